Context: an optimization exercise on an open-source flow, tuned for a short achievable clock period and few clock cycles. The choices shown serve that exercise and are no tape-out recipe.
RTL that was checked went through simulation tests only; none was proved equivalent to the original.
The runs stand in the order in which they began. Some may have run side by side, so a run need not build on the results above it, and the first need not be the original design.
Some runs may be left out. An edit can pass the tests and still lose a function that they never use.
For runs 9, 10, 13, 14 and 17, only the layout was checked, not whether the RTL still works.
The clock cells of runs 8 to 18 come from the design's own scripts or RTL, not from TritonCTS.
The flow treats the clock pin as an ideal source. Dropping or thinning the clock tree relies on that and would not hold on a real chip.

File: flow/run.sh
#!/bin/bash
# synth_recipe.tcl (not shown) runs the flow's synth.tcl, then flattens the netlist and writes it again
# the make line also repeats each setting of config.mk as NAME=value (left out here)
make -C /OpenROAD-flow-scripts/flow DESIGN_CONFIG=/design/flow/config.mk WORK_HOME=/design/flow/orfs CLKGATE_MAP_FILE= SYNTH_SCRIPT=/design/flow/synth_recipe.tcl finish
File: flow/config.mk
export PLATFORM = sky130hd
export DESIGN_NAME = ShortestPath
export DESIGN_NICKNAME = ShortestPath
export VERILOG_FILES = /design/flow/design.v
export SDC_FILE = /design/flow/constraint.sdc
export NUM_CORES = 4
export LEC_CHECK = 0
export CAP_MARGIN = 20
export CORE_MARGIN = 2
export CORE_UTILIZATION = 40
export SLEW_MARGIN = 20
File: flow/constraint.sdc
create_clock -name core_clock -period 7.0 [get_ports {Clk}]
set_input_delay 1.4000 -clock core_clock [delete_from_list [all_inputs] [get_ports {Clk}]]
set_output_delay 1.4000 -clock core_clock [all_outputs]
set_load 0.01 [all_outputs]
File: flow/design.v
`timescale 1 ns/1 ns
module ShortestPath(Go, Clk, Rst, L_In, M_In, L_Out, P_Out, M_Addr, L_Addr, P_Addr,
				M_En, M_Rw, L_En, L_Rw, P_En, P_Rw, Done);
	input Go;
	input Clk, Rst;
	input [7:0] L_In, M_In;
	output [7:0] L_Out;
	output [7:0] P_Out;
	output [12:0] M_Addr, L_Addr, P_Addr;
	output M_En, M_Rw, L_En, L_Rw, P_En, P_Rw, Done;
	localparam [12:0] LAST = 13'd8191;
	reg        iss;
	reg [12:0] cnt;
	reg        m_en_r;
	reg [12:0] m_addr_r;
	reg        fi0_m, fj0_m;
	reg        vd;
	reg        fi0_d, fj0_d;
	reg        v1;
	reg [7:0]  m1;
	reg        fi0_1, fj0_1;
	reg        v2;
	reg [7:0]  m2, mn2;
	reg [1:0]  dir2;
	reg        v3;
	reg [7:0]  l3;
	reg [1:0]  dir3;
	reg [12:0] idx3;
	reg [7:0]  h1, h2, h3, h4, h5, h6;
	reg        w_en_r;
	reg [7:0]  l_out_r;
	reg [1:0]  p_out_r;
	reg [12:0] w_addr_r;
	reg        last_o;
	reg        done_r;
	assign M_En   = m_en_r;
	assign M_Rw   = 1'b0;
	assign M_Addr = m_addr_r;
	assign L_En   = w_en_r;
	assign L_Rw   = 1'b1;
	assign L_Addr = w_addr_r;
	assign L_Out  = l_out_r;
	assign P_En   = w_en_r;
	assign P_Rw   = 1'b1;
	assign P_Addr = w_addr_r;
	assign P_Out  = {6'b000010, p_out_r};
	assign Done   = done_r;
	wire [7:0] left = l3;
	wire [7:0] up   = h6;
	wire       up_lt = up < left;
	always @(posedge Clk) begin
		if (Rst) begin
			iss    <= 1'b0;
			m_en_r <= 1'b0;
			vd     <= 1'b0;
			v1     <= 1'b0;
			v2     <= 1'b0;
			v3     <= 1'b0;
			w_en_r <= 1'b0;
			last_o <= 1'b0;
			done_r <= 1'b0;
		end else begin
			if (Go)
				iss <= 1'b1;
			else if (iss && cnt == LAST)
				iss <= 1'b0;
			m_en_r <= iss;
			vd     <= m_en_r;
			v1     <= vd;
			v2     <= v1;
			v3     <= v2;
			w_en_r <= v3;
			last_o <= v3 && idx3 == LAST;
			done_r <= last_o;
		end
		cnt      <= iss ? cnt + 13'd1 : 13'd0;
		m_addr_r <= {cnt[12:5], cnt[0], cnt[4:1]};
		fi0_m    <= cnt[4:3] == 2'd0;
		fj0_m    <= cnt[2:1] == 2'd0;
		fi0_d <= fi0_m;
		fj0_d <= fj0_m;
		m1    <= M_In;
		fi0_1 <= fi0_d;
		fj0_1 <= fj0_d;
		m2 <= m1;
		if (fi0_1 && fj0_1) begin
			mn2  <= 8'd0;
			dir2 <= 2'b00;        
		end else if (fi0_1) begin
			mn2  <= left;
			dir2 <= 2'b01;        
		end else if (fj0_1) begin
			mn2  <= up;
			dir2 <= 2'b10;        
		end else if (up_lt) begin
			mn2  <= up;
			dir2 <= 2'b10;        
		end else begin
			mn2  <= left;
			dir2 <= 2'b01;        
		end
		l3   <= m2 + mn2;
		dir3 <= dir2;
		idx3 <= v2 ? (v3 ? idx3 + 13'd1 : 13'd0) : 13'd0;
		h1 <= l3;
		h2 <= h1;
		h3 <= h2;
		h4 <= h3;
		h5 <= h4;
		h6 <= h5;
		l_out_r  <= l3;
		p_out_r  <= dir3;
		w_addr_r <= {idx3[12:5], idx3[0], idx3[4:1]};
	end
endmodule
==> flow_metrics.py, run 1 <==
metrics = {
    "finish": {
        "n_fill_cell": 941,
        "multiInputGateArea_mm2": 0.00122,
        "areaGrowthSynthToFinish_pct": 28.0,
        "register_area_mm2": 0.00306,
        "final_nets": 453,
        "layout-drive-gt1-share": 0.0837,
        "final_cell_mix": "dfxtp_1 (153), clkdlybuf4s50_1 (63), nor2_1 (18)",
        "layout_commonest_cell": "dfxtp_1",
        "postLayoutCellArea_mm2": 0.00575,
        "n_antenna_cell": 0,
    },
    "critical_path": {
        "worstPathArrival_ns": 1.45,
        "worstPathMaxFanout": 2,
        "r2r-end": "mn2[2]",
        "r2r_cells": 6,
        "r2r_slack_ns": 5.09,
        "endpoint_kind": "output pin",
        "critical_path_class": "reg -> out",
        "worstPathCellList": "clkdlybuf4s50_1",
        "crit_slowest_cell": "clkdlybuf4s50_1",
        "required_ns": 5.60,
        "crit_family": "buffers and inverters",
        "cp-start-kind": "register",
        "crit_path_max_incr_delay_ns": 0.57,
        "cp_num_buf_inv": 1,
        "reg2reg_from": "l3[7]",
    },
    "sta": {
        "slew_violations": 0,
        "min_period_over_period": 0.407,
        "skew_ns": 0.00390,
        "finalSetupTns_ns": 0,
        "grt_setup_unrepaired": "no",
        "fmax_mhz": 351,
        "setup_viol": 0,
        "layout_min_cycle_time_ns": 2.85,
        "hold_violations": 0,
        "max_slew_margin": 0.546,
        "max_slew.worst_pin.slew_ns": 0.681,
    },
    "cts": {
        "htree_levels": 4,
        "cts_hold_buf": 0,
        "cts_tree": "done",
        "cts_max_path_buffers": 2,
        "post-cts-setup-buffer-count": 0,
        "clock-sinks": 153,
        "root_buffer": "clkbuf_8",
        "cts_resized": 0,
        "cts_inserted_buffers": 17,
        "insertion_delay_ns": 0.52,
        "clk_pin_slew_ns": 0.06,
    },
    "synthesis": {
        "synth.distinct_cells": 40,
        "synthFlopType": "dfxtp_1",
        "synth_enable_flop_cells": 0,
        "ys_warn_count": 1,
        "synth_seq_cells": 153,
        "synth_area_per_cell_um2": 12.7,
        "syn_inst": 355,
        "synth_seq_area_share": 0.682,
        "syn_area_mm2": 0.00449,
        "async_reset_ff_frac": 0,
    },
    "floorplanning": {
        "die_x_um": 110,
        "die-area_mm2": 0.0121,
        "start_util": 0.413,
        "die_h_um": 110,
        "num_rows": 38,
        "io_pins": 81,
        "core_area_mm2": 0.0109,
    },
    "routing": {
        "ant_nets": 0,
        "met3WireLength_um": 309,
        "wire_per_inst_um": 12.2,
        "drt-total-wl_mm": 6.96,
        "first_pass_iters": 4,
        "via_count": 2503,
        "drt-vias-per-instance": 4.39,
        "wl_met2_mm": 3.28,
        "highest_layer": "met4",
        "wl_met1_mm": 3.20,
        "drtIter0Drc": 119,
        "drc_errors": 0,
    },
    "hold_path": {
        "worstHoldStart": "h3[1]",
        "hold_end": "h4[1]",
        "min_path_type": "reg -> reg",
        "min_path_cells": 0,
    },
    "placed_design": {
        "post_dp_cell_area_mm2": 0.00513,
        "portBuffers": 63,
        "place.gp.congestion": 0.749,
        "hpwl_mm": 4.51,
    },
    "global_route": {
        "antenna_found_initial": 0,
        "grt_max_degree": 18,
        "grt_pass1_vias": 2417,
        "grt_pass1_wl_mm": 11.2,
        "track_usage": 0.127,
        "grt_overflow": 0,
    },
    "flow_run": {
        "cap_violations": 0,
    },
    "run_status": {
        "status": "finished clean",
    },
}
final cells by class:
class / instances / area share
clock buffers: 20 / 0.0775
clock inverters: 12 / 0.0298
inverters: 12 / 0.00783
multi-input cells: 170 / 0.212
flip-flops and latches: 153 / 0.533
well taps: 140 / 0.0305
repair buffers: 63 / 0.110
registers in the layout, indices dropped and copies added, names as in the netlist, 8 cells and up:
signal	flops
idx3	13
h6	8
l3	8
cnt	13
w_addr_r	13
m_addr_r	13
m1	8
h4	8
h2	8
l_out_r	8
mn2	8
h3	8
h5	8
m2	8
kinds of logic after synthesis:
family	synth area share
fa+ha+maj	0.0490
compound gates	0.0557
xor+xnor	0.0468
flops	0.682
other cells	0.00167
mux	0.00446
buf+inv	0.0526
simple gates	0.108
synth_stat cells (4+ instances only):
master | n | area (um2)
xor2_1 | 12 | 105
nor2_1 | 18 | 67.6
nor2b_1 | 10 | 62.6
nand4_1 | 6 | 37.5
a22o_1 | 9 | 78.8
dfxtp_1 | 153 | 3060
nand3_1 | 9 | 45.0
ha_1 | 16 | 200
xnor2_1 | 12 | 105
buf_4 | 24 | 180
and3_1 | 6 | 37.5
inv_1 | 12 | 45.0
nand2_1 | 11 | 41.3
and2_1 | 10 | 62.6
a21oi_1 | 4 | 20.0
o21ai_0 | 4 | 20.0
stage by stage:
step	util	std cells	hold WS, ns	setup slack (ns)
2_1_floorplan	-	362	0.310	5.11
3_3_place_gp	0.472	538	0.310	4.56
3_5_place_dp	0.472	538	0.312	4.56
4_1_cts	0.528	570	0.327	4.10
5_1_grt	0.528	570	0.329	4.08
6_report	0.528	570	0.325	4.15
per-layer routing:
layer,vias to the layer above,global-route usage
met3,16,0.0606
met2,42,0.186
li1,1275,-
met5,-,0
met1,1170,0.151
met4,0,0.0759
worst max path at each step:
stage / start / to / slack [ns] / cells after the start
final: l_out_r[7] / L_Out[7] / 4.15 / 1
after global routing: l_out_r[7] / L_Out[7] / 4.08 / 1
after CTS: l_out_r[7] / L_Out[7] / 4.10 / 1
after detailed placement: Rst / last_o / 4.56 / 3
after global placement: Rst / last_o / 4.56 / 3
after floorplan: w_addr_r[0] / P_Addr[0] / 5.11 / 1
Testbench counts, summed over its fixed seeds: cycles 65,596.
Power of run 1 is not shown: the default activity estimate is doubtful for this run.
==> run 2: changes to the inputs <==
--- a/flow/config.mk
+++ b/flow/config.mk
@@ -8,4 +8,6 @@
 export CAP_MARGIN = 20
 export CORE_MARGIN = 2
 export CORE_UTILIZATION = 40
+export SETUP_SLACK_MARGIN = 4.9
 export SLEW_MARGIN = 20
+export TNS_END_PERCENT = 100
==> run 2 against run 1 <==
Still clean. Critical path type unchanged. Synthesized area is the same. Sequential share of layout area grew 0.51 points. Register-to-register slack about the same. Largest cell class unchanged. Clock skew up 0.0018 ns. Cell count rose by 0.18%. Die area stayed put. Worst setup slack improved by 0.48 ns. Routed wire length rose by 0.14%. Synthesized cell count is the same. Sequential cell count did not move.
==> flow_metrics.py, run 2 <==
metrics = {
    "run_status": {
        "status": "finished clean",
    },
    "critical_path": {
        "cp-start-kind": "register",
        "worstPathMaxFanout": 2,
        "cp_num_buf_inv": 1,
        "required_ns": 5.60,
        "crit_path_max_incr_delay_ns": 0.35,
        "endpoint_kind": "output pin",
        "crit_slowest_cell": "dfxtp_2",
        "crit_family": "flip-flops",
        "worstPathArrival_ns": 0.97,
        "worstPathCellList": "buf_6",
        "critical_path_class": "reg -> out",
    },
    "routing": {
        "via_count": 2503,
        "drt-vias-per-instance": 4.38,
        "drt-total-wl_mm": 6.97,
        "drc_errors": 0,
        "wl_met2_mm": 3.29,
        "met3WireLength_um": 313,
        "ant_nets": 0,
        "first_pass_iters": 4,
        "drtIter0Drc": 111,
        "highest_layer": "met4",
        "wl_met1_mm": 3.19,
        "wire_per_inst_um": 12.2,
    },
    "global_route": {
        "antenna_found_initial": 0,
        "grt_pass1_wl_mm": 11.3,
        "grt_pass1_vias": 2427,
        "grt_max_degree": 18,
        "track_usage": 0.128,
        "grt_overflow": 0,
    },
    "sta": {
        "max_slew_margin": 0.547,
        "slew_violations": 0,
        "max_slew.worst_pin.slew_ns": 0.679,
        "setup_viol": 0,
        "skew_ns": 0.00567,
        "layout_min_cycle_time_ns": 2.37,
        "grt_setup_unrepaired": "yes",
        "min_period_over_period": 0.339,
        "fmax_mhz": 421,
        "finalSetupTns_ns": 0,
        "whs_ns": 0.325,
        "hold_violations": 0,
    },
    "finish": {
        "layout_commonest_cell": "dfxtp_1",
        "areaGrowthSynthToFinish_pct": 28.4,
        "layout-drive-gt1-share": 0.283,
        "final_cell_mix": "dfxtp_1 (121), buf_6 (38), dfxtp_2 (32)",
        "n_antenna_cell": 0,
        "final_nets": 454,
    },
    "synthesis": {
        "syn_area_mm2": 0.00449,
        "ys_warn_count": 1,
        "synth.largest_area_cell": "dfxtp_1",
        "synth_commonest_cells": "dfxtp_1 (153), buf_4 (24), nor2_1 (18)",
        "syn_inst": 355,
        "synth_area_per_cell_um2": 12.7,
        "synth_seq_cells": 153,
        "synth_enable_flop_cells": 0,
        "async_reset_ff_frac": 0,
        "synth_seq_area_share": 0.682,
        "yosysMostFrequentCell": "dfxtp_1",
        "synthFlopType": "dfxtp_1",
        "synth_top_area_frac": 0.682,
        "synth.distinct_cells": 40,
        "yosys-top-cells-area": "dfxtp_1 (68%), ha_1 (4.5%), buf_4 (4.0%), xnor2_1 (2.3%), xor2_1 (2.3%)",
    },
    "floorplanning": {
        "die_x_um": 110,
        "num_rows": 38,
        "die_h_um": 110,
        "start_util": 0.413,
        "die-area_mm2": 0.0121,
        "io_pins": 81,
        "core_area_mm2": 0.0109,
    },
    "cts": {
        "root_buffer": "clkbuf_8",
        "htree_levels": 4,
        "cts_tree": "done",
        "insertion_delay_ns": 0.52,
        "cts_inserted_buffers": 17,
        "clock-sinks": 153,
        "clk_pin_slew_ns": 0.06,
        "cts_max_path_buffers": 2,
    },
    "hold_path": {
        "min_path_type": "reg -> reg",
    },
    "placed_design": {
        "place.gp.congestion": 0.749,
        "portBuffers": 63,
        "hpwl_mm": 4.51,
    },
    "flow_run": {
        "cap_violations": 0,
    },
}
run 2: changes by cell type in the layout (fill, tap and decap cells not counted):
cell	change
buf_2	+15
buf_6	+38
buf_4	+1
clkdlybuf4s50_1	-53
dfxtp_2	+32
dfxtp_1	-32
run 2: per-layer routing:
layer	up-vias	GRT usage
li1	1277	-
met1	1170	0.153
met2	40	0.188
met3	16	0.0606
met4	0	0.0759
met5	-	0
run 2: stage by stage:
step,util,instances,cell area [um2],setup WS (ns)
4_1_cts,0.519,571,5650,4.60
3_3_place_gp,0.472,538,5130,4.56
3_5_place_dp,0.472,538,5130,4.56
2_1_floorplan,-,362,4520,5.11
5_1_grt,0.530,571,5770,4.57
6_report,0.530,571,5770,4.63
run 2: what timing repair did:
item / 4_1_cts / 5_1_grt
hold buffers: 0 / 0
setup buffers: 1 / 0
setup endpoints to repair: 53 / 53
gates resized for setup: 258 / 24
run 2: final cells by class:
cell class / count / area [um2]
fill: 932 / 5120
sequential: 153 / 3100
multi-input combinational: 170 / 1220
timing repair buffer: 64 / 611
clock buffer: 20 / 445
tap: 140 / 175
clock inverter: 12 / 171
inverter: 12 / 45.0
run 2: cell families after synthesis:
group | share of synthesized area
flops | 0.682
simple gates | 0.108
buf+inv | 0.0526
compound gates | 0.0557
xor+xnor | 0.0468
fa+ha+maj | 0.0490
other cells | 0.00167
mux | 0.00446
run 2: path summary, 6_finish.rpt:
kind / cells after the start / slack (ns) / end / from
setup / recovery: 1 / 4.63 / P_Addr[5] / w_addr_r[5]
hold / removal: 0 / 0.32 / h6[6] / h5[6]
setup reg to reg: 6 / 5.09 / mn2[2] / l3[7]
hold reg to reg: 0 / 0.32 / h6[6] / h5[6]
Power of run 2 is not shown: the default activity estimate is doubtful for this run.
==> run 3: changes to the inputs <==
--- a/flow/config.mk
+++ b/flow/config.mk
@@ -5,9 +5,11 @@
 export SDC_FILE = /design/flow/constraint.sdc
 export NUM_CORES = 4
 export LEC_CHECK = 0
+export ABC_CLOCK_PERIOD_IN_PS = 2000
 export CAP_MARGIN = 20
 export CORE_MARGIN = 2
-export CORE_UTILIZATION = 40
+export CORE_UTILIZATION = 60
+export PLACE_DENSITY = 0.7
 export SETUP_SLACK_MARGIN = 4.9
 export SLEW_MARGIN = 20
 export TNS_END_PERCENT = 100
==> run 3 against run 2 <==
Cell area decreased by 0.17%. Clock skew increased by 0.00099 ns. Cell count decreased by 7.0%. Largest cell class unchanged. Maximum frequency decreased by 0.40%. Hold slack got worse by 0.0013 ns. Global-route usage increased by 6.9 points. Die area decreased by 32%. Critical path depth unchanged. Routed wire length increased by 5.9%. Clock-buffer cell count decreased by 2.
==> flow_metrics.py, run 3 <==
metrics = {
    "sta": {
        "layout_min_cycle_time_ns": 2.38,
        "setup_viol": 0,
        "finalSetupTns_ns": 0,
        "grt_setup_unrepaired": "yes",
        "slew_violations": 0,
        "fmax_mhz": 420,
        "hold_violations": 0,
        "min_period_over_period": 0.340,
        "skew_ns": 0.00665,
    },
    "cts": {
        "clk_pin_slew_ns": 0.06,
        "insertion_delay_ns": 0.52,
        "cts_inserted_buffers": 17,
        "cts_max_path_buffers": 2,
        "clock-sinks": 153,
        "root_buffer": "clkbuf_8",
        "htree_levels": 4,
        "cts_tree": "done",
    },
    "synthesis": {
        "synth-compound-area-share": 0.0557,
        "syn_inst": 355,
        "synth_seq_area_share": 0.682,
        "muxShareOfSynthArea": 0.00446,
        "yosysMostFrequentCell": "dfxtp_1",
        "synth_commonest_cells": "dfxtp_1 (153), buf_4 (24), nor2_1 (18)",
        "synth_top_family_by_area": "simple AND/OR/NAND/NOR gates",
        "synth_xor_area_frac": 0.0468,
        "yosys.area_share.simple": 0.108,
        "yosys-top-cells-area": "dfxtp_1 (68%), ha_1 (4.5%), buf_4 (4.0%), xnor2_1 (2.3%), xor2_1 (2.3%)",
        "async_reset_ff_frac": 0,
        "synth.distinct_cells": 40,
        "synth_seq_cells": 153,
        "synth.largest_area_cell": "dfxtp_1",
        "syn_area_mm2": 0.00449,
        "synthAdderAreaFrac": 0.0490,
        "synth_top_area_frac": 0.682,
        "synthFlopType": "dfxtp_1",
        "synth_area_per_cell_um2": 12.7,
        "synth_enable_flop_cells": 0,
        "ys_warn_count": 1,
    },
    "floorplanning": {
        "die_h_um": 90.5,
        "core_area_mm2": 0.00725,
        "num_rows": 31,
        "die-area_mm2": 0.00820,
        "start_util": 0.619,
        "io_pins": 81,
        "die_x_um": 90.5,
    },
    "finish": {
        "layout-drive-gt1-share": 0.285,
        "areaGrowthSynthToFinish_pct": 28.2,
        "n_fill_cell": 450,
        "n_antenna_cell": 0,
        "final_cell_mix": "dfxtp_1 (121), buf_6 (42), dfxtp_2 (32)",
        "layout_commonest_cell": "dfxtp_1",
        "final_nets": 455,
    },
    "critical_path": {
        "required_ns": 5.60,
        "endpoint_kind": "output pin",
        "critical_path_class": "reg -> out",
        "crit_path_max_incr_delay_ns": 0.36,
        "crit_family": "flip-flops",
        "crit_slowest_cell": "dfxtp_2",
        "worstPathCellList": "buf_6",
        "cp-start-kind": "register",
        "worstPathArrival_ns": 0.98,
        "cp_num_buf_inv": 1,
        "worstPathMaxFanout": 2,
    },
    "routing": {
        "drtIter0Drc": 121,
        "wire_per_inst_um": 13.9,
        "drt-vias-per-instance": 4.87,
        "drc_errors": 0,
        "first_pass_iters": 4,
        "ant_nets": 0,
        "drt-total-wl_mm": 7.38,
        "via_count": 2588,
    },
    "placed_design": {
        "place.gp.congestion": 0.779,
        "portBuffers": 63,
        "hpwl_mm": 4.44,
    },
    "hold_path": {
        "min_path_type": "reg -> reg",
    },
    "global_route": {
        "grt_pass1_wl_mm": 12.5,
        "grt_overflow": 0,
        "antenna_found_initial": 0,
        "track_usage": 0.197,
        "grt_max_degree": 18,
        "grt_pass1_vias": 2610,
    },
    "flow_run": {
        "cap_violations": 0,
    },
    "run_status": {
        "status": "finished clean",
    },
}
[run 3: cell counts after synthesis]
No cell type changed its count.
[run 3: what timing repair did]
item	CTS	global route
setup endpoints to repair	53	60
cloned	0	0
resized for setup	270	17
setup buffers	1	1
hold buffers	0	0
[run 3: final timing paths]
path                     from         to  slack (ns)  depth (start not counted)
setup reg to reg        l3[7]     mn2[7]        5.13                          6
hold / removal          fj0_d      fj0_1        0.32                          0
hold reg to reg         fj0_d      fj0_1        0.32                          0
setup / recovery  w_addr_r[4]  L_Addr[4]        4.62                          1
[run 3: cells by family after synthesis]
group	Yosys count
multiplexers	2
buffers and inverters	39
flip-flops	153
AO/OA/AOI/OAI	30
adder cells (fa/ha/maj)	17
AND/OR/NAND/NOR	88
XOR/XNOR	24
other	2
[run 3: metal layers]
layer  routed length [um]  part of all wire  track usage  up-vias
met5                    0                 0            0        -
met4                  113             0.015       0.0756        0
met3                  357             0.048       0.0785        9
met2                 3670              0.50        0.322       64
met1                 3230              0.44        0.235     1237
li1                     -                 -            -     1278
[run 3: area by class of cell]
| cell class | instances | area [um2] | area share |
|---|---|---|---|
| clock buffers | 18 | 418 | 0.0725 |
| inverters | 12 | 45.0 | 0.00782 |
| flip-flops and latches | 153 | 3100 | 0.539 |
| clock inverters | 14 | 196 | 0.0341 |
| multi-input cells | 170 | 1230 | 0.214 |
| well taps | 99 | 124 | 0.0215 |
| repair buffers | 65 | 643 | 0.112 |
[run 3: through the flow]
step / utilization / hold WS (ns) / std cells / area [um2] / worst slack [ns]
3_3_place_gp: 0.701 / 0.311 / 497 / 5080 / 4.57
2_1_floorplan: - / 0.310 / 362 / 4520 / 5.11
6_report: 0.794 / 0.324 / 531 / 5760 / 4.62
5_1_grt: 0.794 / 0.332 / 531 / 5760 / 4.58
3_5_place_dp: 0.701 / 0.312 / 497 / 5080 / 4.56
4_1_cts: 0.783 / 0.326 / 530 / 5680 / 4.60
Power of run 3 is not shown: the default activity estimate is doubtful for this run.
==> run 4: changes to the inputs <==
==> flow/config.mk (replaced) <==
export PLATFORM = sky130hd
export DESIGN_NAME = ShortestPath
export DESIGN_NICKNAME = ShortestPath
export VERILOG_FILES = /design/flow/design.v
export SDC_FILE = /design/flow/constraint.sdc
export NUM_CORES = 4
export LEC_CHECK = 0
export CAP_MARGIN = 20
export CORE_MARGIN = 2
export CORE_UTILIZATION = 40
export CTS_BUF_LIST = sky130_fd_sc_hd__clkbuf_16
export CTS_CLUSTER_DIAMETER = 200
export CTS_CLUSTER_SIZE = 50
export SETUP_SLACK_MARGIN = 4.9
export SLEW_MARGIN = 20
export TNS_END_PERCENT = 100
==> run 4 against run 3 <==
First-iteration DRC count fell by 17%. Highest routed layer unchanged. Register-to-register slack got worse by 0.03 ns. Maximum frequency grew 5.5%. Die area increased by 48%. Utilization down 27 points. Critical path type unchanged. Non-clock buffer count decreased by 1. Cell area about the same. Sequential share of layout area barely moved. Via count down 3.2%.
==> flow_metrics.py, run 4 <==
metrics = {
    "run_status": {
        "status": "finished clean",
    },
    "global_route": {
        "grt_overflow": 0,
        "antenna_found_initial": 0,
        "grt_pass1_vias": 2426,
        "track_usage": 0.128,
        "grt_max_degree": 18,
        "grt_pass1_wl_mm": 11.4,
    },
    "routing": {
        "wire_per_inst_um": 12.3,
        "drtIter0Drc": 100,
        "first_pass_iters": 5,
        "drc_errors": 0,
        "highest_layer": "met4",
        "via_count": 2504,
        "ant_nets": 0,
        "met3WireLength_um": 334,
        "wl_met2_mm": 3.32,
        "drt-total-wl_mm": 7.00,
        "drt-vias-per-instance": 4.39,
        "wl_met1_mm": 3.22,
    },
    "sta": {
        "hold_violations": 0,
        "slew_violations": 0,
        "max_slew.worst_pin.slew_ns": 0.673,
        "max_slew_margin": 0.551,
        "finalSetupTns_ns": 0,
        "setup_viol": 0,
        "min_period_over_period": 0.323,
        "skew_ns": 0.00692,
        "fmax_mhz": 443,
        "layout_min_cycle_time_ns": 2.26,
        "grt_setup_unrepaired": "yes",
    },
    "critical_path": {
        "crit_slowest_cell": "dfxtp_2",
        "reg2reg_from": "l3[7]",
        "worstPathArrival_ns": 0.86,
        "critical_path_class": "reg -> out",
        "endpoint_kind": "output pin",
        "r2r_cells": 6,
        "cp_num_buf_inv": 1,
        "crit_path_max_incr_delay_ns": 0.35,
        "worstPathCellList": "buf_6",
        "crit_cells": 1,
        "cp-start-kind": "register",
        "cp-endpoint": "P_Addr[5]",
        "r2r_slack_ns": 5.10,
        "worstPathMaxFanout": 2,
        "r2r-end": "mn2[2]",
        "crit_family": "flip-flops",
        "required_ns": 5.60,
        "startpoint": "w_addr_r[5]",
    },
    "cts": {
        "clk_pin_slew_ns": 0.06,
        "cts_inserted_buffers": 17,
        "clock-sinks": 153,
        "htree_levels": 4,
        "insertion_delay_ns": 0.41,
        "root_buffer": "clkbuf_16",
        "cts_tree": "done",
        "cts_max_path_buffers": 2,
    },
    "placed_design": {
        "place.gp.congestion": 0.749,
        "portBuffers": 63,
        "hpwl_mm": 4.51,
    },
    "finish": {
        "areaGrowthSynthToFinish_pct": 28.2,
        "n_antenna_cell": 0,
        "layout-drive-gt1-share": 0.278,
        "final_nets": 454,
        "n_fill_cell": 934,
        "layout_commonest_cell": "dfxtp_1",
        "final_cell_mix": "dfxtp_1 (121), buf_6 (38), dfxtp_2 (32)",
    },
    "floorplanning": {
        "die_h_um": 110,
        "die-area_mm2": 0.0121,
        "start_util": 0.413,
        "core_area_mm2": 0.0109,
        "die_x_um": 110,
        "num_rows": 38,
        "io_pins": 81,
    },
    "synthesis": {
        "async_reset_ff_frac": 0,
        "yosys-top-cells-area": "dfxtp_1 (68%), ha_1 (4.5%), buf_4 (4.0%), xnor2_1 (2.3%), xor2_1 (2.3%)",
        "synth_area_per_cell_um2": 12.7,
        "ys_warn_count": 1,
        "syn_inst": 355,
        "yosysMostFrequentCell": "dfxtp_1",
        "synth_enable_flop_cells": 0,
        "synth_commonest_cells": "dfxtp_1 (153), buf_4 (24), nor2_1 (18)",
        "synth_seq_cells": 153,
        "synth.largest_area_cell": "dfxtp_1",
        "synth_seq_area_share": 0.682,
        "synthFlopType": "dfxtp_1",
        "synth_top_area_frac": 0.682,
        "syn_area_mm2": 0.00449,
        "synth.distinct_cells": 40,
    },
    "flow_run": {
        "cap_violations": 0,
    },
    "hold_path": {
        "min_path_type": "reg -> reg",
        "min_path_cells": 0,
    },
}
## run 4: changes by cell type in the layout (fill, tap and decap cells not counted), sizes merged
cell and delta:
buf -1, clkbuf -1, inv -1, clkinv +2
## run 4: what timing repair did
action | in CTS | in global routing
endpoints found under the hold margin | 0 | 0
endpoints found under the setup margin | 53 | 53
hold buffers | 0 | 0
gates resized for setup | 258 | 24
pin swaps | 0 | 0
buffers inserted | 1 | 0
## run 4: routing by layer
layer | up-vias | track usage
met3 | 12 | 0.0606
met2 | 40 | 0.188
met5 | - | 0
met1 | 1176 | 0.153
met4 | 0 | 0.0759
li1 | 1276 | -
## run 4: cells by family (layout without fill, tap and decap cells)
logic type,after synthesis,in the layout,synth area share
flops,153,153,0.682
simple gates,88,88,0.108
other cells,2,9,0.00167
fa+ha+maj,17,17,0.0490
mux,2,2,0.00446
buf+inv,39,108,0.0526
xor+xnor,24,24,0.0468
compound gates,30,30,0.0557
## run 4: how the worst min path moves through the flow
stage	startpoint	to	slack, ns
after floorplan	dir2[0]	dir3[0]	0.31
after global placement	h5[4]	h6[4]	0.31
after detailed placement	m1[6]	m2[6]	0.31
after CTS	dir3[0]	p_out_r[0]	0.33
after global routing	h2[4]	h3[4]	0.33
final	h5[6]	h6[6]	0.32
## run 4: stage by stage
step / setup WS (ns) / utilization / instances / cell area (um2) / hold slack, ns
6_report: 4.74 / 0.529 / 571 / 5760 / 0.323
4_1_cts: 4.72 / 0.518 / 571 / 5640 / 0.326
5_1_grt: 4.69 / 0.529 / 571 / 5760 / 0.328
2_1_floorplan: 5.11 / - / 362 / 4520 / 0.310
3_5_place_dp: 4.56 / 0.472 / 538 / 5130 / 0.312
3_3_place_gp: 4.56 / 0.472 / 538 / 5130 / 0.310
## run 4: final cells by class
cell class | instances | area, um2 | share of cell area
Clock buffer | 17 | 425 | 0.0738
Sequential cell | 153 | 3100 | 0.539
Multi-Input combinational cell | 170 | 1220 | 0.212
Timing Repair Buffer | 64 | 611 | 0.106
Clock inverter | 15 | 183 | 0.0317
Inverter | 12 | 45.0 | 0.00782
Tap cell | 140 | 175 | 0.0304
## run 4: worst reg2reg max path, delay by kind of cell, from the launching register on
kind | cells | cell delay, ns
compound gates | 2 | 0.82
simple gates | 2 | 0.34
fa+ha+maj | 1 | 0.28
flops | 1 | 0.35
buf+inv | 1 | 0.05
Power of run 4 is not shown: the default activity estimate is doubtful for this run.
==> run 5: changes to the inputs <==
--- a/flow/config.mk
+++ b/flow/config.mk
@@ -8,9 +8,9 @@
 export CAP_MARGIN = 20
 export CORE_MARGIN = 2
 export CORE_UTILIZATION = 40
-export CTS_BUF_LIST = sky130_fd_sc_hd__clkbuf_16
+export CTS_BUF_LIST = sky130_fd_sc_hd__clkbuf_16 sky130_fd_sc_hd__clkbuf_8
 export CTS_CLUSTER_DIAMETER = 200
-export CTS_CLUSTER_SIZE = 50
+export CTS_CLUSTER_SIZE = 30
 export SETUP_SLACK_MARGIN = 4.9
 export SLEW_MARGIN = 20
 export TNS_END_PERCENT = 100
==> run 5 against run 4 <==
Critical endpoint unchanged. Routed wire length decreased by 0.34%. Synthesized area unchanged. Die area unchanged. Highest routed layer unchanged. Hold slack about the same. Critical path type unchanged. Synthesized cell count unchanged. Cell count unchanged. Sequential share of layout area decreased by 0.082 points. Sequential cell count unchanged. First-iteration DRC count increased by 11%. Non-clock buffer count unchanged.
==> flow_metrics.py, run 5 <==
metrics = {
    "run_status": {
        "status": "finished clean",
    },
    "critical_path": {
        "crit_path_max_incr_delay_ns": 0.35,
        "cp-start-kind": "register",
        "startpoint": "w_addr_r[5]",
        "worstPathCellList": "buf_6",
        "crit_family": "flip-flops",
        "worstPathMaxFanout": 2,
        "crit_slowest_cell": "dfxtp_2",
        "cp_num_buf_inv": 1,
        "r2r_slack_ns": 5.09,
        "reg2reg_from": "l3[7]",
        "critical_path_class": "reg -> out",
        "r2r-end": "mn2[2]",
        "endpoint_kind": "output pin",
        "required_ns": 5.60,
        "cp-endpoint": "P_Addr[5]",
        "r2r_cells": 6,
        "worstPathArrival_ns": 0.97,
        "crit_cells": 1,
    },
    "finish": {
        "register_area_mm2": 0.00310,
        "multiInputGateArea_mm2": 0.00122,
        "final_nets": 454,
        "layout-drive-gt1-share": 0.283,
        "final_cell_mix": "dfxtp_1 (121), buf_6 (38), dfxtp_2 (32)",
        "n_fill_cell": 932,
        "layout_commonest_cell": "dfxtp_1",
        "areaGrowthSynthToFinish_pct": 28.4,
        "n_antenna_cell": 0,
    },
    "sta": {
        "finalSetupTns_ns": 0,
        "max_slew_margin": 0.547,
        "grt_setup_unrepaired": "yes",
        "fmax_mhz": 421,
        "hold_violations": 0,
        "slew_violations": 0,
        "setup_viol": 0,
        "layout_min_cycle_time_ns": 2.37,
        "skew_ns": 0.00544,
        "max_slew.worst_pin.slew_ns": 0.679,
        "min_period_over_period": 0.339,
    },
    "routing": {
        "drc_errors": 0,
        "drt-vias-per-instance": 4.38,
        "drtIter0Drc": 111,
        "wire_per_inst_um": 12.2,
        "via_count": 2499,
        "ant_nets": 0,
        "first_pass_iters": 4,
        "drt-total-wl_mm": 6.97,
    },
    "cts": {
        "htree_levels": 4,
        "clock-sinks": 153,
        "cts_inserted_buffers": 17,
        "cts_tree": "done",
        "cts_max_path_buffers": 2,
        "root_buffer": "clkbuf_8",
        "clk_pin_slew_ns": 0.06,
        "insertion_delay_ns": 0.52,
        "cts_hold_buf": 0,
    },
    "synthesis": {
        "syn_inst": 355,
        "yosysMostFrequentCell": "dfxtp_1",
        "synth_top_area_frac": 0.682,
        "yosys-top-cells-area": "dfxtp_1 (68%), ha_1 (4.5%), buf_4 (4.0%), xnor2_1 (2.3%), xor2_1 (2.3%)",
        "synth.largest_area_cell": "dfxtp_1",
        "synth_seq_area_share": 0.682,
        "synth_area_per_cell_um2": 12.7,
        "synth.distinct_cells": 40,
        "syn_area_mm2": 0.00449,
        "ys_warn_count": 1,
        "synth_seq_cells": 153,
        "synthFlopType": "dfxtp_1",
        "async_reset_ff_frac": 0,
        "synth_commonest_cells": "dfxtp_1 (153), buf_4 (24), nor2_1 (18)",
        "synth_enable_flop_cells": 0,
    },
    "global_route": {
        "grt_max_degree": 18,
        "track_usage": 0.128,
        "antenna_found_initial": 0,
        "grt_pass1_wl_mm": 11.3,
        "grt_overflow": 0,
        "grt_pass1_vias": 2427,
    },
    "floorplanning": {
        "die_h_um": 110,
        "core_area_mm2": 0.0109,
        "die_x_um": 110,
        "num_rows": 38,
        "io_pins": 81,
        "die-area_mm2": 0.0121,
        "start_util": 0.413,
    },
    "placed_design": {
        "portBuffers": 63,
        "place.gp.congestion": 0.749,
        "hpwl_mm": 4.51,
    },
    "hold_path": {
        "min_path_type": "reg -> reg",
    },
    "flow_run": {
        "cap_violations": 0,
    },
}
## run 5: cell counts after synthesis
Identical to the previous run, type by type.
## run 5: logic make-up (layout without fill, tap and decap cells)
kind of cell,Yosys count,in the layout,share of synthesized area
other cells,2,9,0.00167
buf+inv,39,108,0.0526
mux,2,2,0.00446
fa+ha+maj,17,17,0.0490
xor+xnor,24,24,0.0468
simple gates,88,88,0.108
compound gates,30,30,0.0557
flops,153,153,0.682
## run 5: worst min-delay path by stage
stage,cells past startpoint,from,end
2_1_floorplan,0,dir2[0],dir3[0]
3_3_place_gp,0,h5[4],h6[4]
3_5_place_dp,0,m1[6],m2[6]
4_1_cts,0,dir3[0],p_out_r[0]
5_1_grt,0,h2[4],h3[4]
6_report,0,h5[6],h6[6]
## run 5: metal layers
metal / GRT usage / wire, um
met5: 0 / 0
met4: 0.0759 / 169
met3: 0.0606 / 313
met2: 0.188 / 3290
met1: 0.153 / 3210
## run 5: layout make-up
cell class / instances / area share
Sequential cell: 153 / 0.538
Tap cell: 140 / 0.0304
Multi-Input combinational cell: 170 / 0.211
Clock buffer: 19 / 0.0765
Timing Repair Buffer: 64 / 0.106
Clock inverter: 13 / 0.0304
Inverter: 12 / 0.00781
## run 5: repair_timing
item | 4_1_cts | 5_1_grt
pin swaps | 0 | 0
resized for setup | 258 | 24
cloned | 0 | 0
endpoints found under the setup margin | 53 | 53
setup buffers | 1 | 0
## run 5: worst register-to-register path: stages (launching register included)
cell and delay (ns):
dfxtp_1 0.35, inv_1 0.05, ha_1 0.28, nand4_1 0.11, or2_0 0.23, o32ai_2 0.58, a22o_1 0.25
## run 5: per-stage QoR
stage / setup WS, ns / util / cell area [um2] / hold slack, ns / instances
floorplan: 5.11 / - / 4520 / 0.310 / 362
global placement: 4.56 / 0.472 / 5130 / 0.310 / 538
detailed placement: 4.56 / 0.472 / 5130 / 0.312 / 538
CTS: 4.60 / 0.519 / 5650 / 0.327 / 571
global route: 4.57 / 0.530 / 5770 / 0.329 / 571
finish: 4.63 / 0.530 / 5770 / 0.324 / 571
Power of run 5 is not shown: the default activity estimate is doubtful for this run.
==> run 6: changes to the inputs <==
--- a/flow/config.mk
+++ b/flow/config.mk
@@ -8,9 +8,9 @@
 export CAP_MARGIN = 20
 export CORE_MARGIN = 2
 export CORE_UTILIZATION = 40
-export CTS_BUF_LIST = sky130_fd_sc_hd__clkbuf_16 sky130_fd_sc_hd__clkbuf_8
-export CTS_CLUSTER_DIAMETER = 200
-export CTS_CLUSTER_SIZE = 30
+export CTS_BUF_LIST = sky130_fd_sc_hd__clkbuf_16
+export CTS_CLUSTER_DIAMETER = 500
+export CTS_CLUSTER_SIZE = 100
 export SETUP_SLACK_MARGIN = 4.9
 export SLEW_MARGIN = 20
 export TNS_END_PERCENT = 100
==> run 6 against run 5 <==
Cell count did not move. Sequential share of layout area rose by 0.082 points. Maximum frequency rose by 5.0%. Critical path depth did not move. Worst setup slack improved by 0.11 ns. Hold slack barely moved. Non-clock buffer count did not move. Critical path type unchanged. Largest cell class unchanged. Highest routed layer unchanged.
==> flow_metrics.py, run 6 <==
metrics = {
    "floorplanning": {
        "die_x_um": 110,
        "start_util": 0.413,
        "io_pins": 81,
        "num_rows": 38,
        "die-area_mm2": 0.0121,
        "core_area_mm2": 0.0109,
        "die_h_um": 110,
    },
    "routing": {
        "first_pass_iters": 5,
        "wire_per_inst_um": 12.3,
        "drtIter0Drc": 100,
        "drt-total-wl_mm": 7.00,
        "drt-vias-per-instance": 4.39,
        "drc_errors": 0,
        "via_count": 2504,
        "ant_nets": 0,
    },
    "global_route": {
        "grt_pass1_vias": 2426,
        "grt_max_degree": 18,
        "track_usage": 0.128,
        "antenna_found_initial": 0,
        "grt_overflow": 0,
        "grt_pass1_wl_mm": 11.4,
    },
    "critical_path": {
        "cp-start-kind": "register",
        "crit_slowest_cell": "dfxtp_2",
        "r2r_slack_ns": 5.10,
        "critical_path_class": "reg -> out",
        "required_ns": 5.60,
        "crit_family": "flip-flops",
        "worstPathArrival_ns": 0.86,
        "cp_num_buf_inv": 1,
        "r2r_cells": 6,
        "worstPathMaxFanout": 2,
        "crit_cells": 1,
        "crit_path_max_incr_delay_ns": 0.35,
        "endpoint_kind": "output pin",
        "worstPathCellList": "buf_6",
    },
    "sta": {
        "slew_violations": 0,
        "layout_min_cycle_time_ns": 2.26,
        "min_period_over_period": 0.323,
        "hold_violations": 0,
        "max_slew_margin": 0.551,
        "max_slew.worst_pin.slew_ns": 0.673,
        "setup_viol": 0,
        "grt_setup_unrepaired": "yes",
        "finalSetupTns_ns": 0,
        "fmax_mhz": 443,
        "skew_ns": 0.00692,
    },
    "synthesis": {
        "synth_top_area_frac": 0.682,
        "async_reset_ff_frac": 0,
        "synth.distinct_cells": 40,
        "yosys-top-cells-area": "dfxtp_1 (68%), ha_1 (4.5%), buf_4 (4.0%), xnor2_1 (2.3%), xor2_1 (2.3%)",
        "synth_enable_flop_cells": 0,
        "synth_area_per_cell_um2": 12.7,
        "syn_inst": 355,
        "synth_seq_cells": 153,
        "ys_warn_count": 1,
        "synth_seq_area_share": 0.682,
        "synthFlopType": "dfxtp_1",
        "synth.largest_area_cell": "dfxtp_1",
        "yosysMostFrequentCell": "dfxtp_1",
        "synth_commonest_cells": "dfxtp_1 (153), buf_4 (24), nor2_1 (18)",
        "syn_area_mm2": 0.00449,
    },
    "finish": {
        "areaGrowthSynthToFinish_pct": 28.2,
        "layout_commonest_cell": "dfxtp_1",
        "layout-drive-gt1-share": 0.278,
        "n_antenna_cell": 0,
        "final_nets": 454,
        "finalNonFillerCells": 571,
        "final_cell_mix": "dfxtp_1 (121), buf_6 (38), dfxtp_2 (32)",
    },
    "cts": {
        "root_buffer": "clkbuf_16",
        "htree_levels": 4,
        "cts_max_path_buffers": 2,
        "cts_hold_buf": 0,
        "cts_inserted_buffers": 17,
        "cts_tree": "done",
        "clock-sinks": 153,
        "clk_pin_slew_ns": 0.06,
        "insertion_delay_ns": 0.41,
    },
    "hold_path": {
        "min_path_cells": 0,
        "min_path_type": "reg -> reg",
    },
    "placed_design": {
        "place.gp.congestion": 0.749,
        "placed_cells": 538,
        "portBuffers": 63,
        "hpwl_mm": 4.51,
    },
    "run_status": {
        "status": "finished clean",
    },
    "flow_run": {
        "cap_violations": 0,
    },
}
[run 6: cell counts after synthesis]
Identical to the previous run, type by type.
[run 6: area by class of cell]
| class | instances | area (um2) |
|---|---|---|
| multi-input cells | 170 | 1220 |
| clock buffers | 17 | 425 |
| clock inverters | 15 | 183 |
| repair buffers | 64 | 611 |
| well taps | 140 | 175 |
| fillers | 934 | 5130 |
| inverters | 12 | 45.0 |
| flip-flops and latches | 153 | 3100 |
[run 6: final timing paths]
kind / startpoint / endpoint
worst max-delay path: w_addr_r[5] / P_Addr[5]
worst min-delay path: h5[6] / h6[6]
worst max register to register: l3[7] / mn2[2]
worst min register to register: h5[6] / h6[6]
[run 6: through the flow]
step	setup slack [ns]	hold WS [ns]	utilization	area, um2
2_1_floorplan	5.11	0.310	-	4520
6_report	4.74	0.323	0.529	5760
4_1_cts	4.72	0.326	0.518	5640
3_5_place_dp	4.56	0.312	0.472	5130
5_1_grt	4.69	0.328	0.529	5760
3_3_place_gp	4.56	0.310	0.472	5130
[run 6: what timing repair did]
action                                  4_1_cts  5_1_grt
endpoints found under the setup margin       53       53
resized for setup                           258       24
pin swaps                                     0        0
buffers inserted                              1        0
[run 6: routing by layer]
metal | vias to the layer above | GRT usage | wire length [um]
met5 | - | 0 | 0
met4 | 0 | 0.0759 | 125
met3 | 12 | 0.0606 | 334
met2 | 40 | 0.188 | 3320
met1 | 1176 | 0.153 | 3220
li1 | 1276 | - | -
[run 6: kinds of logic (layout without fill, tap and decap cells)]
logic type,after synthesis,count (layout),synth area share
buffers and inverters,39,108,0.0526
flip-flops,153,153,0.682
AO/OA/AOI/OAI,30,30,0.0557
AND/OR/NAND/NOR,88,88,0.108
adder cells (fa/ha/maj),17,17,0.0490
multiplexers,2,2,0.00446
other,2,9,0.00167
XOR/XNOR,24,24,0.0468
Power of run 6 is not shown: the default activity estimate is doubtful for this run.
==> run 7: changes to the inputs <==
==> flow/flow/run.sh (new file) <==
#!/bin/bash
# Standard ORFS layout, except that after CTS the clock tree is replaced by one level
# of clock buffers fed straight from the clock port (see flow/clock_tree.tcl).
set -euo pipefail
here=$(pwd)
bash standard.sh POST_CTS_TCL="$here/flow/clock_tree.tcl" finish > standard.log 2>&1
==> flow/flow/clock_tree.tcl (new file) <==
# Replace the CTS tree with a single level of NBUF clock buffers driven directly by the
# clock port. The registers are split into NBUF balanced groups by position (median
# split on x, then on y) and each group gets a buffer at its centroid.
set nbuf 4
set buf_cell sky130_fd_sc_hd__clkbuf_16

set db [ord::get_db]
set block [ord::get_db_block]
set clk_net [$block findNet Clk]
set buf_master [$db findMaster $buf_cell]

# Walk the clock tree from the port: registers are sinks, everything else is tree.
set sinks {}
set tree_insts {}
set tree_nets {}
set queue [list $clk_net]
while {[llength $queue] > 0} {
  set net [lindex $queue 0]
  set queue [lrange $queue 1 end]
  foreach it [$net getITerms] {
    if {[$it getIoType] ne "INPUT"} { continue }
    set inst [$it getInst]
    set master [$inst getMaster]
    if {[$master isSequential]} {
      lappend sinks $it
      continue
    }
    set mname [$master getName]
    if {![string match "*clkbuf*" $mname] && ![string match "*buf*" $mname]} {
      error "clock_tree.tcl: unexpected cell $mname ([$inst getName]) on the clock tree"
    }
    lappend tree_insts $inst
    foreach ot [$inst getITerms] {
      if {[$ot getIoType] eq "OUTPUT" && [$ot getNet] ne "NULL"} {
        lappend queue [$ot getNet]
        lappend tree_nets [$ot getNet]
      }
    }
  }
}
puts "clock_tree.tcl: [llength $sinks] sinks, removing [llength $tree_insts] tree cells"

foreach inst $tree_insts {
  foreach it [$inst getITerms] { $it disconnect }
  odb::dbInst_destroy $inst
}
foreach net $tree_nets {
  if {[llength [$net getITerms]] == 0} { odb::dbNet_destroy $net }
}

# sink positions (pin centres)
set pts {}
foreach it $sinks {
  set box [[$it getInst] getBBox]
  set x [expr {([$box xMin] + [$box xMax]) / 2}]
  set y [expr {([$box yMin] + [$box yMax]) / 2}]
  lappend pts [list $x $y $it]
}

proc split_half {pts idx} {
  set s [lsort -integer -index $idx $pts]
  set h [expr {[llength $s] / 2}]
  return [list [lrange $s 0 [expr {$h - 1}]] [lrange $s $h end]]
}

set groups {}
foreach half [split_half $pts 0] {
  foreach q [split_half $half 1] { lappend groups $q }
}

set k 0
foreach g $groups {
  set net [odb::dbNet_create $block "clknet_m$k"]
  $net setSigType CLOCK
  set inst [odb::dbInst_create $block $buf_master "clkbuf_m$k"]
  set sx 0; set sy 0
  foreach p $g {
    set it [lindex $p 2]
    $it disconnect
    $it connect $net
    incr sx [lindex $p 0]
    incr sy [lindex $p 1]
  }
  set n [llength $g]
  set cx [expr {$sx / $n}]
  set cy [expr {$sy / $n}]
  foreach it [$inst getITerms] {
    set mt [[$it getMTerm] getName]
    if {$mt eq "A"} { $it connect $clk_net }
    if {$mt eq "X"} { $it connect $net }
  }
  set w [[$inst getMaster] getWidth]
  set hgt [[$inst getMaster] getHeight]
  $inst setLocation [expr {$cx - $w / 2}] [expr {$cy - $hgt / 2}]
  $inst setPlacementStatus PLACED
  puts "clock_tree.tcl: clkbuf_m$k drives $n sinks at ($cx, $cy)"
  incr k
}

detailed_placement
check_placement -verbose
estimate_parasitics -placement
repair_timing_helper
detailed_placement
check_placement -verbose
report_clock_skew
report_checks -path_delay max -format full_clock_expanded
==> flow/standard.sh (new file) <==
#!/bin/bash
# synth_recipe.tcl (not shown) runs the flow's synth.tcl, then flattens the netlist and writes it again
# the make line also repeats each setting of config.mk as NAME=value (left out here)
make -C /OpenROAD-flow-scripts/flow DESIGN_CONFIG=/design/flow/config.mk WORK_HOME=/design/flow/orfs CLKGATE_MAP_FILE= SYNTH_SCRIPT=/design/flow/synth_recipe.tcl "${@:-finish}"
--- a/flow/config.mk
+++ b/flow/config.mk
@@ -9,8 +9,8 @@
 export CORE_MARGIN = 2
 export CORE_UTILIZATION = 40
 export CTS_BUF_LIST = sky130_fd_sc_hd__clkbuf_16
-export CTS_CLUSTER_DIAMETER = 500
-export CTS_CLUSTER_SIZE = 100
+export CTS_CLUSTER_DIAMETER = 200
+export CTS_CLUSTER_SIZE = 50
 export SETUP_SLACK_MARGIN = 4.9
 export SLEW_MARGIN = 20
 export TNS_END_PERCENT = 100
removed: flow/run.sh
==> run 7 against run 6 <==
The run now fails in clock tree synthesis. Synthesized cell count stayed put. Synthesized area did not move.
==> flow_metrics.py, run 7 <==
metrics = {
    "synthesis": {
        "synthFlopType": "dfxtp_1",
        "syn_inst": 355,
        "synth_seq_area_share": 0.682,
        "yosysMostFrequentCell": "dfxtp_1",
        "synth_area_per_cell_um2": 12.7,
        "synth_commonest_cells": "dfxtp_1 (153), buf_4 (24), nor2_1 (18)",
        "synth.distinct_cells": 40,
        "syn_area_mm2": 0.00449,
        "async_reset_ff_frac": 0,
        "synth.largest_area_cell": "dfxtp_1",
        "synth_enable_flop_cells": 0,
        "synth_seq_cells": 153,
        "ys_warn_count": 1,
        "yosys-top-cells-area": "dfxtp_1 (68%), ha_1 (4.5%), buf_4 (4.0%), xnor2_1 (2.3%), xor2_1 (2.3%)",
        "synth_top_area_frac": 0.682,
    },
    "floorplanning": {
        "die_h_um": 110,
        "io_pins": 81,
        "die_x_um": 110,
        "start_util": 0.413,
        "num_rows": 38,
    },
    "run_status": {
        "status": "did not finish",
        "haltStage": "clock tree synthesis",
        "stop_error": "Error: cts.tcl, 90 clock_tree.tcl: unexpected cell sky130_fd_sc_hd__inv_1 (clkload12) on the clock tree",
    },
    "placed_design": {
        "place.gp.congestion": 0.749,
        "hpwl_mm": 4.51,
        "portBuffers": 63,
    },
    "cts": {
        "clock-sinks": 153,
    },
}
-- run 7: cell counts after synthesis --
Identical to the previous run, type by type.
-- run 7: cell families after synthesis --
| kind of cell | after synthesis | synth area share |
|---|---|---|
| other | 2 | 0.00167 |
| multiplexers | 2 | 0.00446 |
| buffers and inverters | 39 | 0.0526 |
| flip-flops | 153 | 0.682 |
| adder cells (fa/ha/maj) | 17 | 0.0490 |
| AND/OR/NAND/NOR | 88 | 0.108 |
| AO/OA/AOI/OAI | 30 | 0.0557 |
| XOR/XNOR | 24 | 0.0468 |
-- run 7: worst max path at each step --
stage / startpoint / endpoint / slack [ns] / depth (start not counted)
floorplan: w_addr_r[0] / P_Addr[0] / 5.11 / 1
global placement: Rst / last_o / 4.56 / 3
detailed placement: Rst / last_o / 4.56 / 3
-- run 7: metrics by stage --
stage / instances / area, um2 / setup WS (ns) / hold slack [ns]
floorplan: 362 / 4520 / 5.11 / 0.310
global placement: 538 / 5130 / 4.56 / 0.310
detailed placement: 538 / 5130 / 4.56 / 0.312
==> run 8: changes to the inputs <==
--- a/flow/flow/clock_tree.tcl
+++ b/flow/flow/clock_tree.tcl
@@ -26,12 +26,13 @@
       continue
     }
     set mname [$master getName]
-    if {![string match "*clkbuf*" $mname] && ![string match "*buf*" $mname]} {
-      error "clock_tree.tcl: unexpected cell $mname ([$inst getName]) on the clock tree"
-    }
+    set is_buf [string match "*buf*" $mname]
     lappend tree_insts $inst
     foreach ot [$inst getITerms] {
       if {[$ot getIoType] eq "OUTPUT" && [$ot getNet] ne "NULL"} {
+        if {!$is_buf} {
+          error "clock_tree.tcl: $mname ([$inst getName]) drives a net on the clock tree"
+        }
         lappend queue [$ot getNet]
         lappend tree_nets [$ot getNet]
       }
==> run 8 against run 7 <==
Now clean on timing, DRC and antenna. Synthesized cell count is the same. Synthesized area is the same.
==> flow_metrics.py, run 8 <==
metrics = {
    "critical_path": {
        "critical_path_class": "in -> reg",
        "crit_path_max_incr_delay_ns": 0.49,
        "worstPathCellList": "clkdlybuf4s50_1 > nor2_1 > a311oi_1",
        "r2r-end": "mn2[2]",
        "reg2reg_from": "l3[5]",
        "r2r_cells": 6,
        "r2r_slack_ns": 5.07,
        "cp-start-kind": "primary input",
        "worstPathMaxFanout": 2,
        "crit_slowest_cell": "clkdlybuf4s50_1",
        "required_ns": 7.11,
        "worstPathArrival_ns": 2.17,
        "endpoint_kind": "register",
    },
    "floorplanning": {
        "core_area_mm2": 0.0109,
        "die_h_um": 110,
        "start_util": 0.413,
        "die-area_mm2": 0.0121,
        "die_x_um": 110,
        "num_rows": 38,
        "io_pins": 81,
    },
    "sta": {
        "finalSetupTns_ns": 0,
        "min_period_over_period": 0.295,
        "layout_min_cycle_time_ns": 2.07,
        "max_slew_margin": 0.547,
        "whs_ns": 0.339,
        "setup_viol": 0,
        "fin_ws_ns": 4.93,
        "max_slew.worst_pin.slew_ns": 0.679,
        "skew_ns": 0.0112,
        "hold_violations": 0,
        "grt_setup_unrepaired": "no",
        "fmax_mhz": 484,
        "slew_violations": 0,
    },
    "placed_design": {
        "place.gp.congestion": 0.749,
        "hpwl_mm": 4.51,
        "portBuffers": 63,
        "preCtsSetupSlack_ns": 4.56,
    },
    "synthesis": {
        "synth_commonest_cells": "dfxtp_1 (153), buf_4 (24), nor2_1 (18)",
        "synth_top_area_frac": 0.682,
        "synth_area_per_cell_um2": 12.7,
        "synth_seq_area_share": 0.682,
        "syn_inst": 355,
        "synth.distinct_cells": 40,
        "synth.largest_area_cell": "dfxtp_1",
        "async_reset_ff_frac": 0,
        "syn_area_mm2": 0.00449,
        "ys_warn_count": 1,
        "synth_enable_flop_cells": 0,
        "synth_seq_cells": 153,
        "yosysMostFrequentCell": "dfxtp_1",
        "yosys-top-cells-area": "dfxtp_1 (68%), ha_1 (4.5%), buf_4 (4.0%), xnor2_1 (2.3%), xor2_1 (2.3%)",
        "synthFlopType": "dfxtp_1",
    },
    "routing": {
        "first_pass_iters": 4,
        "via_count": 2418,
        "drt-vias-per-instance": 4.45,
        "ant_nets": 0,
        "drc_errors": 0,
        "drt-total-wl_mm": 6.68,
        "wire_per_inst_um": 12.3,
        "drtIter0Drc": 103,
    },
    "hold_path": {
        "min_path_cells": 0,
        "min_path_type": "reg -> reg",
        "hold_end": "h6[3]",
        "worstHoldStart": "h5[3]",
    },
    "global_route": {
        "grtUsageMet1": 0.151,
        "antenna_found_initial": 0,
        "met2_usage": 0.186,
        "grt_max_degree": 40,
        "grt_pass1_wl_mm": 10.9,
        "track_usage": 0.114,
        "grt.busiest_layer": "met2",
        "grt_pass1_vias": 2312,
        "use_met3": 0.0323,
        "grt_overflow": 0,
    },
    "finish": {
        "layout-drive-gt1-share": 0.221,
        "final_cell_mix": "dfxtp_1 (127), buf_2 (33), dfxtp_2 (26)",
        "final_nets": 457,
        "layout_commonest_cell": "dfxtp_1",
        "n_antenna_cell": 0,
        "multiInputGateArea_mm2": 0.00122,
        "register_area_mm2": 0.00310,
        "n_fill_cell": 985,
        "areaGrowthSynthToFinish_pct": 14.2,
    },
    "cts": {
        "clk_pin_slew_ns": 0.13,
        "insertion_delay_ns": 0.19,
        "clock-sinks": 153,
    },
    "run_status": {
        "status": "finished clean",
    },
    "flow_run": {
        "cap_violations": 0,
    },
}
-- run 8: cell counts after synthesis --
Identical to the previous run, type by type.
-- run 8: worst max-delay path by stage --
| stage | end | from | slack, ns | cells past startpoint |
|---|---|---|---|---|
| 6_report | iss | Go | 4.93 | 3 |
| 5_1_grt | L_Addr[5] | w_addr_r[5] | 4.90 | 1 |
| 3_5_place_dp | last_o | Rst | 4.56 | 3 |
| 3_3_place_gp | last_o | Rst | 4.56 | 3 |
| 2_1_floorplan | P_Addr[0] | w_addr_r[0] | 5.11 | 1 |
-- run 8: area by class of cell --
cell class,count,area share
Timing Repair Buffer,64,0.0968
Multi-Input combinational cell,170,0.238
Sequential cell,153,0.603
Tap cell,140,0.0341
Buffer,4,0.0195
Inverter,12,0.00878
-- run 8: kinds of logic after synthesis --
family / synth area share
AOI/OAI and AO/OA: 0.0557
buffers and inverters: 0.0526
adders and majority gates: 0.0490
muxes: 0.00446
other: 0.00167
xor gates and xnor gates: 0.0468
and+or+nand+nor: 0.108
DFF: 0.682
-- run 8: stage by stage --
| stage | area (um2) | util | std cells |
|---|---|---|---|
| global route | 5130 | 0.471 | 543 |
| finish | 5130 | 0.471 | 543 |
| detailed placement | 5130 | 0.472 | 538 |
| global placement | 5130 | 0.472 | 538 |
| floorplan | 4520 | - | 362 |
-- run 8: worst max-delay path, delay by kind of cell --
| kind | cells | cell delay [ns] |
|---|---|---|
| AOI/OAI and AO/OA | 1 | 0.23 |
| and+or+nand+nor | 1 | 0.05 |
| buffers and inverters | 1 | 0.49 |
-- run 8: layer usage --
metal	share of wire	vias to the layer above	wire (um)
met5	0	-	0
met4	0.0097	0	65
met3	0.035	3	235
met2	0.49	28	3260
met1	0.47	1148	3110
li1	-	1239	-
Power of run 8 is not shown: the default activity estimate is doubtful for this run.
==> run 9: changes to the inputs <==
==> flow/design.v (replaced) <==
`timescale 1 ns/1 ns
module ShortestPath(Go, Clk, Rst, L_In, M_In, L_Out, P_Out, M_Addr, L_Addr, P_Addr,
				M_En, M_Rw, L_En, L_Rw, P_En, P_Rw, Done);
	input Go;
	input Clk, Rst;
	input [7:0] L_In, M_In;
	output [7:0] L_Out;
	output [7:0] P_Out;
	output [12:0] M_Addr, L_Addr, P_Addr;
	output M_En, M_Rw, L_En, L_Rw, P_En, P_Rw, Done;
	localparam [12:0] LAST = 13'd8191;
	reg        iss;
	reg [12:0] cnt;
	reg        m_en_r;
	reg [12:0] m_addr_r;
	reg        fi0_m, fj0_m;
	reg        vd;
	reg        fi0_d, fj0_d;
	reg        v1;
	reg [7:0]  m1;
	reg        fi0_1, fj0_1;
	reg        v2;
	reg [7:0]  l, h1, h2, h3;
	reg [1:0]  dir2;
	reg [12:0] idx2;
	reg        w_en_r;
	reg [7:0]  l_out_r;
	reg [1:0]  p_out_r;
	reg [12:0] w_addr_r;
	reg        last_o;
	reg        done_r;
	assign M_En   = m_en_r;
	assign M_Rw   = 1'b0;
	assign M_Addr = m_addr_r;
	assign L_En   = w_en_r;
	assign L_Rw   = 1'b1;
	assign L_Addr = w_addr_r;
	assign L_Out  = l_out_r;
	assign P_En   = w_en_r;
	assign P_Rw   = 1'b1;
	assign P_Addr = w_addr_r;
	assign P_Out  = {6'b000010, p_out_r};
	assign Done   = done_r;
	wire [7:0] left = l;
	wire [7:0] up   = h3;
	wire [7:0] sum_left = m1 + left;
	wire [7:0] sum_up   = m1 + up;
	wire       up_lt    = up < left;
	always @(posedge Clk) begin
		if (Rst) begin
			iss    <= 1'b0;
			m_en_r <= 1'b0;
			vd     <= 1'b0;
			v1     <= 1'b0;
			v2     <= 1'b0;
			w_en_r <= 1'b0;
			last_o <= 1'b0;
			done_r <= 1'b0;
		end else begin
			if (Go)
				iss <= 1'b1;
			else if (iss && cnt == LAST)
				iss <= 1'b0;
			m_en_r <= iss;
			vd     <= m_en_r;
			v1     <= vd;
			v2     <= v1;
			w_en_r <= v2;
			last_o <= v2 && idx2 == LAST;
			done_r <= last_o;
		end
		cnt      <= iss ? cnt + 13'd1 : 13'd0;
		m_addr_r <= cnt;
		fi0_m    <= cnt[3:2] == 2'd0;
		fj0_m    <= cnt[1:0] == 2'd0;
		fi0_d <= fi0_m;
		fj0_d <= fj0_m;
		m1    <= M_In;
		fi0_1 <= fi0_d;
		fj0_1 <= fj0_d;
		if (fi0_1 && fj0_1) begin
			l    <= m1;
			dir2 <= 2'b00;        
		end else if (fi0_1) begin
			l    <= sum_left;
			dir2 <= 2'b01;        
		end else if (fj0_1) begin
			l    <= sum_up;
			dir2 <= 2'b10;        
		end else if (up_lt) begin
			l    <= sum_up;
			dir2 <= 2'b10;        
		end else begin
			l    <= sum_left;
			dir2 <= 2'b01;        
		end
		h1   <= l;
		h2   <= h1;
		h3   <= h2;
		idx2 <= v1 ? (v2 ? idx2 + 13'd1 : 13'd0) : 13'd0;
		l_out_r  <= l;
		p_out_r  <= dir2;
		w_addr_r <= idx2;
	end
endmodule
==> flow/flow/run.sh (replaced) <==
#!/bin/bash
# Standard ORFS layout, except that after CTS the clock tree is replaced by one level
# of clock buffers fed straight from the clock port (see flow/clock_tree.tcl), and
# timing repair aims for a slack of 5.0 ns.
set -euo pipefail
here=$(pwd)
bash standard.sh SETUP_SLACK_MARGIN=5.0 POST_CTS_TCL="$here/flow/clock_tree.tcl" finish > standard.log 2>&1
--- a/flow/config.mk
+++ b/flow/config.mk
@@ -8,9 +8,5 @@
 export CAP_MARGIN = 20
 export CORE_MARGIN = 2
 export CORE_UTILIZATION = 40
-export CTS_BUF_LIST = sky130_fd_sc_hd__clkbuf_16
-export CTS_CLUSTER_DIAMETER = 200
-export CTS_CLUSTER_SIZE = 50
-export SETUP_SLACK_MARGIN = 4.9
 export SLEW_MARGIN = 20
 export TNS_END_PERCENT = 100
==> run 9 against run 8 <==
Hold slack lost 0.0070 ns. Cell area shrank 6.0%. First-iteration DRC count shrank 67%. Routed wire length shrank 1.0%. Register-to-register slack lost 0.06 ns. Synthesized area shrank 12%. Die area shrank 12%. Sequential share of layout area shrank 14 points. Largest cell class unchanged.
==> flow_metrics.py, run 9 <==
metrics = {
    "critical_path": {
        "cp-start-kind": "register",
        "critical_path_class": "reg -> out",
        "cp_num_buf_inv": 1,
        "endpoint_kind": "output pin",
        "required_ns": 5.60,
        "worstPathArrival_ns": 0.64,
        "crit_path_max_incr_delay_ns": 0.37,
        "crit_family": "flip-flops",
        "crit_slowest_cell": "dfxtp_2",
        "worstPathMaxFanout": 2,
        "worstPathCellList": "buf_6",
    },
    "global_route": {
        "grt_pass1_vias": 2260,
        "grt_pass1_wl_mm": 10.5,
        "track_usage": 0.126,
        "antenna_found_initial": 0,
        "grt_overflow": 0,
        "grt_max_degree": 29,
    },
    "run_status": {
        "status": "finished clean",
    },
    "routing": {
        "drtIter0Drc": 34,
        "first_pass_iters": 4,
        "via_count": 2429,
        "drt-vias-per-instance": 4.47,
        "drt-total-wl_mm": 6.61,
        "ant_nets": 0,
        "drc_errors": 0,
        "wire_per_inst_um": 12.2,
    },
    "synthesis": {
        "synth_seq_cells": 110,
        "synth_area_per_cell_um2": 11.0,
        "synth_enable_flop_cells": 0,
        "ys_warn_count": 1,
        "synth.distinct_cells": 47,
        "yosys-top-cells-area": "dfxtp_1 (56%), ha_1 (7.6%), buf_4 (4.4%), xor2_1 (3.8%), xnor2_1 (3.3%)",
        "synth_top_area_frac": 0.557,
        "synth.largest_area_cell": "dfxtp_1",
        "synthFlopType": "dfxtp_1",
        "yosysMostFrequentCell": "dfxtp_1",
        "syn_area_mm2": 0.00396,
        "syn_inst": 360,
        "synth_seq_area_share": 0.557,
        "async_reset_ff_frac": 0,
        "synth_commonest_cells": "dfxtp_1 (110), ha_1 (24), buf_4 (23), nor2_1 (23), inv_1 (20)",
    },
    "floorplanning": {
        "io_pins": 81,
        "start_util": 0.409,
        "num_rows": 36,
        "die-area_mm2": 0.0107,
        "die_h_um": 103,
        "core_area_mm2": 0.00968,
        "die_x_um": 103,
    },
    "cts": {
        "insertion_delay_ns": 0.17,
        "clock-sinks": 110,
        "clk_pin_slew_ns": 0.10,
    },
    "placed_design": {
        "portBuffers": 63,
        "place.gp.congestion": 0.780,
        "hpwl_mm": 4.68,
    },
    "finish": {
        "n_antenna_cell": 0,
        "areaGrowthSynthToFinish_pct": 21.9,
        "layout-drive-gt1-share": 0.288,
        "final_cell_mix": "dfxtp_1 (75), buf_6 (44), dfxtp_2 (34)",
        "layout_commonest_cell": "dfxtp_1",
        "final_nets": 465,
    },
    "hold_path": {
        "min_path_type": "reg -> reg",
    },
    "sta": {
        "finalSetupTns_ns": 0,
        "fmax_mhz": 491,
        "max_slew.worst_pin.slew_ns": 0.513,
        "hold_violations": 0,
        "min_period_over_period": 0.291,
        "slew_violations": 0,
        "max_slew_margin": 0.658,
        "layout_min_cycle_time_ns": 2.04,
        "skew_ns": 0.00824,
        "grt_setup_unrepaired": "yes",
        "setup_viol": 0,
    },
    "flow_run": {
        "cap_violations": 0,
    },
}
==> run 9: changes by cell type after synthesis, sizes merged, moves of 4 or more <==
cell	previous run	this run
a21oi	4	9
xor2	12	17
o221ai	0	4
dfxtp	153	110
nor2	18	23
nand3	10	17
a22o	9	0
ha	16	24
inv	12	21
==> run 9: layer usage <==
metal / global-route usage / vias up / routed length [um]
li1: - / 1259 / -
met1: 0.163 / 1125 / 3020
met2: 0.208 / 40 / 3200
met3: 0.0228 / 5 / 296
met4: 0.0547 / 0 / 88
met5: 0 / - / 0
==> run 9: per-stage QoR <==
stage / hold slack (ns) / util / cell area [um2] / cells / setup WS (ns)
2_1_floorplan: 0.310 / - / 3980 / 367 / 5.02
3_3_place_gp: 0.310 / 0.473 / 4580 / 534 / 4.66
3_5_place_dp: 0.312 / 0.473 / 4580 / 534 / 4.67
5_1_grt: 0.336 / 0.498 / 4820 / 543 / 4.88
6_report: 0.332 / 0.498 / 4820 / 543 / 4.96
==> run 9: path summary, 6_finish.rpt <==
kind,from,endpoint,slack (ns),cells after the start
min reg2reg,dir2[1],p_out_r[1],0.33,0
max reg2reg,m1[0],l[6],5.01,11
max,w_addr_r[0],P_Addr[0],4.96,1
min,dir2[1],p_out_r[1],0.33,0
==> run 9: kinds of logic after synthesis <==
group | synth area share
adder cells (fa/ha/maj) | 0.0860
buffers and inverters | 0.0708
multiplexers | 0.00538
flip-flops | 0.557
AND/OR/NAND/NOR | 0.136
other | 0.00190
AO/OA/AOI/OAI | 0.0724
XOR/XNOR | 0.0708
==> run 9: area by class of cell <==
cell class              count  area (um2)
well taps                 133         166
fillers                   894        4860
plain buffers               4         100
repair buffers             68         677
flip-flops and latches    110        2250
inverters                  21        81.3
multi-input cells         207        1550
Power of run 9 is not shown: the default activity estimate is doubtful for this run.
==> run 10: changes to the inputs <==
==> flow/flow/run.sh (replaced) <==
#!/bin/bash
# Standard ORFS layout, except that after CTS the clock tree is replaced by one level
# of clock buffers fed straight from the clock port (see flow/clock_tree.tcl), and
# timing repair aims for a slack of 5.4 ns.
set -euo pipefail
here=$(pwd)
bash standard.sh SETUP_SLACK_MARGIN=5.4 POST_CTS_TCL="$here/flow/clock_tree.tcl" finish > standard.log 2>&1
==> run 10 against run 9 <==
Routed wire length is 11% higher. Global-route usage rose by 1.5 points. Cell area rose by 12%. Critical path type is now reg -> reg. Critical endpoint is now l[6]. Highest routed layer unchanged.
==> flow_metrics.py, run 10 <==
metrics = {
    "synthesis": {
        "syn_inst": 360,
        "synth_enable_flop_cells": 0,
        "synth_area_per_cell_um2": 11.0,
        "synth_seq_area_share": 0.557,
        "synth_top_area_frac": 0.557,
        "synth_commonest_cells": "dfxtp_1 (110), ha_1 (24), buf_4 (23), nor2_1 (23), inv_1 (20)",
        "yosysMostFrequentCell": "dfxtp_1",
        "async_reset_ff_frac": 0,
        "synthFlopType": "dfxtp_1",
        "synth.distinct_cells": 47,
        "yosys-top-cells-area": "dfxtp_1 (56%), ha_1 (7.6%), buf_4 (4.4%), xor2_1 (3.8%), xnor2_1 (3.3%)",
        "ys_warn_count": 1,
        "syn_area_mm2": 0.00396,
        "synth.largest_area_cell": "dfxtp_1",
        "synth_seq_cells": 110,
    },
    "finish": {
        "utilization": 0.558,
        "final_nets": 485,
        "layout_commonest_cell": "buf_6",
        "multiInputGateArea_mm2": 0.00184,
        "final_cell_mix": "buf_6 (62), dfxtp_2 (58), dfxtp_1 (46)",
        "register_area_mm2": 0.00230,
        "n_antenna_cell": 0,
        "postLayoutCellArea_mm2": 0.00540,
        "layout-drive-gt1-share": 0.491,
        "areaGrowthSynthToFinish_pct": 36.6,
        "n_fill_cell": 829,
    },
    "cts": {
        "clk_pin_slew_ns": 0.10,
        "clock-sinks": 110,
        "insertion_delay_ns": 0.16,
    },
    "critical_path": {
        "worstPathArrival_ns": 2.13,
        "r2r_slack_ns": 4.95,
        "r2r_cells": 10,
        "worstPathMaxFanout": 3,
        "r2r-end": "l[6]",
        "cp-start-kind": "register",
        "critical_path_class": "reg -> reg",
        "reg2reg_from": "m1[0]",
        "required_ns": 7.08,
        "endpoint_kind": "register",
    },
    "global_route": {
        "track_usage": 0.141,
        "antenna_found_initial": 0,
        "grt_pass1_wl_mm": 11.6,
        "grt_overflow": 0,
        "grt_max_degree": 29,
        "grt_pass1_vias": 2451,
    },
    "placed_design": {
        "place.gp.congestion": 0.773,
        "post_dp_cell_area_mm2": 0.00466,
        "hpwl_mm": 4.95,
        "portBuffers": 63,
    },
    "floorplanning": {
        "die_x_um": 103,
        "num_rows": 36,
        "die-area_mm2": 0.0107,
        "start_util": 0.409,
        "core_area_mm2": 0.00968,
        "die_h_um": 103,
        "io_pins": 81,
    },
    "routing": {
        "wire_per_inst_um": 13.0,
        "drt-vias-per-instance": 4.57,
        "ant_nets": 0,
        "met3WireLength_um": 337,
        "first_pass_iters": 4,
        "drt-total-wl_mm": 7.34,
        "drtIter0Drc": 37,
        "wl_met1_mm": 3.10,
        "via_count": 2573,
        "drc_errors": 0,
        "highest_layer": "met4",
        "wl_met2_mm": 3.73,
    },
    "hold_path": {
        "hold_end": "p_out_r[1]",
        "worstHoldStart": "dir2[1]",
        "min_path_type": "reg -> reg",
        "min_path_cells": 0,
    },
    "sta": {
        "fmax_mhz": 489,
        "max_slew_margin": 0.608,
        "hold_violations": 0,
        "skew_ns": 0.00921,
        "setup_viol": 0,
        "layout_min_cycle_time_ns": 2.05,
        "slew_violations": 0,
        "finalSetupTns_ns": 0,
        "grt_setup_unrepaired": "yes",
        "max_slew.worst_pin.slew_ns": 0.587,
        "min_period_over_period": 0.292,
    },
    "run_status": {
        "status": "finished clean",
    },
    "flow_run": {
        "cap_violations": 0,
    },
}
==> run 10: cell types whose count changed in the layout (fill, tap and decap cells not counted), sizes merged <==
| cell | change |
|---|---|
| dlygate4sd2 | +7 |
| buf | +22 |
| clkdlybuf4s50 | -9 |
==> run 10: worst max-delay path: stages, from the launching register on <==
cell and delay [ns]:
dfxtp_4 0.40, ha_4 0.14, inv_2 0.03, fa_2 0.34
nor2b_2 0.15, o21ai_2 0.08, a21oi_2 0.17, o21a_1 0.14
o211ai_1 0.11, o211a_1 0.24, a221oi_2 0.16
==> run 10: worst max-delay path by stage <==
stage           from     end
2_1_floorplan  m1[0]    l[6]
3_3_place_gp     Rst  last_o
3_5_place_dp     Rst  last_o
5_1_grt        m1[0]    l[6]
6_report       m1[0]    l[6]
==> run 10: logic make-up (layout without fill, tap and decap cells) <==
| logic type | count (synthesis) | count (layout) | share of synthesized area |
|---|---|---|---|
| DFF | 110 | 110 | 0.557 |
| and+or+nand+nor | 102 | 102 | 0.136 |
| buffers and inverters | 50 | 113 | 0.0708 |
| AOI/OAI and AO/OA | 36 | 36 | 0.0724 |
| xor gates and xnor gates | 32 | 32 | 0.0708 |
| adders and majority gates | 26 | 26 | 0.0860 |
| other | 2 | 9 | 0.00190 |
| muxes | 2 | 2 | 0.00538 |
==> run 10: layer usage <==
layer | vias up | global-route usage
li1 | 1301 | -
met1 | 1216 | 0.169
met2 | 46 | 0.241
met3 | 10 | 0.0397
met4 | 0 | 0.0536
met5 | - | 0
==> run 10: per-stage QoR <==
| stage | worst slack [ns] | hold WS, ns | cells |
|---|---|---|---|
| after floorplan | 5.11 | 0.310 | 367 |
| after global placement | 4.67 | 0.310 | 534 |
| after detailed placement | 4.64 | 0.312 | 534 |
| after global routing | 4.84 | 0.339 | 563 |
| final | 4.95 | 0.331 | 563 |
==> run 10: cell type report <==
class	count	share of cell area
buffer	4	0.0185
inverter	21	0.0160
multi-input combinational	207	0.341
sequential	110	0.425
tap	133	0.0308
timing repair buffer	88	0.168
Power of run 10 is not shown: the default activity estimate is doubtful for this run.
==> run 11: changes to the inputs <==
==> flow/design.v (replaced) <==
`timescale 1 ns/1 ns
module ShortestPath(Go, Clk, Rst, L_In, M_In, L_Out, P_Out, M_Addr, L_Addr, P_Addr,
				M_En, M_Rw, L_En, L_Rw, P_En, P_Rw, Done);
	input Go;
	input Clk, Rst;
	input [7:0] L_In, M_In;
	output [7:0] L_Out;
	output [7:0] P_Out;
	output [12:0] M_Addr, L_Addr, P_Addr;
	output M_En, M_Rw, L_En, L_Rw, P_En, P_Rw, Done;
	localparam [12:0] LAST = 13'd8191;
	reg        iss;
	reg [12:0] cnt;
	reg        m_en_r;
	reg [12:0] m_addr_r;
	reg        vd;
	reg        v1;
	reg [7:0]  m1;
	reg [12:0] idx1;
	reg        v2;
	reg [7:0]  l, h1, h2, h3;
	reg [1:0]  dir2;
	reg        w_en_r;
	reg [7:0]  l_out_r;
	reg [1:0]  p_out_r;
	reg [12:0] l_addr_r, p_addr_r;
	reg        last_o;
	reg        done_r;
	assign M_En   = m_en_r;
	assign M_Rw   = 1'b0;
	assign M_Addr = m_addr_r;
	assign L_En   = w_en_r;
	assign L_Rw   = 1'b1;
	assign L_Addr = l_addr_r;
	assign L_Out  = l_out_r;
	assign P_En   = w_en_r;
	assign P_Rw   = 1'b1;
	assign P_Addr = p_addr_r;
	assign P_Out  = {6'b000010, p_out_r};
	assign Done   = done_r;
	wire       fi0      = idx1[3:2] == 2'd0;
	wire       fj0      = idx1[1:0] == 2'd0;
	wire [7:0] left     = l;
	wire [7:0] up       = h3;
	wire [7:0] sum_left = m1 + left;
	wire [7:0] sum_up   = m1 + up;
	wire       up_lt    = up < left;
	wire [12:0] idx2    = idx1 - 13'd1;
	always @(posedge Clk) begin
		if (Rst) begin
			iss    <= 1'b0;
			m_en_r <= 1'b0;
			vd     <= 1'b0;
			v1     <= 1'b0;
			v2     <= 1'b0;
			w_en_r <= 1'b0;
			last_o <= 1'b0;
			done_r <= 1'b0;
		end else begin
			if (Go)
				iss <= 1'b1;
			else if (iss && cnt == LAST)
				iss <= 1'b0;
			m_en_r <= iss;
			vd     <= m_en_r;
			v1     <= vd;
			v2     <= v1;
			w_en_r <= v2;
			last_o <= v2 && !v1;
			done_r <= last_o;
		end
		cnt      <= iss ? cnt + 13'd1 : 13'd0;
		m_addr_r <= cnt;
		m1   <= M_In;
		idx1 <= (vd && !v1) ? 13'd0 : idx1 + 13'd1;
		if (fi0 && fj0) begin
			l    <= m1;
			dir2 <= 2'b00;        
		end else if (fi0) begin
			l    <= sum_left;
			dir2 <= 2'b01;        
		end else if (fj0) begin
			l    <= sum_up;
			dir2 <= 2'b10;        
		end else if (up_lt) begin
			l    <= sum_up;
			dir2 <= 2'b10;        
		end else begin
			l    <= sum_left;
			dir2 <= 2'b01;        
		end
		h1 <= l;
		h2 <= h1;
		h3 <= h2;
		l_out_r  <= v2 ? l : 8'd0;
		p_out_r  <= dir2;
		l_addr_r <= idx2;
		p_addr_r <= v2 ? idx2 : 13'd0;
	end
endmodule
==> flow/flow/run.sh (replaced) <==
#!/bin/bash
# Standard ORFS layout, except that after CTS the clock tree is replaced by one level
# of clock buffers fed straight from the clock port (see flow/clock_tree.tcl), and
# timing repair aims for a slack of 5.0 ns.
set -euo pipefail
here=$(pwd)
bash standard.sh SETUP_SLACK_MARGIN=5.0 POST_CTS_TCL="$here/flow/clock_tree.tcl" finish > standard.log 2>&1
--- a/flow/config.mk
+++ b/flow/config.mk
@@ -7,6 +7,6 @@
 export LEC_CHECK = 0
 export CAP_MARGIN = 20
 export CORE_MARGIN = 2
-export CORE_UTILIZATION = 40
+export CORE_UTILIZATION = 65
 export SLEW_MARGIN = 20
 export TNS_END_PERCENT = 100
==> run 11 against run 10 <==
Register-to-register slack worse by 0.14 ns. Sequential cell count is 15 higher. Worst setup slack worse by 0.14 ns. Via count up 27%. Utilization is 28 points higher. Critical path type unchanged. Hold slack gained 0.0054 ns. Synthesized cell count up 16%. Global-route usage up 14 points. Still clean. Sequential share of layout area grew 2.6 points. Synthesized area grew 12%. Largest cell class unchanged. Critical path depth is the same.
==> flow_metrics.py, run 11 <==
metrics = {
    "hold_path": {
        "worstHoldStart": "h2[1]",
        "min_path_type": "reg -> reg",
        "min_path_cells": 0,
        "hold_end": "h3[1]",
    },
    "sta": {
        "min_period_over_period": 0.312,
        "max_slew_margin": 0.425,
        "grt_setup_unrepaired": "yes",
        "setup_viol": 0,
        "finalSetupTns_ns": 0,
        "max_slew.worst_pin.slew_ns": 0.861,
        "fmax_mhz": 458,
        "layout_min_cycle_time_ns": 2.18,
        "slew_violations": 0,
        "hold_violations": 0,
        "skew_ns": 0.00846,
    },
    "routing": {
        "ant_nets": 0,
        "drtIter0Drc": 229,
        "via_count": 3271,
        "drc_errors": 0,
        "drt-vias-per-instance": 5.59,
        "first_pass_iters": 4,
        "wire_per_inst_um": 18.4,
        "drt-total-wl_mm": 10.8,
    },
    "synthesis": {
        "synth_area_per_cell_um2": 10.7,
        "yosysMostFrequentCell": "dfxtp_1",
        "synth.largest_area_cell": "dfxtp_1",
        "synth_enable_flop_cells": 0,
        "synth.distinct_cells": 45,
        "synth_seq_area_share": 0.564,
        "synth_commonest_cells": "dfxtp_1 (125), nor2_1 (33), and2_1 (25)",
        "ys_warn_count": 1,
        "synth_seq_cells": 125,
        "synthFlopType": "dfxtp_1",
        "async_reset_ff_frac": 0,
        "yosys-top-cells-area": "dfxtp_1 (56%), ha_1 (6.8%), xor2_1 (3.6%), and2_1 (3.5%), xnor2_1 (3.2%)",
        "syn_inst": 416,
        "syn_area_mm2": 0.00444,
        "synth_top_area_frac": 0.564,
    },
    "global_route": {
        "track_usage": 0.277,
        "grt_overflow": 0,
        "grt_pass1_vias": 3315,
        "antenna_found_initial": 0,
        "grt_max_degree": 33,
        "grt_pass1_wl_mm": 16.0,
    },
    "placed_design": {
        "place.gp.congestion": 0.853,
        "portBuffers": 63,
        "hpwl_mm": 5.47,
    },
    "critical_path": {
        "r2r_slack_ns": 4.82,
        "r2r-end": "l[6]",
        "critical_path_class": "reg -> reg",
        "worstPathArrival_ns": 2.30,
        "worstPathMaxFanout": 3,
        "endpoint_kind": "register",
        "reg2reg_from": "m1[0]",
        "required_ns": 7.11,
        "cp-start-kind": "register",
        "r2r_cells": 10,
    },
    "floorplanning": {
        "die-area_mm2": 0.00751,
        "core_area_mm2": 0.00672,
        "die_h_um": 86.6,
        "num_rows": 30,
        "die_x_um": 86.6,
        "io_pins": 81,
        "start_util": 0.661,
    },
    "finish": {
        "areaGrowthSynthToFinish_pct": 27.4,
        "n_fill_cell": 338,
        "n_antenna_cell": 0,
        "layout_commonest_cell": "dfxtp_1",
        "final_nets": 568,
        "final_cell_mix": "dfxtp_1 (93), nor2_1 (31), buf_2 (31)",
        "layout-drive-gt1-share": 0.335,
    },
    "run_status": {
        "status": "finished clean",
    },
    "cts": {
        "insertion_delay_ns": 0.17,
        "clock-sinks": 125,
        "clk_pin_slew_ns": 0.11,
    },
    "flow_run": {
        "cap_violations": 0,
    },
}
## run 11: changes by cell type after synthesis, moves of 3 or more
cell      before  now
a21boi_0       1    7
o221ai_1       4    0
dfxtp_1      110  125
nor3_1         4   11
o21ai_0        5   13
nor2_1        23   33
and3_1         7    4
nor2b_1       12   15
buf_4         23   10
and2_1        12   25
nor3b_1        0    3
or3_1          1    6
## run 11: logic make-up after synthesis
group	Yosys count	synth area share
compound gates	50	0.0764
xor+xnor	34	0.0671
fa+ha+maj	26	0.0767
buf+inv	41	0.0468
flops	125	0.564
other cells	2	0.00169
simple gates	138	0.168
## run 11: metrics by stage
stage,cells,cell area (um2),worst slack [ns],hold slack (ns),utilization
global placement,546,5070,4.63,0.310,0.754
detailed placement,546,5070,4.59,0.312,0.754
floorplan,423,4470,5.02,0.310,-
global route,585,5660,4.76,0.345,0.842
finish,585,5660,4.82,0.336,0.842
## run 11: how the worst max path moves through the flow
stage / startpoint / endpoint / slack (ns) / cells after the start
6_report: m1[0] / l[6] / 4.82 / 10
5_1_grt: m1[0] / l[6] / 4.76 / 10
3_5_place_dp: idx1[0] / l[4] / 4.59 / 9
3_3_place_gp: l[1] / l[4] / 4.63 / 8
2_1_floorplan: idx1[0] / l[4] / 5.02 / 11
## run 11: final cells by class
type	count	area (um2)	area share
buffer	4	100	0.0177
multi-input combinational	260	2060	0.365
timing repair buffer	95	766	0.135
sequential	125	2550	0.451
inverter	21	78.8	0.0139
tap	80	100	0.0177
## run 11: layer usage
| layer | vias up | routed length, um | GRT usage |
|---|---|---|---|
| met3 | 46 | 561 | 0.0524 |
| met4 | 0 | 458 | 0.173 |
| li1 | 1550 | - | - |
| met5 | - | 0 | 0 |
| met1 | 1556 | 4310 | 0.312 |
| met2 | 119 | 5460 | 0.482 |
## run 11: worst max-delay path, cell delays in order (launching register included)
cell and delay, ns:
dfxtp_4 0.40, ha_4 0.15, inv_2 0.04, fa_2 0.37
nor2b_4 0.14, o21a_1 0.17, o21a_1 0.17, o21ai_1 0.10
a21o_1 0.20, a211oi_2 0.23, a221o_1 0.16
Testbench counts for the RTL of run 11, summed over its fixed seeds: cycles 65,588.
Power of run 11 is not shown: the default activity estimate is doubtful for this run.
==> run 12: changes to the inputs <==
--- a/flow/config.mk
+++ b/flow/config.mk
@@ -7,6 +7,6 @@
 export LEC_CHECK = 0
 export CAP_MARGIN = 20
 export CORE_MARGIN = 2
-export CORE_UTILIZATION = 65
+export CORE_UTILIZATION = 40
 export SLEW_MARGIN = 20
 export TNS_END_PERCENT = 100
==> run 12 against run 11 <==
Largest cell class unchanged. Register-to-register slack improved by 0.18 ns. Global-route usage fell by 14 points. Highest routed layer unchanged. Still clean. Critical path depth down 9. Sequential share of layout area grew 2.0 points. Via count is 11% lower.
==> flow_metrics.py, run 12 <==
metrics = {
    "run_status": {
        "status": "finished clean",
    },
    "synthesis": {
        "ys_warn_count": 1,
        "syn_area_mm2": 0.00444,
        "synth_seq_cells": 125,
        "synth_enable_flop_cells": 0,
        "synth_commonest_cells": "dfxtp_1 (125), nor2_1 (33), and2_1 (25)",
        "synth.distinct_cells": 45,
        "synth.largest_area_cell": "dfxtp_1",
        "synth_area_per_cell_um2": 10.7,
        "syn_inst": 416,
        "synth_seq_area_share": 0.564,
        "synth_top_area_frac": 0.564,
        "synthFlopType": "dfxtp_1",
        "yosys-top-cells-area": "dfxtp_1 (56%), ha_1 (6.8%), xor2_1 (3.6%), and2_1 (3.5%), xnor2_1 (3.2%)",
        "async_reset_ff_frac": 0,
        "yosysMostFrequentCell": "dfxtp_1",
    },
    "critical_path": {
        "reg2reg_from": "m1[0]",
        "cp-endpoint": "L_En",
        "cp_num_buf_inv": 1,
        "crit_cells": 1,
        "crit_path_max_incr_delay_ns": 0.37,
        "r2r_cells": 10,
        "worstPathArrival_ns": 0.63,
        "crit_family": "flip-flops",
        "endpoint_kind": "output pin",
        "worstPathMaxFanout": 2,
        "r2r_slack_ns": 5.00,
        "crit_slowest_cell": "dfxtp_2",
        "required_ns": 5.60,
        "cp-start-kind": "register",
        "worstPathCellList": "buf_6",
        "critical_path_class": "reg -> out",
        "startpoint": "w_en_r",
        "r2r-end": "l[6]",
    },
    "floorplanning": {
        "die_x_um": 109,
        "start_util": 0.410,
        "num_rows": 38,
        "core_area_mm2": 0.0108,
        "io_pins": 81,
        "die-area_mm2": 0.0120,
        "die_h_um": 109,
    },
    "finish": {
        "final_nets": 546,
        "final_cell_mix": "dfxtp_1 (100), buf_2 (36), nor2_1 (33)",
        "areaGrowthSynthToFinish_pct": 21.2,
        "utilization": 0.496,
        "finalNonFillerCells": 623,
        "n_antenna_cell": 0,
        "n_fill_cell": 1016,
        "layout-drive-gt1-share": 0.259,
        "layout_commonest_cell": "dfxtp_1",
    },
    "placed_design": {
        "place.gp.congestion": 0.832,
        "portBuffers": 63,
        "hpwl_mm": 5.33,
        "placed_cells": 606,
    },
    "sta": {
        "min_period_over_period": 0.291,
        "fmax_mhz": 492,
        "slew_violations": 0,
        "whs_ns": 0.331,
        "hold_violations": 0,
        "skew_ns": 0.0107,
        "max_slew.worst_pin.slew_ns": 0.923,
        "setup_viol": 0,
        "grt_setup_unrepaired": "yes",
        "finalSetupTns_ns": 0,
        "layout_min_cycle_time_ns": 2.03,
        "max_slew_margin": 0.383,
    },
    "routing": {
        "drc_errors": 0,
        "first_pass_iters": 4,
        "drt-total-wl_mm": 8.15,
        "drt-vias-per-instance": 4.69,
        "drtIter0Drc": 81,
        "via_count": 2924,
        "ant_nets": 0,
        "wire_per_inst_um": 13.1,
    },
    "global_route": {
        "track_usage": 0.140,
        "grt_pass1_wl_mm": 13.2,
        "grt_max_degree": 33,
        "grt_overflow": 0,
        "antenna_found_initial": 0,
        "grt_pass1_vias": 2770,
    },
    "cts": {
        "clock-sinks": 125,
        "insertion_delay_ns": 0.17,
        "clk_pin_slew_ns": 0.11,
    },
    "hold_path": {
        "min_path_type": "reg -> reg",
    },
    "flow_run": {
        "cap_violations": 0,
    },
}
run 12: cell counts after synthesis:
No cell type changed its count.
run 12: layer usage:
metal	track usage	up-vias	wire (um)
met3	0.0225	8	337
li1	-	1497	-
met5	0	-	0
met1	0.192	1364	3890
met2	0.222	55	3800
met4	0.0497	0	125
run 12: final cells by class:
type / count / area, um2 / area share
plain buffers: 4 / 100 / 0.0186
inverters: 21 / 78.8 / 0.0146
multi-input cells: 259 / 1930 / 0.359
flip-flops and latches: 125 / 2540 / 0.471
well taps: 140 / 175 / 0.0326
repair buffers: 74 / 557 / 0.103
run 12: worst min-delay path by stage:
stage | to | depth (start not counted) | startpoint | slack [ns]
finish | h2[4] | 0 | h1[4] | 0.33
global route | h3[0] | 0 | h2[0] | 0.34
global placement | h3[3] | 0 | h2[3] | 0.31
floorplan | h2[0] | 0 | h1[0] | 0.31
detailed placement | h2[3] | 0 | h1[3] | 0.31
run 12: logic make-up (layout without fill, tap and decap cells):
| logic type | Yosys count | count (layout) | synth area share |
|---|---|---|---|
| compound gates | 50 | 52 | 0.0764 |
| xor+xnor | 34 | 34 | 0.0671 |
| fa+ha+maj | 26 | 26 | 0.0767 |
| buf+inv | 41 | 99 | 0.0468 |
| flops | 125 | 125 | 0.564 |
| other cells | 2 | 9 | 0.00169 |
| simple gates | 138 | 138 | 0.168 |
run 12: worst register-to-register path: cells and delay by family, from the launching register on:
family / cells / cell delay, ns
compound gates: 6 / 0.89
fa+ha+maj: 2 / 0.50
buf+inv: 1 / 0.04
flops: 1 / 0.39
simple gates: 1 / 0.15
run 12: metrics by stage:
stage | cell area, um2 | setup slack (ns)
after detailed placement | 5140 | 4.46
after floorplan | 4470 | 5.02
after global placement | 5140 | 4.50
after global routing | 5380 | 4.85
final | 5380 | 4.97
Power of run 12 is not shown: the default activity estimate is doubtful for this run.
==> run 13: changes to the inputs <==
--- a/flow/design.v
+++ b/flow/design.v
@@ -16,8 +16,8 @@
 	reg        vd;
 	reg        v1;
 	reg [7:0]  m1;
-	reg [12:0] idx1;
 	reg        v2;
+	reg [12:0] idx2;
 	reg [7:0]  l, h1, h2, h3;
 	reg [1:0]  dir2;
 	reg        w_en_r;
@@ -38,14 +38,14 @@
 	assign P_Addr = p_addr_r;
 	assign P_Out  = {6'b000010, p_out_r};
 	assign Done   = done_r;
-	wire       fi0      = idx1[3:2] == 2'd0;
-	wire       fj0      = idx1[1:0] == 2'd0;
+	wire [3:0] cell1    = idx2[3:0] + 4'd1;
+	wire       fi0      = cell1[3:2] == 2'd0;
+	wire       fj0      = cell1[1:0] == 2'd0;
 	wire [7:0] left     = l;
 	wire [7:0] up       = h3;
 	wire [7:0] sum_left = m1 + left;
 	wire [7:0] sum_up   = m1 + up;
 	wire       up_lt    = up < left;
-	wire [12:0] idx2    = idx1 - 13'd1;
 	always @(posedge Clk) begin
 		if (Rst) begin
 			iss    <= 1'b0;
@@ -72,7 +72,7 @@
 		cnt      <= iss ? cnt + 13'd1 : 13'd0;
 		m_addr_r <= cnt;
 		m1   <= M_In;
-		idx1 <= (vd && !v1) ? 13'd0 : idx1 + 13'd1;
+		idx2 <= v1 ? idx2 + 13'd1 : 13'h1fff;
 		if (fi0 && fj0) begin
 			l    <= m1;
 			dir2 <= 2'b00;        
==> run 13 against run 12 <==
Still clean on timing, DRC and antenna. Critical path depth stayed put. Maximum frequency grew 0.62%. Clock skew fell by 0.0021 ns. Sequential cell count unchanged. Cell count down 5.8%. Critical path type unchanged. Critical endpoint unchanged.
==> flow_metrics.py, run 13 <==
metrics = {
    "sta": {
        "finalSetupTns_ns": 0,
        "layout_min_cycle_time_ns": 2.02,
        "grt_setup_unrepaired": "yes",
        "fmax_mhz": 495,
        "slew_violations": 0,
        "setup_viol": 0,
        "skew_ns": 0.00861,
        "max_slew_margin": 0.580,
        "max_slew.worst_pin.slew_ns": 0.629,
        "hold_violations": 0,
        "min_period_over_period": 0.289,
    },
    "synthesis": {
        "synth_area_per_cell_um2": 11.3,
        "yosysMostFrequentCell": "dfxtp_1",
        "ys_warn_count": 1,
        "synth_commonest_cells": "dfxtp_1 (125), and2_1 (34), ha_1 (23)",
        "synth_seq_area_share": 0.591,
        "yosys-top-cells-area": "dfxtp_1 (59%), ha_1 (6.8%), and2_1 (5.0%), xnor2_1 (3.5%), nand3_1 (2.1%)",
        "synthFlopType": "dfxtp_1",
        "synth_seq_cells": 125,
        "synth.largest_area_cell": "dfxtp_1",
        "async_reset_ff_frac": 0,
        "syn_area_mm2": 0.00424,
        "synth_enable_flop_cells": 0,
        "syn_inst": 374,
        "synth.distinct_cells": 46,
        "synth_top_area_frac": 0.591,
    },
    "routing": {
        "drt-total-wl_mm": 7.52,
        "drt-vias-per-instance": 4.50,
        "via_count": 2644,
        "drc_errors": 0,
        "drtIter0Drc": 55,
        "first_pass_iters": 4,
        "wire_per_inst_um": 12.8,
        "ant_nets": 0,
    },
    "finish": {
        "final_nets": 513,
        "n_antenna_cell": 0,
        "final_cell_mix": "dfxtp_1 (93), and2_1 (33), buf_2 (32)",
        "layout_commonest_cell": "dfxtp_1",
        "areaGrowthSynthToFinish_pct": 25.5,
        "layout-drive-gt1-share": 0.339,
    },
    "flow_run": {
        "cap_violations": 0,
    },
    "run_status": {
        "status": "finished clean",
    },
    "floorplanning": {
        "core_area_mm2": 0.0103,
        "num_rows": 37,
        "die_h_um": 107,
        "start_util": 0.410,
        "die_x_um": 107,
        "die-area_mm2": 0.0114,
        "io_pins": 81,
    },
    "critical_path": {
        "endpoint_kind": "output pin",
        "cp_num_buf_inv": 1,
        "crit_slowest_cell": "dfxtp_2",
        "critical_path_class": "reg -> out",
        "r2r_slack_ns": 4.98,
        "crit_family": "flip-flops",
        "cp-start-kind": "register",
        "worstPathMaxFanout": 2,
        "worstPathArrival_ns": 0.62,
        "crit_path_max_incr_delay_ns": 0.34,
        "worstPathCellList": "buf_6",
        "required_ns": 5.60,
    },
    "global_route": {
        "grt_overflow": 0,
        "grt_pass1_wl_mm": 12.2,
        "antenna_found_initial": 0,
        "grt_max_degree": 33,
        "track_usage": 0.135,
        "grt_pass1_vias": 2559,
    },
    "cts": {
        "clk_pin_slew_ns": 0.11,
        "clock-sinks": 125,
        "insertion_delay_ns": 0.17,
    },
    "hold_path": {
        "min_path_type": "reg -> reg",
    },
    "placed_design": {
        "portBuffers": 63,
        "hpwl_mm": 5.03,
        "place.gp.congestion": 0.765,
    },
}
run 13: cell count changes after synthesis, sizes merged, moves of 3 or more:
| cell | delta |
|---|---|
| nand2b | +5 |
| nor2 | -25 |
| and2 | +9 |
| nor3b | -3 |
| nor3 | -4 |
| a21boi | -5 |
| nor2b | -4 |
| o22ai | +3 |
| inv | -6 |
| o21ai | -4 |
| xor2 | -7 |
| nand2 | +5 |
run 13: per-stage QoR:
step / instance area, um2 / util / instances / worst slack (ns) / hold WS [ns]
detailed placement: 4950 / 0.479 / 562 / 4.59 / 0.312
finish: 5320 / 0.515 / 587 / 4.98 / 0.332
global route: 5320 / 0.515 / 587 / 4.92 / 0.339
global placement: 4950 / 0.479 / 562 / 4.62 / 0.310
floorplan: 4260 / - / 381 / 5.03 / 0.310
run 13: worst paths after layout:
check                           startpoint  endpoint  cells after the start
worst max-delay path                w_en_r      L_En                      1
worst min register to register       h2[6]     h3[6]                      0
worst max register to register       m1[1]      l[7]                      8
worst min-delay path                 h2[6]     h3[6]                      0
run 13: area by class of cell:
cell class	instances	area, um2
sequential	125	2550
multi-input combinational	222	1760
tap	136	170
fill	920	5010
timing repair buffer	84	673
buffer	4	100
inverter	16	65.1
run 13: routing by layer:
| metal | share of wire | global-route usage | wire length [um] |
|---|---|---|---|
| met5 | 0 | 0 | 0 |
| met4 | 0.014 | 0.0492 | 102 |
| met3 | 0.039 | 0.0201 | 291 |
| met2 | 0.48 | 0.222 | 3610 |
| met1 | 0.47 | 0.180 | 3520 |
run 13: kinds of logic (layout without fill, tap and decap cells):
logic type | Yosys count | in the layout | synth area share
other cells | 2 | 9 | 0.00177
fa+ha+maj | 25 | 25 | 0.0774
xor+xnor | 29 | 29 | 0.0635
flops | 125 | 125 | 0.591
simple gates | 119 | 119 | 0.156
buf+inv | 34 | 104 | 0.0428
compound gates | 40 | 40 | 0.0676
Power of run 13 is not shown: the default activity estimate is doubtful for this run.
==> run 14: changes to the inputs <==
--- a/flow/design.v
+++ b/flow/design.v
@@ -43,9 +43,32 @@
 	wire       fj0      = cell1[1:0] == 2'd0;
 	wire [7:0] left     = l;
 	wire [7:0] up       = h3;
-	wire [7:0] sum_left = m1 + left;
-	wire [7:0] sum_up   = m1 + up;
+	wire [7:0] sum_left = add8(m1, left);
+	wire [7:0] sum_up   = add8(m1, up);
 	wire       up_lt    = up < left;
+	function [7:0] add8(input [7:0] a, input [7:0] b);
+		reg [7:0] g, p, g1, p1, g2, p2, g3;
+		integer k;
+		begin
+			g = a & b;
+			p = a ^ b;
+			g1 = g; p1 = p;
+			for (k = 1; k < 8; k = k + 2) begin
+				g1[k] = g[k] | (p[k] & g[k-1]);
+				p1[k] = p[k] & p[k-1];
+			end
+			g2 = g1; p2 = p1;
+			for (k = 2; k < 8; k = k + 1)
+				if (k % 4 >= 2) begin
+					g2[k] = g1[k] | (p1[k] & g1[k - k % 4 + 1]);
+					p2[k] = p1[k] & p1[k - k % 4 + 1];
+				end
+			g3 = g2;
+			for (k = 4; k < 8; k = k + 1)
+				g3[k] = g2[k] | (p2[k] & g2[3]);
+			add8 = p ^ {g3[6:0], 1'b0};
+		end
+	endfunction
 	always @(posedge Clk) begin
 		if (Rst) begin
 			iss    <= 1'b0;
==> run 14 against run 13 <==
Still clean. Sequential share of layout area grew 0.81 points. Via count fell by 1.2%. Global-route usage is 0.078 points lower. Maximum frequency decreased by 0.26%. Worst setup slack worse by 0.0053 ns. Cell count down 3.1%. Clock skew shrank 0.0015 ns. Cell area decreased by 2.1%. Utilization is 0.88 points lower. Critical path type unchanged.
==> flow_metrics.py, run 14 <==
metrics = {
    "run_status": {
        "status": "finished clean",
    },
    "sta": {
        "max_slew_margin": 0.506,
        "hold_violations": 0,
        "grt_setup_unrepaired": "yes",
        "skew_ns": 0.00711,
        "setup_viol": 0,
        "fmax_mhz": 493,
        "layout_min_cycle_time_ns": 2.03,
        "slew_violations": 0,
        "min_period_over_period": 0.290,
        "max_slew.worst_pin.slew_ns": 0.740,
        "finalSetupTns_ns": 0,
    },
    "synthesis": {
        "synth_area_per_cell_um2": 11.5,
        "syn_area_mm2": 0.00423,
        "syn_inst": 367,
        "synth_enable_flop_cells": 0,
        "synth.largest_area_cell": "dfxtp_1",
        "yosys-top-cells-area": "dfxtp_1 (59%), ha_1 (6.2%), and2_1 (4.9%), xor2_1 (3.3%), fa_1 (2.8%)",
        "synth_top_area_frac": 0.591,
        "yosysMostFrequentCell": "dfxtp_1",
        "async_reset_ff_frac": 0,
        "synth.distinct_cells": 44,
        "synthFlopType": "dfxtp_1",
        "synth_seq_cells": 125,
        "synth_seq_area_share": 0.591,
        "synth_commonest_cells": "dfxtp_1 (125), and2_1 (33), ha_1 (21)",
        "ys_warn_count": 1,
    },
    "global_route": {
        "grt_pass1_wl_mm": 12.1,
        "grt_max_degree": 33,
        "track_usage": 0.134,
        "antenna_found_initial": 0,
        "grt_pass1_vias": 2473,
        "grt_overflow": 0,
    },
    "floorplanning": {
        "core_area_mm2": 0.0103,
        "die-area_mm2": 0.0114,
        "start_util": 0.412,
        "die_h_um": 107,
        "num_rows": 37,
        "io_pins": 81,
        "die_x_um": 107,
    },
    "finish": {
        "areaGrowthSynthToFinish_pct": 23.0,
        "layout_commonest_cell": "dfxtp_1",
        "layout-drive-gt1-share": 0.268,
        "multiInputGateArea_mm2": 0.00179,
        "register_area_mm2": 0.00254,
        "final_cell_mix": "dfxtp_1 (99), buf_2 (35), and2_1 (33)",
        "n_antenna_cell": 0,
        "final_nets": 497,
        "n_fill_cell": 970,
    },
    "critical_path": {
        "crit_slowest_cell": "dfxtp_2",
        "worstPathArrival_ns": 0.63,
        "worstPathMaxFanout": 2,
        "required_ns": 5.60,
        "endpoint_kind": "output pin",
        "cp-start-kind": "register",
        "r2r_slack_ns": 4.98,
        "worstPathCellList": "buf_2",
        "crit_family": "flip-flops",
        "critical_path_class": "reg -> out",
        "crit_path_max_incr_delay_ns": 0.33,
        "cp_num_buf_inv": 1,
    },
    "placed_design": {
        "place.gp.congestion": 0.798,
        "hpwl_mm": 5.00,
        "portBuffers": 63,
    },
    "routing": {
        "first_pass_iters": 4,
        "drt-total-wl_mm": 7.42,
        "via_count": 2612,
        "wire_per_inst_um": 13.0,
        "drc_errors": 0,
        "drtIter0Drc": 45,
        "ant_nets": 0,
        "drt-vias-per-instance": 4.59,
    },
    "hold_path": {
        "min_path_type": "reg -> reg",
    },
    "cts": {
        "clock-sinks": 125,
        "insertion_delay_ns": 0.17,
        "clk_pin_slew_ns": 0.11,
    },
    "flow_run": {
        "cap_violations": 0,
    },
}
## run 14: changes by cell type in the layout (fill, tap and decap cells not counted), sizes merged, moves of 5 or more
cell,before,now
nor3,7,2
buf,74,61
xor2,11,16
nor2,8,15
xnor2,18,11
nand3,19,11
## run 14: cell type report
cell class,instances,share of cell area
plain buffers,4,0.0192
multi-input cells,220,0.345
flip-flops and latches,125,0.488
repair buffers,71,0.106
inverters,13,0.00938
well taps,136,0.0327
## run 14: final timing paths
path	from	depth (start not counted)	end
worst max-delay path	w_en_r	1	P_En
worst min-delay path	h2[1]	0	h3[1]
worst max register to register	m1[0]	6	l[4]
worst min register to register	h2[1]	0	h3[1]
## run 14: cells by family (layout without fill, tap and decap cells)
group,after synthesis,in the layout,synth area share
mux,4,4,0.00946
fa+ha+maj,27,27,0.0905
xor+xnor,27,27,0.0559
buf+inv,30,88,0.0384
flops,125,125,0.591
compound gates,41,42,0.0692
simple gates,111,111,0.143
other cells,2,9,0.00177
## run 14: per-layer routing
| layer | track usage | routed length (um) |
|---|---|---|
| met1 | 0.184 | 3450 |
| met2 | 0.207 | 3550 |
| met3 | 0.0353 | 325 |
| met4 | 0.0408 | 93 |
| met5 | 0 | 0 |
## run 14: through the flow
stage          setup WS, ns  hold WS, ns  instance area [um2]  instances   util
2_1_floorplan          5.02        0.310                 4260        374      -
3_3_place_gp           4.62        0.310                 4940        556  0.481
3_5_place_dp           4.59        0.312                 4940        556  0.481
5_1_grt                4.92        0.345                 5200        569  0.506
6_report               4.97        0.336                 5200        569  0.506
Power of run 14 is not shown: the default activity estimate is doubtful for this run.
==> run 15: changes to the inputs <==
--- a/flow/design.v
+++ b/flow/design.v
@@ -47,26 +47,13 @@
 	wire [7:0] sum_up   = add8(m1, up);
 	wire       up_lt    = up < left;
 	function [7:0] add8(input [7:0] a, input [7:0] b);
-		reg [7:0] g, p, g1, p1, g2, p2, g3;
-		integer k;
+		reg [4:0] lo;
+		reg [3:0] hi0, hi1;
 		begin
-			g = a & b;
-			p = a ^ b;
-			g1 = g; p1 = p;
-			for (k = 1; k < 8; k = k + 2) begin
-				g1[k] = g[k] | (p[k] & g[k-1]);
-				p1[k] = p[k] & p[k-1];
-			end
-			g2 = g1; p2 = p1;
-			for (k = 2; k < 8; k = k + 1)
-				if (k % 4 >= 2) begin
-					g2[k] = g1[k] | (p1[k] & g1[k - k % 4 + 1]);
-					p2[k] = p1[k] & p1[k - k % 4 + 1];
-				end
-			g3 = g2;
-			for (k = 4; k < 8; k = k + 1)
-				g3[k] = g2[k] | (p2[k] & g2[3]);
-			add8 = p ^ {g3[6:0], 1'b0};
+			lo  = a[3:0] + b[3:0];
+			hi0 = a[7:4] + b[7:4];
+			hi1 = a[7:4] + b[7:4] + 4'd1;
+			add8 = {lo[4] ? hi1 : hi0, lo[3:0]};
 		end
 	endfunction
 	always @(posedge Clk) begin
--- a/flow/flow/clock_tree.tcl
+++ b/flow/flow/clock_tree.tcl
@@ -2,7 +2,7 @@
 # clock port. The registers are split into NBUF balanced groups by position (median
 # split on x, then on y) and each group gets a buffer at its centroid.
 set nbuf 4
-set buf_cell sky130_fd_sc_hd__clkbuf_16
+set buf_cell sky130_fd_sc_hd__buf_16
 
 set db [ord::get_db]
 set block [ord::get_db_block]
==> run 15 against run 14 <==
Sequential cell count did not move. Die area rose by 1.4%. Via count increased by 0.11%. Critical path depth did not move. Hold slack worse by 0.00066 ns. Critical endpoint is now L_En. Register-to-register slack better by 0.02 ns. Global-route usage decreased by 0.74 points. Worst setup slack gained 0.026 ns. Critical path type unchanged. Maximum frequency rose by 1.3%. Largest cell class unchanged. Still clean.
==> flow_metrics.py, run 15 <==
metrics = {
    "run_status": {
        "status": "finished clean",
    },
    "critical_path": {
        "worstPathMaxFanout": 2,
        "crit_path_max_incr_delay_ns": 0.33,
        "reg2reg_from": "l[1]",
        "crit_family": "flip-flops",
        "cp-start-kind": "register",
        "required_ns": 5.60,
        "startpoint": "w_en_r",
        "worstPathCellList": "buf_2",
        "worstPathArrival_ns": 0.60,
        "cp_num_buf_inv": 1,
        "endpoint_kind": "output pin",
        "critical_path_class": "reg -> out",
        "crit_slowest_cell": "dfxtp_2",
    },
    "hold_path": {
        "worstHoldStart": "h1[2]",
        "min_path_type": "reg -> reg",
    },
    "sta": {
        "layout_min_cycle_time_ns": 2.00,
        "fmax_mhz": 500,
        "hold_violations": 0,
        "max_slew_margin": 0.540,
        "min_period_over_period": 0.286,
        "grt_setup_unrepaired": "yes",
        "fin_ws_ns": 5.00,
        "skew_ns": 0.00893,
        "max_slew.worst_pin.slew_ns": 0.690,
        "setup_viol": 0,
        "slew_violations": 0,
        "finalSetupTns_ns": 0,
    },
    "finish": {
        "areaGrowthSynthToFinish_pct": 21.7,
        "layout-drive-gt1-share": 0.283,
        "utilization": 0.504,
        "finalNonFillerCells": 577,
        "final_cell_mix": "dfxtp_1 (95), buf_2 (37), and2_1 (32)",
        "final_nets": 507,
        "n_fill_cell": 955,
        "layout_commonest_cell": "dfxtp_1",
        "n_antenna_cell": 0,
    },
    "placed_design": {
        "portBuffers": 63,
        "hpwl_mm": 4.95,
        "place.gp.congestion": 0.740,
        "placed_cells": 562,
        "preCtsSetupSlack_ns": 4.60,
    },
    "routing": {
        "first_pass_iters": 4,
        "drt-total-wl_mm": 7.17,
        "drt-vias-per-instance": 4.53,
        "via_count": 2615,
        "ant_nets": 0,
        "wire_per_inst_um": 12.4,
        "drtIter0Drc": 83,
        "drc_errors": 0,
    },
    "flow_run": {
        "cap_violations": 0,
    },
    "synthesis": {
        "syn_area_mm2": 0.00429,
        "synth_enable_flop_cells": 0,
        "synth.largest_area_cell": "dfxtp_1",
        "synth_seq_area_share": 0.583,
        "synth.distinct_cells": 36,
        "synthFlopType": "dfxtp_1",
        "yosys-top-cells-area": "dfxtp_1 (58%), ha_1 (7.3%), and2_1 (4.7%), xnor2_1 (3.9%), xor2_1 (2.9%)",
        "ys_warn_count": 1,
        "syn_inst": 372,
        "async_reset_ff_frac": 0,
        "synth_commonest_cells": "dfxtp_1 (125), and2_1 (32), ha_1 (25)",
        "synth_area_per_cell_um2": 11.5,
        "yosysMostFrequentCell": "dfxtp_1",
        "synth_top_area_frac": 0.583,
        "synth_seq_cells": 125,
    },
    "floorplanning": {
        "io_pins": 81,
        "core_area_mm2": 0.0104,
        "die-area_mm2": 0.0116,
        "die_x_um": 108,
        "die_h_um": 108,
        "num_rows": 37,
        "start_util": 0.414,
    },
    "cts": {
        "insertion_delay_ns": 0.14,
        "clk_pin_slew_ns": 0.11,
        "clock-sinks": 125,
    },
    "global_route": {
        "grt_overflow": 0,
        "track_usage": 0.127,
        "grt_max_degree": 33,
        "grt_pass1_wl_mm": 11.8,
        "antenna_found_initial": 0,
        "grt_pass1_vias": 2505,
    },
}
[run 15: cell count changes in the layout (fill, tap and decap cells not counted), moves of 5 or more]
cell / previous run / this run
a21oi_1: 7 / 14
and3_1: 2 / 7
buf_16: 0 / 5
ha_1: 15 / 20
mux2i_1: 3 / 8
xnor2_1: 10 / 19
[run 15: logic make-up (layout without fill, tap and decap cells)]
family,Yosys count,in the layout,synth area share
buffers and inverters,30,92,0.0367
other,2,9,0.00175
DFF,125,125,0.583
and+or+nand+nor,102,102,0.129
adders and majority gates,29,29,0.0915
AOI/OAI and AO/OA,41,41,0.0647
xor gates and xnor gates,33,33,0.0673
muxes,10,10,0.0257
[run 15: final cells by class]
cell class	instances	area, um2	area share
sequential	125	2540	0.487
buffer	4	110	0.0211
timing repair buffer	74	592	0.113
tap	136	170	0.0326
multi-input combinational	224	1760	0.336
inverter	14	52.6	0.0101
[run 15: final timing paths]
| kind | end | slack, ns | depth (start not counted) |
|---|---|---|---|
| max | L_En | 5.00 | 1 |
| min | h2[2] | 0.34 | 0 |
| max reg2reg | l[5] | 5.00 | 8 |
| min reg2reg | h2[2] | 0.34 | 0 |
[run 15: through the flow]
stage	hold slack [ns]	area [um2]
6_report	0.336	5230
3_5_place_dp	0.312	5010
2_1_floorplan	0.310	4320
3_3_place_gp	0.310	5010
5_1_grt	0.345	5230
[run 15: layer usage]
metal / track usage / vias up / wire length [um]
met5: 0 / - / 0
met4: 0.0311 / 0 / 93
met3: 0.0339 / 7 / 344
met2: 0.214 / 44 / 3550
met1: 0.161 / 1229 / 3190
li1: - / 1335 / -
Testbench counts for the RTL of run 15, summed over its fixed seeds: cycles 65,588.
Power of run 15 is not shown: the default activity estimate is doubtful for this run.
==> run 16: changes to the inputs <==
==> flow/flow/run.sh (replaced) <==
#!/bin/bash
# Standard ORFS layout, except that after CTS the clock tree is replaced by one level
# of clock buffers fed straight from the clock port (see flow/clock_tree.tcl), and
# timing repair aims for a slack of 5.1 ns.
set -euo pipefail
here=$(pwd)
bash standard.sh SETUP_SLACK_MARGIN=5.1 POST_CTS_TCL="$here/flow/clock_tree.tcl" finish > standard.log 2>&1
==> run 16 against run 15 <==
Sequential share of layout area shrank 0.32 points. Maximum frequency is essentially flat. Register-to-register slack gained 0.08 ns. Cell area grew 0.86%. Die area is the same. Critical path type unchanged. Critical endpoint unchanged.
==> flow_metrics.py, run 16 <==
metrics = {
    "global_route": {
        "grt_max_degree": 33,
        "grt_pass1_vias": 2531,
        "track_usage": 0.128,
        "met2_usage": 0.217,
        "grt_pass1_wl_mm": 11.9,
        "antenna_found_initial": 0,
        "use_met3": 0.0339,
        "grt.busiest_layer": "met2",
        "grt_overflow": 0,
        "grtUsageMet1": 0.162,
    },
    "synthesis": {
        "ys_warn_count": 1,
        "synth.distinct_cells": 36,
        "synth_enable_flop_cells": 0,
        "synth_seq_cells": 125,
        "synth.largest_area_cell": "dfxtp_1",
        "synth_seq_area_share": 0.583,
        "synth_top_area_frac": 0.583,
        "synth_commonest_cells": "dfxtp_1 (125), and2_1 (32), ha_1 (25)",
        "async_reset_ff_frac": 0,
        "syn_area_mm2": 0.00429,
        "synth_area_per_cell_um2": 11.5,
        "yosysMostFrequentCell": "dfxtp_1",
        "syn_inst": 372,
        "synthFlopType": "dfxtp_1",
        "yosys-top-cells-area": "dfxtp_1 (58%), ha_1 (7.3%), and2_1 (4.7%), xnor2_1 (3.9%), xor2_1 (2.9%)",
    },
    "critical_path": {
        "cp_num_buf_inv": 1,
        "critical_path_class": "reg -> out",
        "r2r-end": "l[3]",
        "crit_path_max_incr_delay_ns": 0.33,
        "worstPathArrival_ns": 0.60,
        "required_ns": 5.60,
        "crit_slowest_cell": "dfxtp_2",
        "cp-start-kind": "register",
        "worstPathCellList": "buf_2",
        "reg2reg_from": "l[5]",
        "worstPathMaxFanout": 2,
        "crit_family": "flip-flops",
        "r2r_slack_ns": 5.08,
        "endpoint_kind": "output pin",
        "r2r_cells": 10,
    },
    "routing": {
        "drt-total-wl_mm": 7.20,
        "first_pass_iters": 4,
        "drtIter0Drc": 56,
        "drc_errors": 0,
        "ant_nets": 0,
        "via_count": 2624,
        "drt-vias-per-instance": 4.53,
        "wire_per_inst_um": 12.4,
    },
    "placed_design": {
        "hpwl_mm": 4.95,
        "portBuffers": 63,
        "preCtsSetupSlack_ns": 4.60,
        "place.gp.congestion": 0.740,
    },
    "floorplanning": {
        "num_rows": 37,
        "io_pins": 81,
        "start_util": 0.414,
        "die_h_um": 108,
        "core_area_mm2": 0.0104,
        "die_x_um": 108,
        "die-area_mm2": 0.0116,
    },
    "sta": {
        "skew_ns": 0.00968,
        "hold_violations": 0,
        "layout_min_cycle_time_ns": 2.00,
        "max_slew_margin": 0.534,
        "min_period_over_period": 0.286,
        "grt_setup_unrepaired": "yes",
        "slew_violations": 0,
        "max_slew.worst_pin.slew_ns": 0.698,
        "whs_ns": 0.332,
        "fin_ws_ns": 5.00,
        "fmax_mhz": 500,
        "finalSetupTns_ns": 0,
        "setup_viol": 0,
    },
    "cts": {
        "clock-sinks": 125,
        "insertion_delay_ns": 0.14,
        "clk_pin_slew_ns": 0.11,
    },
    "finish": {
        "utilization": 0.508,
        "layout-drive-gt1-share": 0.307,
        "final_nets": 509,
        "layout_commonest_cell": "dfxtp_1",
        "areaGrowthSynthToFinish_pct": 22.8,
        "final_cell_mix": "dfxtp_1 (93), buf_2 (37), and2_1 (32)",
        "n_antenna_cell": 0,
    },
    "run_status": {
        "status": "finished clean",
    },
    "hold_path": {
        "min_path_type": "reg -> reg",
        "hold_end": "h3[5]",
        "worstHoldStart": "h2[5]",
        "min_path_cells": 0,
    },
    "flow_run": {
        "cap_violations": 0,
    },
}
-- run 16: area by class of cell --
cell class	instances	area, um2
multi-input cells	224	1790
inverters	14	52.6
fillers	938	5100
flip-flops and latches	125	2550
well taps	136	170
repair buffers	76	602
plain buffers	4	110
-- run 16: kinds of logic after synthesis --
logic type / share of synthesized area
and+or+nand+nor: 0.129
DFF: 0.583
muxes: 0.0257
adders and majority gates: 0.0915
AOI/OAI and AO/OA: 0.0647
buffers and inverters: 0.0367
xor gates and xnor gates: 0.0673
other: 0.00175
-- run 16: worst max-delay path by stage --
stage / startpoint / end / slack, ns / cells past startpoint
detailed placement: l[1] / l[5] / 4.60 / 7
global placement: l[1] / l[5] / 4.58 / 7
floorplan: l[6] / l[1] / 5.11 / 9
finish: w_en_r / L_En / 5.00 / 1
global route: m1[4] / l[7] / 4.97 / 8
-- run 16: stage by stage --
stage               area (um2)  cells
floorplan                 4320    379
global placement          5010    562
detailed placement        5010    562
global route              5270    579
finish                    5270    579
-- run 16: routing by layer --
metal,vias up,wire (um)
met1,1232,3220
li1,1341,-
met2,44,3550
met3,7,346
met5,-,0
met4,0,87
-- run 16: worst reg2reg max path: cells and delay by family, from the launching register on --
family                     cells  cell delay [ns]
AOI/OAI and AO/OA              5             0.80
DFF                            1             0.39
buffers and inverters          3             0.28
muxes                          1             0.20
adders and majority gates      1             0.15
Power of run 16 is not shown: the default activity estimate is doubtful for this run.
==> run 17: changes to the inputs <==
--- a/flow/design.v
+++ b/flow/design.v
@@ -17,7 +17,6 @@
 	reg        v1;
 	reg [7:0]  m1;
 	reg        v2;
-	reg [12:0] idx2;
 	reg [7:0]  l, h1, h2, h3;
 	reg [1:0]  dir2;
 	reg        w_en_r;
@@ -38,7 +37,7 @@
 	assign P_Addr = p_addr_r;
 	assign P_Out  = {6'b000010, p_out_r};
 	assign Done   = done_r;
-	wire [3:0] cell1    = idx2[3:0] + 4'd1;
+	wire [3:0] cell1    = cnt[3:0] - 4'd3;
 	wire       fi0      = cell1[3:2] == 2'd0;
 	wire       fj0      = cell1[1:0] == 2'd0;
 	wire [7:0] left     = l;
@@ -46,6 +45,7 @@
 	wire [7:0] sum_left = add8(m1, left);
 	wire [7:0] sum_up   = add8(m1, up);
 	wire       up_lt    = up < left;
+	wire [12:0] idx2    = cnt - 13'd4;
 	function [7:0] add8(input [7:0] a, input [7:0] b);
 		reg [4:0] lo;
 		reg [3:0] hi0, hi1;
@@ -79,10 +79,9 @@
 			last_o <= v2 && !v1;
 			done_r <= last_o;
 		end
-		cnt      <= iss ? cnt + 13'd1 : 13'd0;
+		cnt      <= (iss || m_en_r || vd || v1 || v2) ? cnt + 13'd1 : 13'd0;
 		m_addr_r <= cnt;
-		m1   <= M_In;
-		idx2 <= v1 ? idx2 + 13'd1 : 13'h1fff;
+		m1 <= M_In;
 		if (fi0 && fj0) begin
 			l    <= m1;
 			dir2 <= 2'b00;        
==> run 17 against run 16 <==
Maximum frequency down 0.41%. Cell area decreased by 8.1%. Sequential cell count is 15 lower. Synthesized area fell by 8.5%. First-iteration DRC count shrank 14%. Global-route usage is 0.39 points higher. Worst setup slack worse by 0.0082 ns. Routed wire length fell by 7.0%. Cell count is 5.0% lower. Critical path type is now reg -> reg. Critical endpoint is now l[1]. Largest cell class unchanged.
==> flow_metrics.py, run 17 <==
metrics = {
    "run_status": {
        "status": "finished clean",
    },
    "synthesis": {
        "async_reset_ff_frac": 0,
        "synth_top_area_frac": 0.561,
        "yosysMostFrequentCell": "dfxtp_1",
        "synth.largest_area_cell": "dfxtp_1",
        "ys_warn_count": 1,
        "syn_area_mm2": 0.00393,
        "synth.distinct_cells": 39,
        "yosys-top-cells-area": "dfxtp_1 (56%), ha_1 (8.3%), xor2_1 (4.2%), xnor2_1 (3.6%), and2_1 (3.0%)",
        "synth_enable_flop_cells": 0,
        "synth_commonest_cells": "dfxtp_1 (110), ha_1 (26), nor2_1 (26)",
        "synthFlopType": "dfxtp_1",
        "syn_inst": 352,
        "synth_area_per_cell_um2": 11.2,
        "synth_seq_cells": 110,
        "synth_seq_area_share": 0.561,
    },
    "finish": {
        "finalNonFillerCells": 550,
        "final_nets": 476,
        "register_area_mm2": 0.00224,
        "layout-drive-gt1-share": 0.297,
        "n_fill_cell": 919,
        "final_cell_mix": "dfxtp_1 (87), buf_2 (38), nor2_1 (25)",
        "multiInputGateArea_mm2": 0.00167,
        "layout_commonest_cell": "dfxtp_1",
        "areaGrowthSynthToFinish_pct": 23.3,
        "n_antenna_cell": 0,
        "reg_top3": "cnt x13, l_addr_r x13, p_addr_r x13",
    },
    "critical_path": {
        "worstPathCellList": "inv_2 > ha_4 > a21o_1 > a221oi_2 > o211ai_1 > a21oi_4 > buf_6 > mux2_4 > o21ai_2",
        "worstPathMaxFanout": 3,
        "crit_slowest_cell": "dfxtp_2",
        "endpoint_kind": "register",
        "cp-start-kind": "register",
        "crit_path_max_incr_delay_ns": 0.35,
        "crit_family": "compound AO/OA/AOI/OAI gates",
        "worstPathArrival_ns": 2.08,
        "cp_num_buf_inv": 2,
        "critical_path_class": "reg -> reg",
        "required_ns": 7.07,
    },
    "floorplanning": {
        "start_util": 0.407,
        "die_x_um": 103,
        "num_rows": 36,
        "die_h_um": 103,
        "core_area_mm2": 0.00964,
        "die-area_mm2": 0.0106,
        "io_pins": 81,
    },
    "routing": {
        "drt-vias-per-instance": 4.36,
        "via_count": 2399,
        "drc_errors": 0,
        "drtIter0Drc": 48,
        "first_pass_iters": 4,
        "ant_nets": 0,
        "wire_per_inst_um": 12.2,
        "drt-total-wl_mm": 6.70,
    },
    "sta": {
        "max_slew.worst_pin.slew_ns": 0.784,
        "setup_viol": 0,
        "whs_ns": 0.332,
        "grt_setup_unrepaired": "yes",
        "hold_violations": 0,
        "skew_ns": 0.00785,
        "max_slew_margin": 0.477,
        "finalSetupTns_ns": 0,
        "layout_min_cycle_time_ns": 2.01,
        "fmax_mhz": 498,
        "slew_violations": 0,
        "min_period_over_period": 0.287,
    },
    "global_route": {
        "grt.busiest_layer": "met2",
        "antenna_found_initial": 0,
        "grt_pass1_vias": 2281,
        "met2_usage": 0.217,
        "grtUsageMet1": 0.166,
        "track_usage": 0.132,
        "use_met3": 0.0359,
        "grt_max_degree": 29,
        "grt_pass1_wl_mm": 10.8,
        "grt_overflow": 0,
    },
    "hold_path": {
        "min_path_type": "reg -> reg",
    },
    "cts": {
        "clock-sinks": 110,
        "insertion_delay_ns": 0.14,
        "clk_pin_slew_ns": 0.10,
    },
    "placed_design": {
        "portBuffers": 63,
        "place.gp.congestion": 0.753,
        "hpwl_mm": 4.65,
        "placed_cells": 531,
    },
    "flow_run": {
        "cap_violations": 0,
    },
}
[run 17: metal layers]
metal  vias up  routed length [um]
met5         -                   0
met4         0                 100
met3         7                 309
met2        45                3290
met1      1096                3000
li1       1251                   -
[run 17: layout make-up]
cell class,count,share of cell area
plain buffers,4,0.0227
inverters,17,0.0132
multi-input cells,208,0.346
flip-flops and latches,110,0.462
well taps,133,0.0344
repair buffers,78,0.122
[run 17: final timing paths]
check        cells after the start    end   from  slack, ns
max                              9   l[1]   l[6]       4.99
min                              0  h3[6]  h2[6]       0.33
max reg2reg                      9   l[1]   l[6]       4.99
min reg2reg                      0  h3[6]  h2[6]       0.33
[run 17: cell families after synthesis]
group	after synthesis	share of synthesized area
muxes	11	0.0287
xor gates and xnor gates	35	0.0781
and+or+nand+nor	92	0.121
DFF	110	0.561
adders and majority gates	30	0.103
AOI/OAI and AO/OA	31	0.0519
other	2	0.00191
buffers and inverters	41	0.0539
[run 17: stage by stage]
stage	util	worst slack [ns]	area [um2]
after floorplan	-	5.11	3960
after global placement	0.479	4.30	4610
after detailed placement	0.479	4.29	4610
after global routing	0.502	4.89	4840
final	0.502	4.99	4840
Power of run 17 is not shown: the default activity estimate is doubtful for this run.
==> run 18: changes to the inputs <==
--- a/flow/design.v
+++ b/flow/design.v
@@ -44,8 +44,27 @@
 	wire [7:0] up       = h3;
 	wire [7:0] sum_left = add8(m1, left);
 	wire [7:0] sum_up   = add8(m1, up);
-	wire       up_lt    = up < left;
+	wire       up_lt    = lt8(up, left);
 	wire [12:0] idx2    = cnt - 13'd4;
+	function lt8(input [7:0] a, input [7:0] b);
+		reg [7:0] g, e;
+		reg [3:0] g1, e1;
+		reg [1:0] g2, e2;
+		integer k;
+		begin
+			g = ~a & b;
+			e = ~(a ^ b);
+			for (k = 0; k < 4; k = k + 1) begin
+				g1[k] = g[2*k+1] | (e[2*k+1] & g[2*k]);
+				e1[k] = e[2*k+1] & e[2*k];
+			end
+			for (k = 0; k < 2; k = k + 1) begin
+				g2[k] = g1[2*k+1] | (e1[2*k+1] & g1[2*k]);
+				e2[k] = e1[2*k+1] & e1[2*k];
+			end
+			lt8 = g2[1] | (e2[1] & g2[0]);
+		end
+	endfunction
 	function [7:0] add8(input [7:0] a, input [7:0] b);
 		reg [4:0] lo;
 		reg [3:0] hi0, hi1;
==> run 18 against run 17 <==
Sequential share of layout area down 1.9 points. Critical path depth down 8. Sequential cell count unchanged. Hold slack worse by 0.0010 ns. Cell area up 6.0%.
==> flow_metrics.py, run 18 <==
metrics = {
    "critical_path": {
        "reg2reg_from": "m1[4]",
        "cp_num_buf_inv": 1,
        "startpoint": "l_addr_r[0]",
        "critical_path_class": "reg -> out",
        "r2r-end": "l[6]",
        "r2r_slack_ns": 5.03,
        "cp-start-kind": "register",
        "crit_family": "flip-flops",
        "worstPathMaxFanout": 2,
        "endpoint_kind": "output pin",
        "crit_path_max_incr_delay_ns": 0.36,
        "worstPathArrival_ns": 0.60,
        "required_ns": 5.60,
        "crit_slowest_cell": "dfxtp_2",
        "r2r_cells": 7,
        "worstPathCellList": "buf_6",
    },
    "cts": {
        "insertion_delay_ns": 0.14,
        "clock-sinks": 110,
        "clk_pin_slew_ns": 0.10,
    },
    "global_route": {
        "met2_usage": 0.220,
        "grt_pass1_wl_mm": 11.0,
        "grtUsageMet1": 0.180,
        "grt_max_degree": 29,
        "antenna_found_initial": 0,
        "grt_pass1_vias": 2288,
        "track_usage": 0.134,
        "grt.busiest_layer": "met2",
        "grt_overflow": 0,
        "use_met3": 0.0343,
    },
    "synthesis": {
        "synth.largest_area_cell": "dfxtp_1",
        "async_reset_ff_frac": 0,
        "yosys-top-cells-area": "dfxtp_1 (56%), ha_1 (8.3%), xnor2_1 (4.4%), xor2_1 (3.6%), and2_1 (3.2%)",
        "synth_commonest_cells": "dfxtp_1 (110), ha_1 (26), nor2_1 (25)",
        "synth.distinct_cells": 40,
        "synthFlopType": "dfxtp_1",
        "yosysMostFrequentCell": "dfxtp_1",
        "synth_top_area_frac": 0.559,
        "syn_inst": 354,
        "ys_warn_count": 1,
        "synth_enable_flop_cells": 0,
        "synth_seq_area_share": 0.559,
        "syn_area_mm2": 0.00394,
        "synth_area_per_cell_um2": 11.1,
        "synth_seq_cells": 110,
    },
    "sta": {
        "whs_ns": 0.331,
        "hold_violations": 0,
        "setup_viol": 0,
        "fmax_mhz": 501,
        "min_period_over_period": 0.285,
        "grt_setup_unrepaired": "yes",
        "max_slew_margin": 0.594,
        "slew_violations": 0,
        "skew_ns": 0.00682,
        "finalSetupTns_ns": 0,
        "layout_min_cycle_time_ns": 2.00,
        "max_slew.worst_pin.slew_ns": 0.607,
    },
    "floorplanning": {
        "die_h_um": 103,
        "die_x_um": 103,
        "die-area_mm2": 0.0107,
        "core_area_mm2": 0.00968,
        "io_pins": 81,
        "start_util": 0.407,
        "num_rows": 36,
    },
    "routing": {
        "drt-total-wl_mm": 7.12,
        "drt-vias-per-instance": 4.42,
        "wire_per_inst_um": 12.7,
        "drtIter0Drc": 76,
        "first_pass_iters": 4,
        "ant_nets": 0,
        "drc_errors": 0,
        "via_count": 2470,
    },
    "placed_design": {
        "place.gp.congestion": 0.767,
        "post_dp_cell_area_mm2": 0.00462,
        "hpwl_mm": 4.73,
        "portBuffers": 63,
    },
    "finish": {
        "postLayoutCellArea_mm2": 0.00513,
        "areaGrowthSynthToFinish_pct": 30.1,
        "register_area_mm2": 0.00227,
        "final_cell_mix": "dfxtp_1 (67), dfxtp_2 (36), buf_2 (29)",
        "layout_commonest_cell": "dfxtp_1",
        "n_antenna_cell": 0,
        "n_fill_cell": 879,
        "final_nets": 485,
        "layout-drive-gt1-share": 0.401,
        "reg_top3": "cnt x13, l_addr_r x13, p_addr_r x13",
        "multiInputGateArea_mm2": 0.00185,
    },
    "hold_path": {
        "min_path_type": "reg -> reg",
        "min_path_cells": 0,
        "worstHoldStart": "h2[4]",
        "hold_end": "h3[4]",
    },
    "run_status": {
        "status": "finished clean",
    },
    "flow_run": {
        "cap_violations": 0,
    },
}
==> run 18: cell count changes after synthesis, sizes merged, moves of 3 or more <==
| cell | delta |
|---|---|
| xor2 | -3 |
| clkbuf | -7 |
| a21oi | +4 |
| buf | +3 |
| xnor2 | +4 |
==> run 18: cells by family after synthesis <==
logic type	share of synthesized area
DFF	0.559
xor gates and xnor gates	0.0800
adders and majority gates	0.103
AOI/OAI and AO/OA	0.0514
other	0.00190
and+or+nand+nor	0.121
muxes	0.0295
buffers and inverters	0.0549
==> run 18: cell type report <==
class	count	share of cell area
Inverter	19	0.0149
Tap cell	133	0.0324
Sequential cell	110	0.443
Timing Repair Buffer	81	0.128
Multi-Input combinational cell	212	0.360
Buffer	4	0.0215
==> run 18: worst max path at each step <==
stage                 to  slack [ns]  depth (start not counted)
2_1_floorplan  M_Addr[0]        5.11                          1
3_3_place_gp        l[5]        4.64                          7
3_5_place_dp        l[5]        4.65                          7
5_1_grt             l[6]        4.93                          7
6_report       M_Addr[0]        5.00                          1
==> run 18: through the flow <==
stage / setup slack, ns / instances / utilization
after floorplan: 5.11 / 361 / -
after global placement: 4.64 / 536 / 0.477
after detailed placement: 4.65 / 536 / 0.477
after global routing: 4.93 / 559 / 0.530
final: 5.00 / 559 / 0.530
==> run 18: layer usage <==
layer  wire length (um)  share of wire  vias to the layer above
met5                  0              0                        -
met2               3370           0.47                       49
met1               3390           0.48                     1143
li1                   -              -                     1273
met4                 64         0.0090                        0
met3                300          0.042                        5
Testbench counts for the RTL of run 18, summed over its fixed seeds: cycles 65,588.
Power of run 18 is not shown: the default activity estimate is doubtful for this run.

-- separate check: timing with driven ports --
How much do the figures lean on ideal ports? The routed layouts below were timed once more, with nothing changed but the port constraints. Step 1 assumes that a clkbuf_16 drives the clock port and a buf_2 every other input. Step 2 moves the port delays by t, midway between the first and last clock arrival at a register: inputs arrive t later, outputs are due t later. That takes back most of the time a late clock gives input paths. Slacks: ideal / step 1 / step 2; pairs: ideal / step 1.
| run | shift t [ns] | slack for setup (ns) | worst setup path at the end | worst slew at a driven data input, ns | cell pins on the clock port's net |
|---|---|---|---|---|---|
| run 1 | 0.552 | 4.149 / 4.117 / 4.547 | input to register | 0.03 | 1 |
| run 2 | 0.552 | 4.627 / 4.596 / 4.547 | input to register | 0.03 | 1 |
| run 3 | 0.544 | 4.618 / 4.585 / 4.557 | input to register | 0.03 | 1 |
| run 4 | 0.446 | 4.741 / 4.705 / 4.537 | input to register | 0.03 | 1 |
| run 5 | 0.552 | 4.627 / 4.596 / 4.547 | input to register | 0.03 | 1 |
| run 6 | 0.446 | 4.741 / 4.705 / 4.537 | input to register | 0.03 | 1 |
| run 8 | 0.256 | 4.934 / 4.868 / 4.727 | input to register | 0.03 | 4 |
| run 9 | 0.239 | 4.963 / 4.885 / 4.915 | input to register | 0.05 | 4 |
| run 10 | 0.236 | 4.953 / 4.890 / 4.953 | register to register | 0.05 | 4 |
| run 11 | 0.246 | 4.816 / 4.816 / 4.816 | register to register | 0.04 | 4 |
| run 12 | 0.247 | 4.965 / 4.885 / 4.920 | input to register | 0.03 | 4 |
| run 13 | 0.245 | 4.978 / 4.901 / 4.886 | input to register | 0.04 | 4 |
| run 14 | 0.244 | 4.973 / 4.898 / 4.889 | input to register | 0.04 | 4 |
| run 15 | 0.241 | 4.999 / 4.896 / 4.907 | input to register | 0.03 | 4 |
| run 16 | 0.241 | 5.000 / 4.897 / 5.073 | input to register | 0.03 | 4 |
| run 17 | 0.236 | 4.991 / 4.905 / 4.985 | input to register | 0.04 | 4 |
| run 18 | 0.235 | 5.003 / 4.899 / 5.021 | input to register | 0.03 | 4 |
After both steps every run listed still meets setup and hold. For run 8, which loses most, drivers alone change the setup slack by -0.066 ns; drivers and shift together by -0.207 ns.
